This is an optimization exercise on Yosys and OpenROAD, whose aim is small area, not a production implementation.
Only simulation tests tie the RTL to the original design; equivalence was not proved.
The runs stand in the order in which they began. Some may have run side by side, so a run need not build on the results above it, and the first need not be the original design.
Not every run is shown, and edits may drop behaviour that the tests do not exercise. The flow treats the clock pin as an ideal source, which a real chip does not have.

--- config.mk ---
export PLATFORM = sky130hd
export DESIGN_NAME = dvbcFec
export DESIGN_NICKNAME = dvbcFec
export VERILOG_FILES = /design/flow/design.v
export SDC_FILE = /design/flow/constraint.sdc
export NUM_CORES = 4
export LEC_CHECK = 0
export CAP_MARGIN = 20
export CELL_PAD_IN_SITES_DETAIL_PLACEMENT = 1
export CELL_PAD_IN_SITES_GLOBAL_PLACEMENT = 1
export CORE_MARGIN = 2
export CORE_UTILIZATION = 30
export PLACE_DENSITY = 0.35
export SLEW_MARGIN = 20
export SYNTH_MEMORY_MAX_BITS = 16384
--- run.sh ---
#!/bin/bash
# synth_recipe.tcl (not shown) runs the flow's synth.tcl, then flattens the netlist and writes it again
# the make line also repeats each setting of config.mk as NAME=value (left out here)
make -C /OpenROAD-flow-scripts/flow DESIGN_CONFIG=/design/flow/config.mk WORK_HOME=/design/flow/orfs CLKGATE_MAP_FILE= SYNTH_SCRIPT=/design/flow/synth_recipe.tcl finish
--- design.v ---
`timescale 1ns/1ns
module sync1InvertPRBS(
	input iClk,
	input iClrn,
	input iValid,
	input[7:0] iData,
	input iPSync,
	input iCheck,
	output logic[7:0] oData
	);
	localparam INITIALBITS = 15'b000000010101001;
	logic[2:0] packCnt;	 
	logic[15:1] prbs;	 
	logic[7:0] serial;
	assign serial = prbs[15:8] ^ prbs[14:7];
	always_comb begin
		if (iPSync)
			oData = (packCnt == 3'b0) ? ~iData : iData;
		else
			oData = serial ^ iData;
	end
	always_ff @(posedge iClk or negedge iClrn) begin
		if (!iClrn)
			packCnt <= 3'b0;
		else if (iValid & ~iCheck & iPSync)
			packCnt <= packCnt + 3'b1;
	end
	always_ff @(posedge iClk) begin
		if (iValid & ~iCheck) begin
			if (iPSync & (packCnt == 3'b0))
				prbs <= INITIALBITS;
			else
				prbs <= {prbs[7:1], serial};
		end
	end
endmodule
`timescale 1ns/1ns
module rsenc(
	input iClk,
	input iValid,
	input iCheck,
	input[7:0] iData,
	output[7:0] oParity
	);
	localparam logic[127:0] G = {8'd59, 8'd13, 8'd104, 8'd189, 8'd68, 8'd209, 8'd30, 8'd8,
		8'd163, 8'd65, 8'd41, 8'd229, 8'd98, 8'd50, 8'd36, 8'd59};
	function automatic logic[7:0] gfmul(input logic[7:0] a, input logic[7:0] k);
		logic[7:0] p, s;
		p = 8'd0;
		s = a;
		for (int i = 0; i < 8; i++) begin
			if (k[i]) p = p ^ s;
			s = {s[6:0], 1'b0} ^ (s[7] ? 8'h1d : 8'h00);
		end
		gfmul = p;
	endfunction
	logic[127:0] rem;	 
	logic[7:0] fb;
	assign fb = iCheck ? 8'd0 : (iData ^ rem[127:120]);
	assign oParity = rem[127:120];
	always_ff @(posedge iClk) begin
		if (iValid) begin
			rem[7:0] <= gfmul(fb, G[7:0]);
			for (int k = 1; k < 16; k++)
				rem[8*k +: 8] <= rem[8*k-8 +: 8] ^ gfmul(fb, G[8*k +: 8]);
		end
	end
endmodule
`timescale 1ns/1ns
module cycleCounter(
	input iClk,
	input iClrn,
	input iEn,
	input iPSync,
	output logic[3:0] oCnt
	);
	always_ff @(posedge iClk or negedge iClrn) begin
		if (!iClrn)
			oCnt <= 4'd0;
		else if (iEn) begin
			if (iPSync)
				oCnt <= 4'd1;
			else if (oCnt == 4'd11)
				oCnt <= 4'd0;
			else
				oCnt <= oCnt + 4'd1;
		end
	end
endmodule
`timescale 1ns/1ns
module interleavor(
	input iClk,
	input iClrn,
	input[7:0] iData,
	input iValid,
	input iPSync,
	output logic[7:0] oData,
	output logic oValid,
	output logic oPSync
	);
	localparam LENGTH = 17;
	localparam INTER_B = 12;
	logic[7:0] d1, d2, d3;
	logic p1, p2, p3;
	logic v1, v2, v3;
	logic[3:0] branch;
	logic[7:0] tail[0:INTER_B-1];
	always_ff @(posedge iClk or negedge iClrn) begin
		if (!iClrn) begin
			v1 <= 1'b0;
			v2 <= 1'b0;
			v3 <= 1'b0;
			oValid <= 1'b0;
		end
		else begin
			v1 <= iValid;
			v2 <= v1;
			v3 <= v2;
			oValid <= v3;
		end
	end
	always_ff @(posedge iClk) begin
		d1 <= iData;
		d2 <= d1;
		d3 <= d2;
		p1 <= iPSync;
		p2 <= p1;
		p3 <= p2;
		oPSync <= p3;
	end
	cycleCounter branch_cnt(.iClk(iClk), .iClrn(iClrn), .iEn(v3), .iPSync(p3), .oCnt(branch));
	assign tail[0] = d3;
	genvar b;
	generate
		for (b = 1; b < INTER_B; b = b + 1) begin : gen_branch
			logic[8*LENGTH*b-1:0] sr;
			always_ff @(posedge iClk)
				if (v3 && branch == b)
					sr <= {sr[8*LENGTH*b-9:0], d3};
			assign tail[b] = sr[8*LENGTH*b-1 -: 8];
		end
	endgenerate
	always_ff @(posedge iClk)
		oData <= (branch < INTER_B) ? tail[branch] : 8'd0;
endmodule
`timescale 1ns/1ns
module dvbcFec(
	iClk, iClrn,
	iValid,
	iData,
	iPSync,
	iCheck,
	oData,
	oPSync,
	oValid);
	input iClk;
	input iClrn;
	input iValid;
	input[7:0] iData;
	input iPSync;
	input iCheck;
	output[7:0] oData;
	output oPSync;
	output oValid;
	logic[7:0] rndData;	 
	logic[7:0] parity;	 
	logic[7:0] coded;
	sync1InvertPRBS prbs_inst(
		.iClk(iClk), .iClrn(iClrn), .iCheck(iCheck),
		.iValid(iValid), .iData(iData), .iPSync(iPSync),
		.oData(rndData));
	rsenc rs_inst(
		.iClk(iClk), .iCheck(iCheck),
		.iData(rndData), .iValid(iValid),
		.oParity(parity));
	assign coded = iCheck ? parity : rndData;
	interleavor interleaver_inst(
		.iClk(iClk), .iClrn(iClrn),
		.iData(coded), .iValid(iValid), .iPSync(iPSync),
		.oData(oData), .oValid(oValid), .oPSync(oPSync));
endmodule
--- constraint.sdc ---
create_clock -name core_clock -period 10.0 [get_ports {iClk}]
set_input_delay 2.0000 -clock core_clock [delete_from_list [all_inputs] [get_ports {iClk}]]
set_output_delay 2.0000 -clock core_clock [all_outputs]
set_load 0.01 [all_outputs]
==> impl_results.md, run 1 <==
- # DRC: 0
- Hold-fix buffer count after cts: 0
- Die Y: between 900 and 1000 um
- Top_reg_cell synth: edfxtp_1
- Cts bufs inserted: around 1,100
- Fin nets: 10,915
- Commonest cells in the netlist: edfxtp_1, xnor2_1, xor2_1
- Fillers: between 80,000 and 90,000
- Multi-input logic area: 4270 um^2
- Layout area overhead: 17.9%
- Setup bufs post-CTS: 0
- CP Cell Sequence: inv_1 > ha_1 > nand2_1 > nor2_4 > buf_4 > buf_12 > buf_16 > buf_12
- Syn nets: 9,741
- Tightest Pin Transition: 1230 ps
- FF+latch area: 275,000 um^2
- Most common cell on crit path: buf_12
- Ys Warns: 5
- CP startpoint kind: register
- Clock-pin slew on the worst setup and hold paths: 60 ps
- Final setup violating endpoints: 0
- Mean post-synth cell area: about 29 um^2
- Post-Route Setup TNS: 0 ps
- Seq/Total Area, Yosys: 98.4%
- Maximum clock frequency: 201 MHz
- Die area: 938,000 um^2
- Initial antenna violation count: 35
- Final cell count without fillers: 24,000
- Crit path max-delay family: buffers and inverters
- Worst EP arrival: 5620 ps
- Max Slew Vio Count: 0
- Worst slew margin: 17.8%
- DR WL/cell: about 17 um
- #FFs+latches synth: 9,166
- Clock sinks: 9,166
- Vias in the first global route: approximately 100k
- CTS Buffer Depth: 5
- Post-DP HPWL: 178,000 um
- Minimum clock period after layout: 4970 ps
- CTS tree: yes
- Worst path slowest cell: ha_1
- Slowest cell delay on critical path: 770 ps
- Detailed-route via count: about 95,000
- CTS root buf: clkbuf_16
- Routed WL: 409,000 um
- Final Wtd Congestion: ~0.7
- Ys async rst share: 0.120%
- Crit Path Max Fanout: 189
- Cell area after synthesis: 279,000 um^2
- Layout cells sized above 1: 13.1%
- Final hold violations: 0
- Status: finished clean
- RSZ-0062 raised after global routing: false
- Initial DRC Count: 7,857
- Core Area: between 900,000 and 1,000,000 um^2
- Area share of the largest cell type after synthesis: between 90% and 100%
- H-tree lvl count: 7
- Vias per std cell: 3.94
- Placed Cells: 22,110
- Final ANT Viol Nets: 0
- IO Port Bufs: 22
- Worst skew pair latency: 1050 ps
- All-Layer GR Usage: 8.71%
- WP data required: 10,650 ps
- Place WS: between 4000 and 5000 ps
- Crit Path Class: reg2reg
- Worst path buffer plus inverter count: 5
- Setup Skew: 45.2 ps
- Drt first pass iters: 6
- Critical Path End Type: register
- GRT overflow: 0
- Starting density of the core: ~30%
- Final Cycle Share: 49.7%
- Hold WC Path Type: reg2reg
- First-pass GRT wire length: 649,000 um
- CTS resizes: 0
- Most frequent cell after synthesis: edfxtp_1
- Top cells by area, synth: edfxtp_1, xnor2_1, xor2_1
- Cells after synthesis: 9,722
- Largest net degree at the start of global routing: 201
- Worst setup margin: 5030 ps
- Max cap viols: 0
- Die width: 969 um
- Post-synthesis cell type count: 56
- Post-synth EDFFs: 9,119
- Top-Level Pins: 23
- Most area-hungry cell type in the Yosys netlist: edfxtp_1
- Placement Rows: 354
-- metrics by stage --
stage	utilization, %	hold WS (ps)	cell area [um^2]
final	35.4	334	329000
after global routing	35.4	353	329000
after CTS	35.4	335	329000
after detailed placement	31.9	313	296000
after global placement	31.9	315	296000
after floorplan	-	310	279000
-- cell type report --
class | instances | area share (%)
Sequential cell | 9166 | 83.5
Clock buffer | 1379 | 8.70
Tap cell | 12282 | 4.67
Multi-Input combinational cell | 515 | 1.30
Clock inverter | 495 | 1.27
Timing Repair Buffer | 140 | 0.512
Inverter | 11 | 0.0133
Antenna cell | 12 | 0.00913
-- per-layer routing --
layer	GRT usage, %	vias up	routed length (um)
li1	-	42078	-
met1	13.1	49925	197000
met5	0	-	0
met4	3.17	0	12800
met3	2.41	1015	23300
met2	12.0	1637	175000
-- final timing paths --
kind / from / to / slack [ps] / cells after the start
worst min-delay path: interleaver_inst.d2[7]$_DFF_P_ / interleaver_inst.d3[7]$_DFF_P_ / 330 / 0
max in group asynchronous: iClrn / prbs_inst.packCnt[2]$_DFFE_PN0P_ / 8510 / 1
worst min register to register: interleaver_inst.d2[7]$_DFF_P_ / interleaver_inst.d3[7]$_DFF_P_ / 330 / 0
worst max register to register: interleaver_inst.branch_cnt.oCnt[0]$_DFFE_PN0P_ / interleaver_inst.gen_branch[10].sr[478]$_DFFE_PP_ / 5030 / 8
min in group asynchronous: iClrn / interleaver_inst.branch_cnt.oCnt[1]$_DFFE_PN0P_ / 1000 / 1
worst max-delay path: interleaver_inst.branch_cnt.oCnt[0]$_DFFE_PN0P_ / interleaver_inst.gen_branch[10].sr[478]$_DFFE_PP_ / 5030 / 8
-- worst register-to-register path, stage by stage (launching register included) --
cell and delay, ps:
dfrtp_1 420, inv_1 120, ha_1 770, nand2_1 400, nor2_4 410, buf_4 420
buf_12 410, buf_16 530, buf_12 870
-- layout by cell type (no fill, tap or decap), drive strengths merged, types with 3 or more instances in the layout --
master and n:
a21oi 20, a221oi 4, a222oi 7, a22o 10
a22oi 17, and2 8, buf 121, bufinv 58
clkbuf 1379, clkdlybuf4s50 19, clkinv 392, clkinvlp 6
dfrtp 11, dfxtp 36, diode 12, edfxtp 9119
ha 6, inv 50, mux2 8, mux2i 11
nand2 30, nand2b 5, nor2 67, nor2b 7
nor3b 3, o21ai 14, o22ai 4, xnor2 177
xnor3 3, xor2 92
-- sequential cells by signal, summed over array words and instances, names as in the netlist, 3 cells and up --
signal                            count
interleaver_inst.gen_branch.sr     8976
rs_inst.rem                         128
prbs_inst.prbs                       15
interleaver_inst.d1                   8
interleaver_inst.d2                   8
interleaver_inst.d3                   8
interleaver_inst.oData                8
interleaver_inst.branch_cnt.oCnt      4
prbs_inst.packCnt                     3
-- cell families (layout without fill, tap and decap cells) --
| group | after synthesis | in the layout | share of synthesized area (%) |
|---|---|---|---|
| flip-flops | 9166 | 9166 | 98.4 |
| XOR/XNOR | 274 | 274 | 0.944 |
| AND/OR/NAND/NOR | 127 | 127 | 0.217 |
| AO/OA/AOI/OAI | 89 | 89 | 0.229 |
| buffers and inverters | 41 | 2025 | 0.0610 |
| multiplexers | 19 | 19 | 0.0771 |
| adder cells (fa/ha/maj) | 6 | 6 | 0.0269 |
| other | 0 | 12 | 0 |
Power of run 1 is not shown: the default activity estimate is doubtful for this run.
==> run 2, diff against run 1 <==
--- a/config.mk
+++ b/config.mk
@@ -8,7 +8,7 @@
 export CAP_MARGIN = 20
-export CELL_PAD_IN_SITES_DETAIL_PLACEMENT = 1
-export CELL_PAD_IN_SITES_GLOBAL_PLACEMENT = 1
+export CELL_PAD_IN_SITES_DETAIL_PLACEMENT = 0
+export CELL_PAD_IN_SITES_GLOBAL_PLACEMENT = 0
 export CORE_MARGIN = 2
-export CORE_UTILIZATION = 30
-export PLACE_DENSITY = 0.35
+export CORE_UTILIZATION = 60
+export PLACE_DENSITY = 0.7
 export SLEW_MARGIN = 20
==> run 2 against run 1 <==
Compared with the run above: utilization rose by 32 points; register-to-register slack improved by 410 ps; global-route usage rose by 5.3 points; critical path depth rose by 1; synthesized area did not move.
==> impl_results.md, run 2 <==
- Status: finished clean
- Simple-Gate Fraction of Synth Area: 0.217% (unchanged)
- First-pass GRT wire length: 519,000 um (-20%)
- Tightest Pin Transition: 1190 ps (-46.8 ps)
- RSZ-0062 raised after global routing: false
- Max Slew Vio Count: 0 (unchanged)
- Vias per std cell: 5.16 (+31%)
- Commonest non-fill, non-tap cell in the layout: edfxtp_1
- Final ANT Viol Nets: 0 (unchanged)
- Initial DRC Count: 9,459 (+20%)
- Most area-hungry cell type in the Yosys netlist: edfxtp_1
- Drt first pass iters: 6 (unchanged)
- Final Cycle Share: 46.7% (-3.0 points)
- CTS root buf: clkbuf_16
- Hold WC Path Type: reg2reg
- Core Area: 464,000 um^2 (-50%)
- Seq/Total Area, Yosys: 98.4% (unchanged)
- Critical Path End Type: register
- #FFs+latches synth: 9,166 (unchanged)
- Ys Warns: 5 (unchanged)
- Leading cell types in the layout, fill and taps excluded: edfxtp_1, clkbuf_16, clkinv_1, clkbuf_1, xnor2_1
- Cells after synthesis: 9,722 (unchanged)
- Placement Rows: 250 (-29%)
- Post-synth EDFFs: 9,119 (unchanged)
- Layout cells sized above 1: 11.1% (-2.0 points)
- Clock-pin slew on the worst setup and hold paths: 60 ps (about the same)
- Post-synthesis cell type count: 56 (unchanged)
- Minimum clock period after layout: 4670 ps (-304 ps)
- Syn nets: 9,741 (unchanged)
- IO Port Bufs: 22 (unchanged)
- Clock sinks: 9,166 (unchanged)
- Top cells by area, synth: edfxtp_1, xnor2_1, xor2_1
- Worst skew pair latency: 1090 ps (+40 ps)
- FF+latch area: 275,000 um^2 (unchanged)
- Starting density of the core: 60.2% (+30 points)
- Routed WL: 338,000 um (-17%)
- Hold-fix buffer count after cts: 0 (unchanged)
- # DRC: 0 (unchanged)
- Multi-input logic area: 4270 um^2 (unchanged)
- Largest net degree at the start of global routing: 243 (+21%)
- Setup bufs post-CTS: 0 (unchanged)
- Main combinational cell family by area after synthesis: XOR/XNOR gates
- Mean post-synth cell area: 28.7 um^2 (unchanged)
- Top-Level Pins: 23 (unchanged)
- Largest register by flop count: interleaver_inst.gen_branch.sr
- Cell area after synthesis: 279,000 um^2 (unchanged)
- Detailed-route via count: 90,283 (-4.6%)
- Max FFs per register: 8,976 (unchanged)
- Worst slew margin: 20.9% (+3.1 points)
- Die width: 686 um (-29%)
- Final Wtd Congestion: 0.763 (+9.4%)
- GRT overflow: 0 (unchanged)
- DR WL/cell: 19.3 um (+13%)
- Post-synthesis xor/xnor area fraction: 0.944% (unchanged)
- All-Layer GR Usage: 14.0% (+5.3 points)
- Synth Area in Compound Gates: 0.229% (unchanged)
- Die area: 471,000 um^2 (-50%)
- Cts bufs inserted: 822 (-23%)
- Most frequent cell after synthesis: edfxtp_1
- Fin nets: 10,650 (-2.4%)
- Synth Area in Adders: 0.0269% (unchanged)
- Largest regs: interleaver_inst.gen_branch.sr: 8976 flops, rs_inst.rem: 128 flops, prbs_inst.prbs: 15 flops
- Ys async rst share: 0.120% (unchanged)
- CP startpoint kind: input pin
- Layout area overhead: 12.5%
- Multiplexer share of the synthesized area: 0.0771% (unchanged)
- Final hold violations: 0 (unchanged)
- Commonest cells in the netlist: edfxtp_1, xnor2_1, xor2_1
- Post-Route Setup TNS: 0 ps (unchanged)
- Crit Path Class: in2reg
- Die Y: 686 um (-29%)
- Top_reg_cell synth: edfxtp_1
- Fillers: 27,079 (-69%)
- Worst EP arrival: 5420 ps (-200 ps)
- Final setup violating endpoints: 0 (unchanged)
- Initial antenna violation count: 20 (-43%)
- H-tree lvl count: 6 (-1)
- Maximum clock frequency: 214 MHz (+6.5%)
- WP data required: 10,750 ps (+100 ps)
- Max cap viols: 0 (unchanged)
- Crit Path Max Fanout: 15 (-92%)
- CTS resizes: 0 (unchanged)
- Setup Skew: 70.1 ps (+25.0 ps)
- CTS Buffer Depth: 4 (-1)
- Area share of the largest cell type after synthesis: 98.1% (unchanged)
- CTS tree: yes
- Post-DP HPWL: 145,000 um (-18%)
- Vias in the first global route: 89,145 (-12%)
run 2: cell counts after synthesis:
No cell type changed its count.
run 2: cells by family after synthesis:
| group | after synthesis |
|---|---|
| multiplexers | 19 |
| XOR/XNOR | 274 |
| adder cells (fa/ha/maj) | 6 |
| AO/OA/AOI/OAI | 89 |
| buffers and inverters | 41 |
| AND/OR/NAND/NOR | 127 |
| flip-flops | 9166 |
run 2: layout make-up:
type / instances / area share (%)
Antenna cell: 12 / 0.00956
Sequential cell: 9166 / 87.5
Timing Repair Buffer: 115 / 0.470
Tap cell: 6174 / 2.46
Inverter: 11 / 0.0139
Clock inverter: 479 / 1.27
Multi-Input combinational cell: 515 / 1.36
Clock buffer: 1039 / 6.93
run 2: critical path, cell delays in order:
cell and delay [ps]:
clkdlybuf4s50_1 570, nand3b_1 380, o21ai_1 290, xnor2_4 490
xor2_1 230, nor2_8 480, xor3_2 590, xor2_2 190
xor2_1 170
run 2: path summary, 6_finish.rpt:
path | slack [ps] | to | depth (start not counted) | from
hold reg to reg | 330 | interleaver_inst.d3[5]$_DFF_P_ | 0 | interleaver_inst.d2[5]$_DFF_P_
setup / recovery | 5330 | rs_inst.rem[102]$_DFFE_PP_ | 9 | iPSync
max in group asynchronous | 8210 | interleaver_inst.v1$_DFF_PN0_ | 2 | iClrn
min in group asynchronous | 1370 | interleaver_inst.branch_cnt.oCnt[0]$_DFFE_PN0P_ | 2 | iClrn
setup reg to reg | 5440 | interleaver_inst.gen_branch[5].sr[211]$_DFFE_PP_ | 7 | interleaver_inst.branch_cnt.oCnt[1]$_DFFE_PN0P_
hold / removal | 330 | interleaver_inst.d3[5]$_DFF_P_ | 0 | interleaver_inst.d2[5]$_DFF_P_
run 2: metal layers:
layer | global-route usage [%] | vias to the layer above | wire, um
met5 | 0 | - | 0
met2 | 19.7 | 1741 | 149000
met1 | 22.9 | 46558 | 166000
li1 | - | 41317 | -
met3 | 2.50 | 667 | 15600
met4 | 4.42 | 0 | 8660
run 2: through the flow:
step / util, % / hold slack, ps / area (um^2) / worst slack [ps] / cells
floorplan: - / 310 / 279000 / -13760 / 9722
global placement: 62.2 / 317 / 288000 / 4330 / 15978
detailed placement: 62.2 / 312 / 288000 / 4230 / 15979
CTS: 67.8 / 321 / 314000 / 5380 / 17497
global route: 67.8 / 332 / 314000 / 5130 / 17502
finish: 67.8 / 326 / 314000 / 5330 / 17511
Power of run 2 is not shown: the default activity estimate is doubtful for this run.
==> run 3, diff against run 2 <==
--- a/config.mk
+++ b/config.mk
@@ -12,2 +12,4 @@
 export CORE_UTILIZATION = 60
+export CTS_CLUSTER_DIAMETER = 80
+export CTS_CLUSTER_SIZE = 30
 export PLACE_DENSITY = 0.7
==> run 3 against run 2 <==
Compared with the run above: critical path depth unchanged; clock skew is 34 ps lower; global-route usage fell by 1.1 points; cell count down 5.9%; via count is 4.3% lower; first-iteration DRC count fell by 3.0%; hold slack better by 13 ps; critical endpoint unchanged; synthesized area did not move; wire length shrank 7.2%; final area fell by 5.0%; die area did not move; utilization is 3.4 points lower.
==> impl_results.md, run 3 <==
- Status: finished clean
- Drt first pass iters: 8 (+2)
- Hold WC Path Type: reg2reg
- Post-Route Setup TNS: 0 ps (unchanged)
- Vias per std cell: 5.24 (+1.7%)
- CTS resizes: 0 (unchanged)
- Post-synthesis cell type count: 56 (unchanged)
- CTS Buffer Depth: 4 (unchanged)
- CTS tree: yes
- Min-delay src: interleaver_inst.d2[1]$_DFF_P_
- Worst slew margin: 19.1% (-1.7 points)
- WP data required: 10,690 ps (-60 ps)
- Commonest non-fill, non-tap cell in the layout: edfxtp_1
- Largest regs: interleaver_inst.gen_branch.sr: 8976 flops, rs_inst.rem: 128 flops, prbs_inst.prbs: 15 flops
- Routed WL: 314,000 um (-7.2%)
- Layout area overhead: 6.93%
- GRT overflow: 0 (unchanged)
- Cell area after synthesis: 279,000 um^2 (unchanged)
- RSZ-0062 raised after global routing: false
- Cells after synthesis: 9,722 (unchanged)
- Fillers: 28,690 (+5.9%)
- Setup Skew: 36.5 ps (-33.6 ps)
- Tightest Pin Transition: 1210 ps (+25.9 ps)
- Initial antenna violation count: 15 (-25%)
- Final setup violating endpoints: 0 (unchanged)
- # DRC: 0 (unchanged)
- Ys Warns: 5 (unchanged)
- Critical path launch point: iPSync
- Setup bufs post-CTS: 0 (unchanged)
- Largest net degree at the start of global routing: 243 (unchanged)
- Leading cell types in the layout, fill and taps excluded: edfxtp_1, clkbuf_16, xnor2_1, xor2_1, clkbuf_1
- Layout cells sized above 1: 5.52% (-5.6 points)
- Worst path slowest cell: xor3_2
- Cells on worst reg2reg path: 7 (unchanged)
- Worst EP arrival: 5430 ps (about the same)
- Mean post-synth cell area: 28.7 um^2 (unchanged)
- Ys async rst share: 0.120% (unchanged)
- Area share of the largest cell type after synthesis: 98.1% (unchanged)
- Initial DRC Count: 9,179 (-3.0%)
- Largest register by flop count: interleaver_inst.gen_branch.sr
- Minimum clock period after layout: 4740 ps (+70.6 ps)
- Clock sinks: 9,166 (unchanged)
- Maximum clock frequency: 211 MHz (-1.5%)
- Die area: 471,000 um^2 (unchanged)
- Die width: 686 um (unchanged)
- Vias in the first global route: 82,668 (-7.3%)
- Finished Cell Area: 299,000 um^2 (-5.0%)
- Syn nets: 9,741 (unchanged)
- Hold-fix buffer count after cts: 0 (unchanged)
- Most common cell on crit path: xor2_1
- Final Wtd Congestion: 0.763 (unchanged)
- Max Slew Vio Count: 0 (unchanged)
- Crit Path Class: in2reg
- Area after DPL: 288,000 um^2 (unchanged)
- Post-synth EDFFs: 9,119 (unchanged)
- CTS root buf: clkbuf_16
- Final ANT Viol Nets: 0 (unchanged)
- All-Layer GR Usage: 12.9% (-1.1 points)
- Flop2flop setup slack: 5430 ps (about the same)
- Final hold violations: 0 (unchanged)
- Cts bufs inserted: 357 (-57%)
- Starting density of the core: 60.2% (unchanged)
- DR WL/cell: 19.1 um (-1.4%)
- H-tree lvl count: 5 (-1)
- Seq/Total Area, Yosys: 98.4% (unchanged)
- Placement Rows: 250 (unchanged)
- Top_reg_cell synth: edfxtp_1
- Die Y: 686 um (unchanged)
- Max FFs per register: 8,976 (unchanged)
- Most area-hungry cell type in the Yosys netlist: edfxtp_1
- First-pass GRT wire length: 482,000 um (-7.2%)
- Top-Level Pins: 23 (unchanged)
- Slowest cell delay on critical path: 580 ps (about the same)
- Post-DP HPWL: 145,000 um (unchanged)
- Critical Path End Type: register
- RR Endpoint: interleaver_inst.gen_branch[5].sr[444]$_DFFE_PP_
- Commonest cells in the netlist: edfxtp_1, xnor2_1, xor2_1
- Crit Path Max Fanout: 15 (unchanged)
- Worst Hold Path Cells: 0 (unchanged)
- #FFs+latches synth: 9,166 (unchanged)
- Hold EP: interleaver_inst.d3[1]$_DFF_P_
- Worst skew pair latency: 960 ps (-130 ps)
- CP Cell Sequence: clkdlybuf4s50_1 > nand3b_1 > o21ai_1 > xnor2_4 > xor2_1 > nor2_8 > xor3_2 > xor2_2 > xor2_1
- Clock-pin slew on the worst setup and hold paths: 110 ps (+50 ps)
- Worst path buffer plus inverter count: 1 (unchanged)
- Max cap viols: 0 (unchanged)
- CP startpoint kind: input pin
- Crit path max-delay family: XOR/XNOR gates
- Fin nets: 10,185 (-4.4%)
- FF-to-FF Start: interleaver_inst.branch_cnt.oCnt[1]$_DFFE_PN0P_
- IO Port Bufs: 22 (unchanged)
- Most frequent cell after synthesis: edfxtp_1
- Detailed-route via count: 86,390 (-4.3%)
- Final Cycle Share: 47.4% (+0.71 points)
- Core Area: 464,000 um^2 (unchanged)
- Top cells by area, synth: edfxtp_1, xnor2_1, xor2_1
[run 3: cell counts after synthesis]
Identical to the previous run, type by type.
[run 3: worst max path at each step]
stage	cells past startpoint	to	slack, ps
after global routing	10	rs_inst.rem[12]$_DFFE_PP_	5110
after global placement	9	rs_inst.rem[99]$_DFFE_PP_	4330
after floorplan	5	interleaver_inst.gen_branch[11].sr[0]$_DFFE_PP_	-13760
final	9	rs_inst.rem[102]$_DFFE_PP_	5260
after CTS	9	rs_inst.rem[102]$_DFFE_PP_	5310
after detailed placement	9	rs_inst.rem[108]$_DFFE_PP_	4230
[run 3: kinds of logic after synthesis]
| group | Yosys count | share of synthesized area (%) |
|---|---|---|
| xor+xnor | 274 | 0.944 |
| buf+inv | 41 | 0.0610 |
| mux | 19 | 0.0771 |
| fa+ha+maj | 6 | 0.0269 |
| flops | 9166 | 98.4 |
| compound gates | 89 | 0.229 |
| simple gates | 127 | 0.217 |
[run 3: per-stage QoR]
stage	hold slack, ps	cells	setup WS [ps]	utilization [%]
2_1_floorplan	310	9722	-13760	-
3_3_place_gp	317	15978	4330	62.2
3_5_place_dp	312	15979	4230	62.2
4_1_cts	339	16472	5310	64.4
5_1_grt	346	16475	5110	64.4
6_report	339	16483	5260	64.4
[run 3: final cells by class]
class / instances / area, um^2 / area share (%)
diodes: 9 / 22.5 / 0.00754
clock buffers: 430 / 9380 / 3.14
clock inverters: 63 / 757 / 0.254
inverters: 11 / 43.8 / 0.0147
repair buffers: 115 / 1480 / 0.495
well taps: 6174 / 7720 / 2.59
multi-input cells: 515 / 4270 / 1.43
flip-flops and latches: 9166 / 275000 / 92.1
[run 3: routing by layer]
metal  vias up  GRT usage (%)  wire length (um)  share of wire [%]
met5         -              0                 0                  0
met4         0           3.28              7640                2.4
met3       444           1.61             12000                3.8
met2      1196           18.3            136000                 43
met1     45037           21.9            158000                 50
li1      39713              -                 -                  -
[run 3: worst register-to-register path: cells and delay by family (launching register included)]
kind	cells	cell delay, ps
buffers and inverters	4	2380
flip-flops	1	430
adder cells (fa/ha/maj)	1	610
AND/OR/NAND/NOR	2	550
Power of run 3 is not shown: the default activity estimate is doubtful for this run.
==> run 4, diff against run 3 <==
==> flow/run.sh (new file) <==
#!/bin/bash
# Standard layout (standard.sh, unchanged synthesis) with one change:
# clock tree synthesis uses larger sink clusters and no dummy loads, which
# gives far fewer clock buffers for this flip-flop-dominated design.
set -euo pipefail
cd "$(dirname "$0")/.."
export CTS_ARGS="-sink_clustering_enable -repair_clock_nets -dont_use_dummy_load -sink_clustering_size 30 -sink_clustering_max_diameter 80"
bash standard.sh synth > synth.log 2>&1
bash standard.sh floorplan > floorplan.log 2>&1
bash standard.sh place > place.log 2>&1
bash standard.sh cts > cts.log 2>&1
bash standard.sh route > route.log 2>&1
bash standard.sh finish > finish.log 2>&1
==> standard.sh (new file) <==
#!/bin/bash
# synth_recipe.tcl (not shown) runs the flow's synth.tcl, then flattens the netlist and writes it again
# the make line also repeats each setting of config.mk as NAME=value (left out here)
make -C /OpenROAD-flow-scripts/flow DESIGN_CONFIG=/design/flow/config.mk WORK_HOME=/design/flow/orfs CLKGATE_MAP_FILE= SYNTH_SCRIPT=/design/flow/synth_recipe.tcl "${@:-finish}"
--- a/config.mk
+++ b/config.mk
@@ -12,4 +12,2 @@
 export CORE_UTILIZATION = 60
-export CTS_CLUSTER_DIAMETER = 80
-export CTS_CLUSTER_SIZE = 30
 export PLACE_DENSITY = 0.7
removed: run.sh
==> run 4 against run 3 <==
Compared with the run above: sequential share of layout area increased by 0.37 points; global-route usage about the same; wire length decreased by 0.10%; critical endpoint unchanged.
==> impl_results.md, run 4 <==
- Commonest non-fill, non-tap cell in the layout: edfxtp_1
- Top_reg_cell synth: edfxtp_1
- CP startpoint kind: input pin
- Die area: 471,000 um^2 (unchanged)
- Maximum clock frequency: 209 MHz (-1.1%)
- Final Wtd Congestion: 0.763 (unchanged)
- Cells on worst reg2reg path: 7 (unchanged)
- Met2 routed WL: 136,000 um (-0.24%)
- #FFs+latches synth: 9,166 (unchanged)
- Initial DRC Count: 9,096 (-0.90%)
- Most frequent cell after synthesis: edfxtp_1
- Final core utilization: 64.1% (-0.26 points)
- Max FFs per register: 8,976 (unchanged)
- Post-synth EDFFs: 9,119 (unchanged)
- Clock-pin slew on the worst setup and hold paths: 100 ps (about the same)
- WP data required: 10,620 ps (-70 ps)
- Area share of the largest cell type after synthesis: 98.1% (unchanged)
- Setup bufs post-CTS: 0 (unchanged)
- Mean post-synth cell area: 28.7 um^2 (unchanged)
- Worst EP arrival: 5410 ps (-20 ps)
- Die Y: 686 um (unchanged)
- Status: finished clean
- Tightest Pin Transition: 1210 ps (-0.969 ps)
- FF-to-FF Start: interleaver_inst.branch_cnt.oCnt[1]$_DFFE_PN0P_
- Met3 wire length: 11,600 um (-3.3%)
- Post-DP HPWL: 145,000 um (unchanged)
- Post-Route Setup TNS: 0 ps (unchanged)
- Most area-hungry cell type in the Yosys netlist: edfxtp_1
- Fin nets: 10,185 (unchanged)
- All-Layer GR Usage: 12.9% (-0.036 points)
- Hold-fix buffer count after cts: 0 (unchanged)
- Top cells by area, synth: edfxtp_1, xnor2_1, xor2_1
- CTS Buffer Depth: 4 (unchanged)
- Leading cell types in the layout, fill and taps excluded: edfxtp_1, clkbuf_16, xnor2_1, xor2_1, nor2_1
- Syn nets: 9,741 (unchanged)
- Ys async rst share: 0.120% (unchanged)
- GRT overflow: 0 (unchanged)
- First-pass GRT wire length: 480,000 um (-0.28%)
- Setup Skew: 89.6 ps (+53.1 ps)
- Max Slew Vio Count: 0 (unchanged)
- Final ANT Viol Nets: 0 (unchanged)
- Worst skew pair latency: 940 ps (-20 ps)
- Minimum clock period after layout: 4790 ps (+51.2 ps)
- Cells after synthesis: 9,722 (unchanged)
- Largest net degree at the start of global routing: 243 (unchanged)
- RR Endpoint: interleaver_inst.gen_branch[5].sr[677]$_DFFE_PP_
- Commonest cells in the netlist: edfxtp_1, xnor2_1, xor2_1
- IO Port Bufs: 22 (unchanged)
- Layout area overhead: 6.49%
- Flop2flop setup slack: 5470 ps (+40 ps)
- End point of the critical path: rs_inst.rem[102]$_DFFE_PP_
- Largest regs: interleaver_inst.gen_branch.sr: 8976 flops, rs_inst.rem: 128 flops, prbs_inst.prbs: 15 flops
- RSZ-0062 raised after global routing: false
- Crit Path Max Fanout: 15 (unchanged)
- # DRC: 0 (unchanged)
- Die width: 686 um (unchanged)
- Critical path launch point: iPSync
- Crit Path Class: in2reg
- Drt first pass iters: 6 (-2)
- Final Cycle Share: 47.9% (+0.51 points)
- Final setup violating endpoints: 0 (unchanged)
- Wire length on met1: 159,000 um (+0.22%)
- Placement Rows: 250 (unchanged)
- CTS resizes: 0 (unchanged)
- Cell area after synthesis: 279,000 um^2 (unchanged)
- Max cap viols: 0 (unchanged)
- H-tree lvl count: 5 (unchanged)
- Hold WC Path Type: reg2reg
- Vias per std cell: 5.26 (+0.40%)
- Largest register by flop count: interleaver_inst.gen_branch.sr
- Worst slew margin: 19.2% (+0.065 points)
- CTS root buf: clkbuf_16
- Clock sinks: 9,166 (unchanged)
- Initial antenna violation count: 15 (unchanged)
- Detailed-route via count: 86,001 (-0.45%)
- Seq/Total Area, Yosys: 98.4% (unchanged)
- Core Area: 464,000 um^2 (unchanged)
- Ys Warns: 5 (unchanged)
- Final hold violations: 0 (unchanged)
- DR WL/cell: 19.2 um (+0.75%)
- Starting density of the core: 60.2% (unchanged)
- CTS tree: yes
- Top-Level Pins: 23 (unchanged)
- Post-synthesis cell type count: 56 (unchanged)
- Routed WL: 314,000 um (-0.10%)
- Vias in the first global route: 82,393 (-0.33%)
- Critical Path End Type: register
- Layout cells sized above 1: 5.00% (-0.53 points)
- Cts bufs inserted: 357 (unchanged)
- Top sig layer: met4
## run 4: cell types whose count changed in the layout (fill, tap and decap cells not counted), sizes merged
cell	change
bufinv	-2
clkbuf	-73
clkinv	-28
clkinvlp	-3
diode	-3
inv	-30
## run 4: routing by layer
metal  vias up  GRT usage, %
met5         -             0
met4         0          3.25
met3       440          1.61
met2      1126          18.2
met1     44874          21.9
li1      39561             -
## run 4: layout make-up
cell class	instances	area, um^2
Tap cell	6174	7720
Fill cell	28772	166000
Multi-Input combinational cell	515	4270
Timing Repair Buffer	115	1480
Sequential cell	9166	275000
Clock buffer	357	8930
Inverter	11	43.8
Antenna cell	6	15.0
## run 4: worst min path at each step
stage / end / slack [ps] / from / cells past startpoint
2_1_floorplan: interleaver_inst.d2[0]$_DFF_P_ / 310 / interleaver_inst.d1[0]$_DFF_P_ / 0
3_3_place_gp: interleaver_inst.d3[5]$_DFF_P_ / 320 / interleaver_inst.d2[5]$_DFF_P_ / 0
3_5_place_dp: interleaver_inst.d3[6]$_DFF_P_ / 310 / interleaver_inst.d2[6]$_DFF_P_ / 0
4_1_cts: interleaver_inst.d2[1]$_DFF_P_ / 310 / interleaver_inst.d1[1]$_DFF_P_ / 0
5_1_grt: interleaver_inst.d2[1]$_DFF_P_ / 290 / interleaver_inst.d1[1]$_DFF_P_ / 0
6_report: interleaver_inst.d2[1]$_DFF_P_ / 300 / interleaver_inst.d1[1]$_DFF_P_ / 0
## run 4: cells by family (layout without fill, tap and decap cells)
family	Yosys count	in the layout	share of synthesized area, %
buffers and inverters	41	483	0.0610
AND/OR/NAND/NOR	127	127	0.217
XOR/XNOR	274	274	0.944
other	0	6	0
AO/OA/AOI/OAI	89	89	0.229
adder cells (fa/ha/maj)	6	6	0.0269
multiplexers	19	19	0.0771
flip-flops	9166	9166	98.4
## run 4: per-stage QoR
step | setup slack [ps] | std cells | cell area [um^2] | hold WS, ps
floorplan | -13760 | 9722 | 279000 | 310
global placement | 4330 | 15978 | 288000 | 317
detailed placement | 4230 | 15979 | 288000 | 312
CTS | 5240 | 16336 | 297000 | 306
global route | 5040 | 16339 | 297000 | 294
finish | 5210 | 16344 | 297000 | 301
## run 4: critical path, stage by stage
cell             delay [ps]
clkdlybuf4s50_1         570
nand3b_1                380
o21ai_1                 290
xnor2_4                 480
xor2_1                  230
nor2_8                  470
xor3_2                  580
xor2_2                  190
xor2_1                  170
Power of run 4 is not shown: the default activity estimate is doubtful for this run.
==> run 5, diff against run 4 <==
--- a/design.v
+++ b/design.v
@@ -102,2 +102,3 @@
 	localparam INTER_B = 12;
+	logic[7:0] oNext;
 	logic[7:0] d1, d2, d3;
@@ -105,3 +106,5 @@
 	logic v1, v2, v3;
-	logic[3:0] branch;
+	logic[3:0] branch2;		 
+	logic[INTER_B-1:0] shift;	 
+	logic[INTER_B-1:1] hold;	 
 	logic[7:0] tail[0:INTER_B-1];
@@ -130,3 +133,9 @@
 	end
-	cycleCounter branch_cnt(.iClk(iClk), .iClrn(iClrn), .iEn(v3), .iPSync(p3), .oCnt(branch));
+	cycleCounter branch_cnt(.iClk(iClk), .iClrn(iClrn), .iEn(v2), .iPSync(p2), .oCnt(branch2));
+	always_ff @(posedge iClk) begin
+		for (int i = 0; i < INTER_B; i++)
+			shift[i] <= v2 && branch2 == i;
+		for (int i = 1; i < INTER_B; i++)
+			hold[i] <= !(v2 && branch2 == i);
+	end
 	assign tail[0] = d3;
@@ -137,4 +146,4 @@
 			always_ff @(posedge iClk)
-				if (v3 && branch == b)
-					sr <= {sr[8*LENGTH*b-9:0], d3};
+				sr <= ({sr[8*LENGTH*b-9:0], d3} & {8*LENGTH*b{shift[b]}})
+					| (sr & {8*LENGTH*b{hold[b]}});
 			assign tail[b] = sr[8*LENGTH*b-1 -: 8];
@@ -142,4 +151,9 @@
 	endgenerate
+	always_comb begin
+		oNext = 8'd0;
+		for (int i = 0; i < INTER_B; i++)
+			oNext = oNext | (tail[i] & {8{shift[i]}});
+	end
 	always_ff @(posedge iClk)
-		oData <= (branch < INTER_B) ? tail[branch] : 8'd0;
+		oData <= oNext;
 endmodule
==> run.sh (new file) <==
#!/bin/bash
# synth_recipe.tcl (not shown) runs the flow's synth.tcl, then flattens the netlist and writes it again
# the make line also repeats each setting of config.mk as NAME=value (left out here)
make -C /OpenROAD-flow-scripts/flow DESIGN_CONFIG=/design/flow/config.mk WORK_HOME=/design/flow/orfs CLKGATE_MAP_FILE= SYNTH_SCRIPT=/design/flow/synth_recipe.tcl finish
--- a/config.mk
+++ b/config.mk
@@ -12,2 +12,4 @@
 export CORE_UTILIZATION = 60
+export CTS_CLUSTER_DIAMETER = 80
+export CTS_CLUSTER_SIZE = 30
 export PLACE_DENSITY = 0.7
removed: flow/run.sh
removed: standard.sh
==> run 5 against run 4 <==
Compared with the run above: still clean; sequential share of layout area shrank 28 points; hold slack gained 38 ps; utilization shrank 1.4 points; synthesized area shrank 1.2%; critical path depth grew 1; synthesized cell count grew 110%; critical path type unchanged.
==> impl_results.md, run 5 <==
- Initial DRC Count: 11,300 (+24%)
- Tightest Pin Transition: 1200 ps (-14.5 ps)
- Hold EP: interleaver_inst.d3[2]$_DFF_P_
- Layout cells sized above 1: 3.37% (-1.6 points)
- Drt first pass iters: 5 (-1)
- Cts bufs inserted: 357 (unchanged)
- Top cells by area, synth: dfxtp_1, a22o_1, clkbuf_1
- CTS root buf: clkbuf_16
- Routed WL: 421,000 um (+34%)
- Syn nets: 20,716 (+110%)
- DR WL/cell: 16.5 um (-14%)
- Area share of the largest cell type after synthesis: 65.6% (-33 points)
- Worst skew pair latency: 970 ps (+30 ps)
- Largest net degree at the start of global routing: 277 (+14%)
- Worst slew margin: 20.2% (+0.97 points)
- Largest register by flop count: interleaver_inst.gen_branch.sr
- Crit Path Class: in2reg
- Post-DP HPWL: 223,000 um (+53%)
- Layout area overhead: 4.38%
- Maximum clock frequency: 211 MHz (+0.94%)
- Minimum clock period after layout: 4740 ps (-44.5 ps)
- Core Area: 459,000 um^2 (-1.0%)
- Leading cell types in the layout, fill and taps excluded: dfxtp_1, a22o_1, clkbuf_16, edfxtp_1, xnor2_1
- All-Layer GR Usage: 17.3% (+4.4 points)
- Ys async rst share: 0.120% (-0.00030 points)
- CP startpoint kind: input pin
- FF-to-FF Start: prbs_inst.packCnt[0]$_DFFE_PN0P_
- Setup Skew: 35.3 ps (-54.4 ps)
- Ys Warns: 5 (unchanged)
- #FFs+latches synth: 9,189 (+0.25%)
- Flop2flop setup slack: 6210 ps (+740 ps)
- Status: finished clean
- CTS tree: yes
- RSZ-0062 raised after global routing: false
- Final hold violations: 0 (unchanged)
- Worst EP arrival: 5460 ps (+50 ps)
- Initial antenna violation count: 17 (+2)
- Vias in the first global route: 145,560 (+77%)
- Fin nets: 19,217 (+89%)
- Post-synthesis cell type count: 40 (-29%)
- Setup bufs post-CTS: 0 (unchanged)
- CTS Buffer Depth: 4 (unchanged)
- Mean post-synth cell area: 13.3 um^2 (-54%)
- CTS resizes: 0 (unchanged)
- Die Y: 682 um (-0.59%)
- RR Endpoint: rs_inst.rem[75]$_DFFE_PP_
- Clock-pin slew on the worst setup and hold paths: 110 ps (about the same)
- Vias per std cell: 6.00 (+14%)
- GRT overflow: 0 (unchanged)
- Final ANT Viol Nets: 0 (unchanged)
- Max FFs per register: 8,976 (unchanged)
- Hold WC Path Type: reg2reg
- Critical Path End Type: register
- Starting density of the core: 60.1% (-0.11 points)
- Cells on worst reg2reg path: 9 (+2)
- Max cap viols: 0 (unchanged)
- Seq/Total Area, Yosys: 67.2% (-31 points)
- Placement Rows: 249 (-0.40%)
- Top-Level Pins: 23 (unchanged)
- Worst Hold Path Cells: 0 (unchanged)
- Final Cycle Share: 47.4% (-0.45 points)
- Min-delay src: interleaver_inst.d2[2]$_DFF_P_
- WP data required: 10,720 ps (+100 ps)
- Commonest cells in the netlist: dfxtp_1, a22o_1, clkbuf_1
- Final setup violating endpoints: 0 (unchanged)
- Most area-hungry cell type in the Yosys netlist: dfxtp_1
- Max Slew Vio Count: 0 (unchanged)
- H-tree lvl count: 5 (unchanged)
- Detailed-route via count: 152,714 (+78%)
- Cell area after synthesis: 276,000 um^2 (-1.2%)
- Largest regs: interleaver_inst.gen_branch.sr: 8976 flops, rs_inst.rem: 128 flops, prbs_inst.prbs: 15 flops
- Crit Path Max Fanout: 12 (-3)
- Final Wtd Congestion: 0.744 (-2.4%)
- # DRC: 0 (unchanged)
- Cells after synthesis: 20,697 (+110%)
- Die width: 682 um (-0.59%)
- Hold-fix buffer count after cts: 0 (unchanged)
- Top_reg_cell synth: dfxtp_1
- IO Port Bufs: 22 (unchanged)
- Clock sinks: 9,189 (+0.25%)
- Die area: 465,000 um^2 (-1.2%)
- Post-synth EDFFs: 143 (-98%)
- First-pass GRT wire length: 711,000 um (+48%)
- Post-Route Setup TNS: 0 ps (unchanged)
- Most frequent cell after synthesis: dfxtp_1
- Commonest non-fill, non-tap cell in the layout: dfxtp_1
[run 5: cell count changes after synthesis, sizes merged, moves of 19 or more]
cell	before	now
a221oi	4	24
a22o	10	9000
buf	10	172
clkbuf	20	1862
dfxtp	36	9035
edfxtp	9119	143
nand2	30	9
nand3	2	21
xnor2	177	149
xor2	92	119
[run 5: worst max path at each step]
stage	slack [ps]	cells after the start	end	start
after floorplan	5730	9	rs_inst.rem[107]$_DFFE_PP_	iPSync
after global placement	4220	10	rs_inst.rem[107]$_DFFE_PP_	iPSync
after detailed placement	4210	10	rs_inst.rem[107]$_DFFE_PP_	iPSync
after CTS	5310	10	rs_inst.rem[107]$_DFFE_PP_	iPSync
after global routing	5110	10	rs_inst.rem[107]$_DFFE_PP_	iPSync
final	5260	10	rs_inst.rem[107]$_DFFE_PP_	iPSync
[run 5: cell families after synthesis]
logic type / share of synthesized area (%)
AOI/OAI and AO/OA: 28.7
xor gates and xnor gates: 0.979
adders and majority gates: 0.0272
buffers and inverters: 2.80
DFF: 67.2
muxes: 0.0631
and+or+nand+nor: 0.212
[run 5: worst max-delay path, stage by stage]
cell             delay, ps
clkdlybuf4s50_1        640
nand3b_1               380
o21ai_1                360
xnor2_2                110
buf_4                  250
xnor2_2                560
nand2_1                200
a21oi_4                340
xnor3_1                460
xor2_1                 150
[run 5: final cells by class]
| class | count | area [um^2] |
|---|---|---|
| fillers | 35132 | 171000 |
| inverters | 19 | 76.3 |
| flip-flops and latches | 9189 | 186000 |
| well taps | 6149 | 7690 |
| clock inverters | 58 | 743 |
| repair buffers | 176 | 1920 |
| clock buffers | 389 | 9280 |
| diodes | 2 | 5.00 |
| multi-input cells | 9455 | 82700 |
[run 5: per-layer routing]
layer  part of all wire [%]  vias up  global-route usage, %
met5                 0.0052        -                      0
met4                    2.3        4                   4.04
met3                    2.7      466                   1.93
met2                     43     1007                   28.0
met1                     52    75036                   24.9
li1                       -    76201                      -
[run 5: metrics by stage]
stage / util, % / worst slack, ps / instance area (um^2) / hold WS [ps] / std cells
after floorplan: - / 5730 / 276000 / 310 / 20697
after global placement: 60.5 / 4220 / 278000 / 310 / 24985
after detailed placement: 60.5 / 4210 / 278000 / 312 / 24985
after CTS: 62.7 / 5310 / 288000 / 340 / 25432
after global routing: 62.7 / 5110 / 288000 / 347 / 25436
final: 62.7 / 5260 / 288000 / 339 / 25437
Power of run 5 is not shown: the default activity estimate is doubtful for this run.
==> run 6, diff against run 5 <==
==> flow/run.sh (new file) <==
#!/bin/bash
# Standard layout (standard.sh, unchanged synthesis) with one change:
# clock tree synthesis uses larger sink clusters and no dummy loads, which
# gives far fewer clock buffers for this flip-flop-dominated design.
set -euo pipefail
cd "$(dirname "$0")/.."
export CTS_ARGS="-sink_clustering_enable -repair_clock_nets -dont_use_dummy_load -sink_clustering_size 30 -sink_clustering_max_diameter 80"
bash standard.sh synth > synth.log 2>&1
bash standard.sh floorplan > floorplan.log 2>&1
bash standard.sh place > place.log 2>&1
bash standard.sh cts > cts.log 2>&1
bash standard.sh route > route.log 2>&1
bash standard.sh finish > finish.log 2>&1
==> standard.sh (new file) <==
#!/bin/bash
# synth_recipe.tcl (not shown) runs the flow's synth.tcl, then flattens the netlist and writes it again
# the make line also repeats each setting of config.mk as NAME=value (left out here)
make -C /OpenROAD-flow-scripts/flow DESIGN_CONFIG=/design/flow/config.mk WORK_HOME=/design/flow/orfs CLKGATE_MAP_FILE= SYNTH_SCRIPT=/design/flow/synth_recipe.tcl "${@:-finish}"
--- a/config.mk
+++ b/config.mk
@@ -12,4 +12,2 @@
 export CORE_UTILIZATION = 60
-export CTS_CLUSTER_DIAMETER = 80
-export CTS_CLUSTER_SIZE = 30
 export PLACE_DENSITY = 0.7
removed: run.sh
==> run 6 against run 5 <==
Compared with the run above: die area is the same; sequential share of layout area increased by 0.24 points; final area is 0.38% lower; critical path type unchanged; still clean; sequential cell count unchanged; wire length shrank 0.15%; first-iteration DRC count barely moved.
==> impl_results.md, run 6 <==
- Status: finished clean
- Largest regs: interleaver_inst.gen_branch.sr: 8976 flops, rs_inst.rem: 128 flops, prbs_inst.prbs: 15 flops
- Post-synthesis cell type count: 40 (unchanged)
- Die width: 682 um (unchanged)
- Post-synth EDFFs: 143 (unchanged)
- Fin nets: 19,217 (unchanged)
- Worst path slowest cell: clkdlybuf4s50_1
- Ys async rst share: 0.120% (unchanged)
- Layout cells sized above 1: 3.02% (-0.35 points)
- Most frequent cell after synthesis: dfxtp_1
- Area share of the largest cell type after synthesis: 65.6% (unchanged)
- Detailed-route via count: 152,452 (-0.17%)
- Vias in the first global route: 145,442 (-0.081%)
- Clock-pin slew on the worst setup and hold paths: 100 ps (about the same)
- Commonest non-fill, non-tap cell in the layout: dfxtp_1
- IO Port Bufs: 22 (unchanged)
- CP Cell Sequence: clkdlybuf4s50_1 > nand3b_1 > o21ai_1 > xnor2_2 > buf_4 > xnor2_2 > nand2_1 > a21oi_4 > xnor3_1 > xor2_1
- Maximum clock frequency: 209 MHz (-0.95%)
- Seq/Total Area, Yosys: 67.2% (unchanged)
- Cts bufs inserted: 357 (unchanged)
- Fillers: 35,221 (+0.25%)
- Setup Skew: 79.1 ps (+43.9 ps)
- Syn nets: 20,716 (unchanged)
- Cells after synthesis: 20,697 (unchanged)
- DR WL/cell: 16.6 um (+0.21%)
- Die Y: 682 um (unchanged)
- Vias per std cell: 6.01 (+0.18%)
- Final Wtd Congestion: 0.744 (unchanged)
- Min-delay src: interleaver_inst.d1[3]$_DFF_P_
- Initial antenna violation count: 18 (+1)
- RR Endpoint: rs_inst.rem[75]$_DFFE_PP_
- Largest net degree at the start of global routing: 277 (unchanged)
- Most area-hungry cell type in the Yosys netlist: dfxtp_1
- Starting density of the core: 60.1% (unchanged)
- Placement Rows: 249 (unchanged)
- CTS Buffer Depth: 4 (unchanged)
- Max cap viols: 0 (unchanged)
- Hold-fix buffer count after cts: 0 (unchanged)
- WP data required: 10,670 ps (-50 ps)
- Hold WC Path Type: reg2reg
- Final hold violations: 0 (unchanged)
- Max Slew Vio Count: 0 (unchanged)
- Leading cell types in the layout, fill and taps excluded: dfxtp_1, a22o_1, clkbuf_16, edfxtp_1, xnor2_1
- Ys Warns: 5 (unchanged)
- Final ANT Viol Nets: 0 (unchanged)
- Flop2flop setup slack: 6210 ps (about the same)
- Worst EP arrival: 5460 ps (about the same)
- Minimum clock period after layout: 4790 ps (+45.6 ps)
- Tightest Pin Transition: 1270 ps (+69.1 ps)
- Layout area overhead: 3.99%
- RSZ-0062 raised after global routing: false
- Mean post-synth cell area: 13.3 um^2 (unchanged)
- CP startpoint kind: input pin
- Worst slew margin: 15.6% (-4.6 points)
- Top cells by area, synth: dfxtp_1, a22o_1, clkbuf_1
- Most common cell on crit path: xnor2_2
- Final setup violating endpoints: 0 (unchanged)
- Hold EP: interleaver_inst.d2[3]$_DFF_P_
- Area after DPL: 278,000 um^2 (unchanged)
- Initial DRC Count: 11,305 (+0.044%)
- Slowest cell delay on critical path: 650 ps (about the same)
- Post-Route Setup TNS: 0 ps (unchanged)
- Post-DP HPWL: 223,000 um (unchanged)
- Routed WL: 420,000 um (-0.15%)
- Drt first pass iters: 5 (unchanged)
- Cells on worst reg2reg path: 9 (unchanged)
- Top-Level Pins: 23 (unchanged)
- Commonest cells in the netlist: dfxtp_1, a22o_1, clkbuf_1
- GRT overflow: 0 (unchanged)
- Largest register by flop count: interleaver_inst.gen_branch.sr
- All-Layer GR Usage: 17.3% (-0.018 points)
- Top_reg_cell synth: dfxtp_1
- Worst Hold Path Cells: 0 (unchanged)
- #FFs+latches synth: 9,189 (unchanged)
- Die area: 465,000 um^2 (unchanged)
- Worst skew pair latency: 960 ps (about the same)
- # DRC: 0 (unchanged)
- FF-to-FF Start: prbs_inst.packCnt[0]$_DFFE_PN0P_
- Clock sinks: 9,189 (unchanged)
- First-pass GRT wire length: 710,000 um (about the same)
- CTS root buf: clkbuf_16
- CTS tree: yes
- Crit Path Class: in2reg
- Finished Cell Area: 287,000 um^2 (-0.38%)
- Final Cycle Share: 47.9% (+0.46 points)
- Critical Path End Type: register
- Max FFs per register: 8,976 (unchanged)
- Cell area after synthesis: 276,000 um^2 (unchanged)
- Setup bufs post-CTS: 0 (unchanged)
- Crit Path Max Fanout: 12 (unchanged)
- CTS resizes: 0 (unchanged)
- Core Area: 459,000 um^2 (unchanged)
- H-tree lvl count: 5 (unchanged)
## run 6: cell counts after synthesis
Identical to the previous run, type by type.
## run 6: critical path: cells and delay by family
family	cells	cell delay, ps
buffers and inverters	2	890
AO/OA/AOI/OAI	2	700
AND/OR/NAND/NOR	2	580
XOR/XNOR	4	1270
## run 6: logic make-up (layout without fill, tap and decap cells)
| group | Yosys count | count (layout) | share of synthesized area, % |
|---|---|---|---|
| AO/OA/AOI/OAI | 9039 | 9039 | 28.7 |
| XOR/XNOR | 274 | 274 | 0.979 |
| adder cells (fa/ha/maj) | 6 | 6 | 0.0272 |
| buffers and inverters | 2053 | 552 | 2.80 |
| flip-flops | 9189 | 9189 | 67.2 |
| multiplexers | 14 | 14 | 0.0631 |
| other | 0 | 2 | 0 |
| AND/OR/NAND/NOR | 122 | 122 | 0.212 |
## run 6: stage by stage
step | utilization (%) | setup slack (ps) | hold WS, ps | instances
after CTS | 62.5 | 5260 | 324 | 25342
after global routing | 62.5 | 5050 | 328 | 25346
after global placement | 60.5 | 4220 | 310 | 24985
after detailed placement | 60.5 | 4210 | 312 | 24985
after floorplan | - | 5730 | 310 | 20697
final | 62.5 | 5210 | 327 | 25347
## run 6: layer usage
| layer | GRT usage, % | routed length, um | vias to the layer above |
|---|---|---|---|
| met4 | 4.01 | 9760 | 4 |
| met1 | 24.9 | 219000 | 74855 |
| li1 | - | - | 76085 |
| met5 | 0 | 22 | - |
| met2 | 28.0 | 180000 | 1039 |
| met3 | 1.87 | 11600 | 469 |
## run 6: final cells by class
class / instances / area [um^2] / area share, %
timing repair buffer: 176 / 1920 / 0.670
inverter: 19 / 76.3 / 0.0266
tap: 6149 / 7690 / 2.68
antenna: 2 / 5.00 / 0.00174
clock buffer: 357 / 8930 / 3.11
multi-input combinational: 9455 / 82700 / 28.8
sequential: 9189 / 186000 / 64.7
## run 6: worst max path at each step
stage	slack [ps]	depth (start not counted)	start	end
3_5_place_dp	4210	10	iPSync	rs_inst.rem[107]$_DFFE_PP_
5_1_grt	5050	10	iPSync	rs_inst.rem[107]$_DFFE_PP_
2_1_floorplan	5730	9	iPSync	rs_inst.rem[107]$_DFFE_PP_
6_report	5210	10	iPSync	rs_inst.rem[107]$_DFFE_PP_
4_1_cts	5260	10	iPSync	rs_inst.rem[107]$_DFFE_PP_
3_3_place_gp	4220	10	iPSync	rs_inst.rem[107]$_DFFE_PP_
Power of run 6 is not shown: the default activity estimate is doubtful for this run.
==> run 7, diff against run 6 <==
--- a/flow/run.sh
+++ b/flow/run.sh
@@ -6,3 +6,3 @@
 cd "$(dirname "$0")/.."
-export CTS_ARGS="-sink_clustering_enable -repair_clock_nets -dont_use_dummy_load -sink_clustering_size 30 -sink_clustering_max_diameter 80"
+export CTS_ARGS="-sink_clustering_enable -repair_clock_nets -dont_use_dummy_load -sink_clustering_size 33 -sink_clustering_max_diameter 75"
 bash standard.sh synth > synth.log 2>&1
--- a/config.mk
+++ b/config.mk
@@ -11,4 +11,4 @@
 export CORE_MARGIN = 2
-export CORE_UTILIZATION = 60
-export PLACE_DENSITY = 0.7
+export CORE_UTILIZATION = 70
+export PLACE_DENSITY = 0.78
 export SLEW_MARGIN = 20
==> run 7 against run 6 <==
Compared with the run above: worst setup slack better by 59 ps; cell count down 3.7%; still clean; final area down 0.66%; first-iteration DRC count up 3.9%; wire length up 0.42%; count of clock-buffer cells in the layout down 31; sequential share of layout area up 0.43 points; utilization up 10 points; fmax up 1.2%; largest cell class unchanged; critical endpoint unchanged; via count up 0.23%; hold slack better by 2.5 ps; highest routed layer is now met4; global-route usage up 3.1 points.
==> impl_results.md, run 7 <==
- Final hold violations: 0 (unchanged)
- Max FFs per register: 8,976 (unchanged)
- Die Y: 632 um (-7.4%)
- Core Area: 392,000 um^2 (-15%)
- Largest register by flop count: interleaver_inst.gen_branch.sr
- DR WL/cell: 17.3 um (+4.3%)
- RSZ-0062 raised after global routing: false
- Cell area after synthesis: 276,000 um^2 (unchanged)
- Layout cells sized above 1: 2.87% (-0.15 points)
- Met1 usage: 30.8% (+5.9 points)
- Fillers: 26,710 (-24%)
- Vias per std cell: 6.26 (+4.1%)
- Worst setup margin: 5270 ps (+58.8 ps)
- Max cap viols: 0 (unchanged)
- Leading cell types in the layout, fill and taps excluded: dfxtp_1, a22o_1, clkbuf_16, edfxtp_1, xnor2_1
- Status: finished clean
- H-tree lvl count: 5 (unchanged)
- Die width: 632 um (-7.4%)
- Detailed-route via count: 152,803 (+0.23%)
- Initial antenna violation count: 9 (-9)
- Layout area overhead: 3.30%
- #FFs+latches synth: 9,189 (unchanged)
- Starting density of the core: 70.3% (+10 points)
- Largest net degree at the start of global routing: 275 (-0.72%)
- Top_reg_cell synth: dfxtp_1
- Placement Rows: 230 (-7.6%)
- Ys async rst share: 0.120% (unchanged)
- Top-Level Pins: 23 (unchanged)
- Worst skew pair latency: 940 ps (-20 ps)
- Finished Cell Area: 285,000 um^2 (-0.66%)
- CP startpoint kind: input pin
- Post-synth EDFFs: 143 (unchanged)
- Worst slew margin: 16.5% (+0.92 points)
- Final setup violating endpoints: 0 (unchanged)
- CTS root buf: clkbuf_16
- Final Wtd Congestion: 0.756 (+1.6%)
- Maximum clock frequency: 211 MHz (+1.2%)
- WP data required: 10,710 ps (+40 ps)
- Commonest non-fill, non-tap cell in the layout: dfxtp_1
- Grt met2 use: 32.0% (+4.0 points)
- Clock-pin slew on the worst setup and hold paths: 110 ps (about the same)
- Hold Slack: 330 ps (+2.53 ps)
- Critical Path End Type: register
- CTS Buffer Depth: 4 (unchanged)
- Area after DPL: 277,000 um^2 (-0.44%)
- Hold WC Path Type: reg2reg
- Post-Route Setup TNS: 0 ps (unchanged)
- Place WS: 4300 ps (+88.3 ps)
- Clock sinks: 9,189 (unchanged)
- Largest regs: interleaver_inst.gen_branch.sr: 8976 flops, rs_inst.rem: 128 flops, prbs_inst.prbs: 15 flops
- Worst EP arrival: 5440 ps (-20 ps)
- Tightest Pin Transition: 1250 ps (-13.8 ps)
- Seq/Total Area, Yosys: 67.2% (unchanged)
- Die area: 399,000 um^2 (-14%)
- Hold-fix buffer count after cts: 0 (unchanged)
- Ys Warns: 5 (unchanged)
- Routed WL: 422,000 um (+0.42%)
- Final ANT Viol Nets: 0 (unchanged)
- Fin nets: 19,184 (-0.17%)
- Max Slew Vio Count: 0 (unchanged)
- Top cells by area, synth: dfxtp_1, a22o_1, clkbuf_1
- Met3 GRT Util: 1.86% (-0.011 points)
- Post-synthesis cell type count: 40 (unchanged)
- Cells after synthesis: 20,697 (unchanged)
- Syn nets: 20,716 (unchanged)
- Minimum clock period after layout: 4730 ps (-58.8 ps)
- Vias in the first global route: 143,612 (-1.3%)
- GRT overflow: 0 (unchanged)
- Crit Path Max Fanout: 12 (unchanged)
- Post-DP HPWL: 227,000 um (+1.8%)
- First-pass GRT wire length: 716,000 um (+0.74%)
- Most Used Layer, Global Route: met2
- Most area-hungry cell type in the Yosys netlist: dfxtp_1
- Drt first pass iters: 6 (+1)
- Setup Skew: 50.5 ps (-28.6 ps)
- CTS resizes: 0 (unchanged)
- Most frequent cell after synthesis: dfxtp_1
- Mean post-synth cell area: 13.3 um^2 (unchanged)
- Setup bufs post-CTS: 0 (unchanged)
- All-Layer GR Usage: 20.3% (+3.1 points)
- Area share of the largest cell type after synthesis: 65.6% (unchanged)
- # DRC: 0 (unchanged)
- CTS tree: yes
- Commonest cells in the netlist: dfxtp_1, a22o_1, clkbuf_1
- Cts bufs inserted: 326 (-8.7%)
- IO Port Bufs: 22 (unchanged)
- Final Cycle Share: 47.3% (-0.59 points)
- Crit Path Class: in2reg
- Initial DRC Count: 11,748 (+3.9%)
## run 7: cell counts after synthesis
No cell type changed its count.
## run 7: kinds of logic after synthesis
group / Yosys count / synth area share (%)
buffers and inverters: 2053 / 2.80
AO/OA/AOI/OAI: 9039 / 28.7
AND/OR/NAND/NOR: 122 / 0.212
multiplexers: 14 / 0.0631
XOR/XNOR: 274 / 0.979
flip-flops: 9189 / 67.2
adder cells (fa/ha/maj): 6 / 0.0272
## run 7: final cells by class
type,instances,area [um^2],share of cell area (%)
timing repair buffer,174,1920,0.675
antenna,17,42.5,0.0149
inverter,19,76.3,0.0268
multi-input combinational,9455,82700,29.0
tap,5220,6530,2.29
clock buffer,326,8160,2.86
sequential,9189,186000,65.1
## run 7: critical path, cell delays in order
cell	delay (ps)
clkdlybuf4s50_1	670
nand3b_1	340
o21ai_1	310
xnor2_2	130
buf_4	250
xnor2_2	570
nand2_1	220
a21oi_4	320
xnor3_1	460
xor2_1	150
## run 7: through the flow
stage               std cells  utilization (%)
floorplan               20697                -
global placement        24052             70.5
detailed placement      24052             70.5
CTS                     24378             72.6
global route            24397             72.6
finish                  24400             72.6
## run 7: final timing paths
path,start,to,slack [ps],depth (start not counted)
worst max-delay path,iPSync,rs_inst.rem[107]$_DFFE_PP_,5270,10
worst min-delay path,interleaver_inst.d2[5]$_DFF_P_,interleaver_inst.d3[5]$_DFF_P_,330,0
worst max register to register,prbs_inst.packCnt[0]$_DFFE_PN0P_,rs_inst.rem[59]$_DFFE_PP_,6370,10
worst min register to register,interleaver_inst.d2[5]$_DFF_P_,interleaver_inst.d3[5]$_DFF_P_,330,0
max in group asynchronous,iClrn,prbs_inst.packCnt[2]$_DFFE_PN0P_,7830,1
min in group asynchronous,iClrn,interleaver_inst.branch_cnt.oCnt[2]$_DFFE_PN0P_,1570,1
## run 7: routing by layer
layer  routed length [um]  up-vias
met2               183000     1215
met3                11300      427
li1                     -    76045
met4                 7990        0
met1               219000    75116
met5                    0        -
Power of run 7 is not shown: the default activity estimate is doubtful for this run.
==> run 8, diff against run 7 <==
--- a/design.v
+++ b/design.v
@@ -44,16 +44,219 @@
 	);
-	localparam logic[127:0] G = {8'd59, 8'd13, 8'd104, 8'd189, 8'd68, 8'd209, 8'd30, 8'd8,
-		8'd163, 8'd65, 8'd41, 8'd229, 8'd98, 8'd50, 8'd36, 8'd59};
-	function automatic logic[7:0] gfmul(input logic[7:0] a, input logic[7:0] k);
-		logic[7:0] p, s;
-		p = 8'd0;
-		s = a;
-		for (int i = 0; i < 8; i++) begin
-			if (k[i]) p = p ^ s;
-			s = {s[6:0], 1'b0} ^ (s[7] ? 8'h1d : 8'h00);
-		end
-		gfmul = p;
-	endfunction
 	logic[127:0] rem;	 
 	logic[7:0] fb;
+	logic[127:0] prod;	 
+	logic t8;
+	logic t9;
+	logic t10;
+	logic t11;
+	logic t12;
+	logic t13;
+	logic t14;
+	logic t15;
+	logic t16;
+	logic t17;
+	logic t18;
+	logic t19;
+	logic t20;
+	logic t21;
+	logic t22;
+	logic t23;
+	logic t24;
+	logic t25;
+	logic t26;
+	logic t27;
+	logic t28;
+	logic t29;
+	logic t30;
+	logic t31;
+	logic t32;
+	logic t33;
+	logic t34;
+	logic t35;
+	logic t36;
+	logic t37;
+	logic t38;
+	logic t39;
+	logic t40;
+	logic t41;
+	logic t42;
+	logic t43;
+	logic t44;
+	logic t45;
+	logic t46;
+	logic t47;
+	logic t48;
+	logic t49;
+	logic t50;
+	assign t8 = fb[6] ^ fb[7];
+	assign t9 = fb[1] ^ fb[5];
+	assign t10 = fb[0] ^ fb[4];
+	assign t11 = fb[2] ^ fb[3];
+	assign t12 = t8 ^ t11;
+	assign t13 = fb[2] ^ t8;
+	assign t14 = fb[3] ^ t8;
+	assign t15 = fb[6] ^ t9;
+	assign t16 = fb[5] ^ t10;
+	assign t17 = t9 ^ t10;
+	assign t18 = fb[0] ^ fb[5];
+	assign t19 = fb[1] ^ t10;
+	assign t20 = fb[3] ^ fb[7];
+	assign t21 = fb[4] ^ fb[5];
+	assign t22 = fb[4] ^ t9;
+	assign t23 = fb[7] ^ t11;
+	assign t24 = fb[2] ^ fb[7];
+	assign t25 = fb[1] ^ fb[4];
+	assign t26 = fb[0] ^ t9;
+	assign t27 = fb[2] ^ fb[6];
+	assign t28 = fb[2] ^ t15;
+	assign t29 = fb[6] ^ t11;
+	assign t30 = fb[2] ^ t22;
+	assign t31 = fb[3] ^ fb[4];
+	assign t32 = fb[4] ^ t14;
+	assign t33 = fb[6] ^ t18;
+	assign t34 = t12 ^ t25;
+	assign t35 = fb[0] ^ t23;
+	assign t36 = fb[0] ^ t24;
+	assign t37 = fb[0] ^ t28;
+	assign t38 = fb[1] ^ t8;
+	assign t39 = fb[1] ^ t12;
+	assign t40 = fb[1] ^ t13;
+	assign t41 = fb[3] ^ fb[6];
+	assign t42 = fb[3] ^ t16;
+	assign t43 = fb[3] ^ t19;
+	assign t44 = fb[4] ^ t23;
+	assign t45 = fb[5] ^ t29;
+	assign t46 = fb[7] ^ t21;
+	assign t47 = t8 ^ t9;
+	assign t48 = t10 ^ t15;
+	assign t49 = t10 ^ t24;
+	assign t50 = t11 ^ t15;
+	assign prod[0] = t42;
+	assign prod[1] = t48;
+	assign prod[2] = t34;
+	assign prod[3] = t36;
+	assign prod[4] = t17;
+	assign prod[5] = t37;
+	assign prod[6] = t39;
+	assign prod[7] = t44;
+	assign prod[8] = t14;
+	assign prod[9] = fb[4] ^ fb[7];
+	assign prod[10] = t14 ^ t18;
+	assign prod[11] = fb[3] ^ t25;
+	assign prod[12] = t12 ^ t21;
+	assign prod[13] = t14 ^ t16;
+	assign prod[14] = t8 ^ t22;
+	assign prod[15] = fb[5] ^ t13;
+	assign prod[16] = t31;
+	assign prod[17] = t16;
+	assign prod[18] = t15 ^ t31;
+	assign prod[19] = fb[5] ^ t12;
+	assign prod[20] = fb[0] ^ t8;
+	assign prod[21] = fb[0] ^ fb[1] ^ fb[7];
+	assign prod[22] = fb[1] ^ fb[2];
+	assign prod[23] = t11;
+	assign prod[24] = t12;
+	assign prod[25] = t10 ^ t20;
+	assign prod[26] = t12 ^ t22;
+	assign prod[27] = t21;
+	assign prod[28] = fb[5] ^ t23;
+	assign prod[29] = t10 ^ t41;
+	assign prod[30] = fb[7] ^ t17;
+	assign prod[31] = t28;
+	assign prod[32] = t12 ^ t26;
+	assign prod[33] = t34;
+	assign prod[34] = fb[6] ^ t19;
+	assign prod[35] = t41;
+	assign prod[36] = fb[4] ^ t50;
+	assign prod[37] = t12 ^ t16;
+	assign prod[38] = t14 ^ t17;
+	assign prod[39] = t13 ^ t17;
+	assign prod[40] = t18 ^ t20;
+	assign prod[41] = fb[6] ^ t25;
+	assign prod[42] = t11;
+	assign prod[43] = fb[7] ^ t16;
+	assign prod[44] = fb[1] ^ t14;
+	assign prod[45] = t49;
+	assign prod[46] = fb[3] ^ t9;
+	assign prod[47] = fb[4] ^ t27;
+	assign prod[48] = fb[0] ^ t13;
+	assign prod[49] = fb[1] ^ t20;
+	assign prod[50] = fb[4] ^ t8;
+	assign prod[51] = fb[5] ^ t27;
+	assign prod[52] = t11;
+	assign prod[53] = t31;
+	assign prod[54] = t16;
+	assign prod[55] = t15;
+	assign prod[56] = t14 ^ t26;
+	assign prod[57] = t13 ^ t19;
+	assign prod[58] = t27;
+	assign prod[59] = t15;
+	assign prod[60] = t9 ^ t11;
+	assign prod[61] = t10 ^ t29;
+	assign prod[62] = t20 ^ t22;
+	assign prod[63] = t16 ^ t27;
+	assign prod[64] = fb[5];
+	assign prod[65] = fb[6];
+	assign prod[66] = fb[5] ^ fb[7];
+	assign prod[67] = t33;
+	assign prod[68] = t47;
+	assign prod[69] = t13;
+	assign prod[70] = t20;
+	assign prod[71] = fb[4];
+	assign prod[72] = t8 ^ t21;
+	assign prod[73] = t8 ^ t18;
+	assign prod[74] = t17;
+	assign prod[75] = t19 ^ t24;
+	assign prod[76] = t12 ^ t19;
+	assign prod[77] = t22 ^ t23;
+	assign prod[78] = t21 ^ t29;
+	assign prod[79] = t14 ^ t21;
+	assign prod[80] = fb[2] ^ t17;
+	assign prod[81] = t50;
+	assign prod[82] = t9 ^ t14;
+	assign prod[83] = t47;
+	assign prod[84] = t8 ^ t17;
+	assign prod[85] = t9 ^ t13;
+	assign prod[86] = fb[0] ^ t12;
+	assign prod[87] = t19 ^ t20;
+	assign prod[88] = t24;
+	assign prod[89] = fb[3];
+	assign prod[90] = t49;
+	assign prod[91] = t9 ^ t23;
+	assign prod[92] = t32;
+	assign prod[93] = t46;
+	assign prod[94] = t33;
+	assign prod[95] = t38;
+	assign prod[96] = t43;
+	assign prod[97] = t30;
+	assign prod[98] = t10 ^ t28;
+	assign prod[99] = t13 ^ t16;
+	assign prod[100] = t8 ^ t16;
+	assign prod[101] = t8 ^ t26;
+	assign prod[102] = t40;
+	assign prod[103] = t35;
+	assign prod[104] = t45;
+	assign prod[105] = t32;
+	assign prod[106] = fb[4] ^ t12;
+	assign prod[107] = t10 ^ t13;
+	assign prod[108] = t40;
+	assign prod[109] = t35;
+	assign prod[110] = t43;
+	assign prod[111] = t30;
+	assign prod[112] = t33;
+	assign prod[113] = t38;
+	assign prod[114] = t13 ^ t18;
+	assign prod[115] = t20 ^ t26;
+	assign prod[116] = t30;
+	assign prod[117] = t45;
+	assign prod[118] = t32;
+	assign prod[119] = t46;
+	assign prod[120] = t42;
+	assign prod[121] = t48;
+	assign prod[122] = t34;
+	assign prod[123] = t36;
+	assign prod[124] = t17;
+	assign prod[125] = t37;
+	assign prod[126] = t39;
+	assign prod[127] = t44;
 	assign fb = iCheck ? 8'd0 : (iData ^ rem[127:120]);
@@ -62,5 +265,3 @@
 		if (iValid) begin
-			rem[7:0] <= gfmul(fb, G[7:0]);
-			for (int k = 1; k < 16; k++)
-				rem[8*k +: 8] <= rem[8*k-8 +: 8] ^ gfmul(fb, G[8*k +: 8]);
+			rem <= {rem[119:0], 8'd0} ^ prod;
 		end
==> run 8 against run 7 <==
Compared with the run above: still clean on timing, DRC and antenna; non-clock buffer count shrank 3; final area is essentially flat; hold slack lost 12 ps; sequential cell count is the same.
==> impl_results.md, run 8 <==
- Seq/Total Area, Yosys: 67.3% (+0.074 points)
- Vias in the first global route: 144,699 (+0.76%)
- Leading cell types in the layout, fill and taps excluded: dfxtp_1, a22o_1, clkbuf_16, xnor2_1, edfxtp_1
- First-pass GRT wire length: 709,000 um (-0.89%)
- Hold EP: interleaver_inst.d3[0]$_DFF_P_
- All-Layer GR Usage: 20.2% (-0.16 points)
- # DRC: 0 (unchanged)
- Worst slew margin: 25.3% (+8.8 points)
- CTS resizes: 0 (unchanged)
- Clock-pin slew on the worst setup and hold paths: 90 ps (-20 ps)
- Starting density of the core: 70.2% (-0.078 points)
- Critical Path End Type: register
- WP data required: 10,640 ps (-70 ps)
- Min-delay src: interleaver_inst.d2[0]$_DFF_P_
- Ys Warns: 5 (unchanged)
- H-tree lvl count: 5 (unchanged)
- Worst EP arrival: 5510 ps (+70 ps)
- Flop2flop setup slack: 6430 ps (+60 ps)
- Cells after synthesis: 20,654 (-0.21%)
- Setup Skew: 71.4 ps (+20.9 ps)
- Worst skew pair latency: 970 ps (+30 ps)
- Largest regs: interleaver_inst.gen_branch.sr: 8976 flops, rs_inst.rem: 128 flops, prbs_inst.prbs: 15 flops
- CP startpoint kind: input pin
- Max Slew Vio Count: 0 (unchanged)
- Commonest cells in the netlist: dfxtp_1, a22o_1, clkbuf_1
- IO Port Bufs: 22 (unchanged)
- Routed WL: 419,000 um (-0.60%)
- Core Area: 392,000 um^2 (unchanged)
- Cell area after synthesis: 276,000 um^2 (-0.11%)
- Final ANT Viol Nets: 0 (unchanged)
- Fin nets: 19,142 (-0.22%)
- Most area-hungry cell type in the Yosys netlist: dfxtp_1
- RSZ-0062 raised after global routing: false
- Mean post-synth cell area: 13.3 um^2 (about the same)
- Minimum clock period after layout: 4870 ps (+140 ps)
- Post-Route Setup TNS: 0 ps (unchanged)
- Largest register by flop count: interleaver_inst.gen_branch.sr
- Setup bufs post-CTS: 0 (unchanged)
- Cells on worst reg2reg path: 11 (+1)
- GRT overflow: 0 (unchanged)
- Post-synthesis cell type count: 37 (-7.5%)
- Final hold violations: 0 (unchanged)
- Area share of the largest cell type after synthesis: 65.6% (+0.073 points)
- RR Endpoint: rs_inst.rem[33]$_DFFE_PP_
- Hold-fix buffer count after cts: 0 (unchanged)
- Max FFs per register: 8,976 (unchanged)
- CTS tree: yes
- Tightest Pin Transition: 1120 ps (-132 ps)
- Hold WC Path Type: reg2reg
- Detailed-route via count: 152,570 (-0.15%)
- Cts bufs inserted: 327 (+0.31%)
- Initial antenna violation count: 13 (+4)
- Initial DRC Count: 11,087 (-5.6%)
- Ys async rst share: 0.120% (unchanged)
- Top_reg_cell synth: dfxtp_1
- Final Wtd Congestion: 0.749 (-0.93%)
- Crit Path Class: in2reg
- Status: finished clean
- Die width: 631 um (about the same)
- Clock sinks: 9,189 (unchanged)
- Post-DP HPWL: 226,000 um (-0.28%)
- Final core utilization: 72.6% (about the same)
- Top-Level Pins: 23 (unchanged)
- Vias per std cell: 6.27 (about the same)
- Most frequent cell after synthesis: dfxtp_1
- Placement Rows: 230 (unchanged)
- Die area: 399,000 um^2 (-0.11%)
- Syn nets: 20,673 (-0.21%)
- FF-to-FF Start: prbs_inst.packCnt[0]$_DFFE_PN0P_
- CTS Buffer Depth: 4 (unchanged)
- Post-synth EDFFs: 143 (unchanged)
- Worst Hold Path Cells: 0 (unchanged)
- Layout area overhead: 3.32% (about the same)
- DR WL/cell: 17.2 um (-0.38%)
- CTS root buf: clkbuf_16
- Final setup violating endpoints: 0 (unchanged)
- Die Y: 631 um (about the same)
- Maximum clock frequency: 205 MHz (-2.9%)
- Final Cycle Share: 48.7% (+1.4 points)
- #FFs+latches synth: 9,189 (unchanged)
- Drt first pass iters: 5 (-1)
- Top cells by area, synth: dfxtp_1, a22o_1, clkbuf_1
- Hold Slack: 318 ps (-11.9 ps)
- Commonest non-fill, non-tap cell in the layout: dfxtp_1
- Max cap viols: 0 (unchanged)
- Crit Path Max Fanout: 13 (+1)
- Layout cells sized above 1: 2.82% (-0.046 points)
- Largest net degree at the start of global routing: 285 (+3.6%)
[run 8: through the flow]
step           area, um^2  std cells  setup slack (ps)
2_1_floorplan      276000      20654              5890
3_3_place_gp       276000      24006              4160
6_report           285000      24345              5130
5_1_grt            285000      24343              4940
3_5_place_dp       276000      24007              4170
4_1_cts            284000      24334              5150
[run 8: worst max path at each step]
| stage | startpoint | endpoint | slack, ps |
|---|---|---|---|
| 2_1_floorplan | iPSync | rs_inst.rem[125]$_DFFE_PP_ | 5890 |
| 3_3_place_gp | iPSync | rs_inst.rem[36]$_DFFE_PP_ | 4160 |
| 3_5_place_dp | iPSync | rs_inst.rem[36]$_DFFE_PP_ | 4170 |
| 4_1_cts | iPSync | rs_inst.rem[36]$_DFFE_PP_ | 5150 |
| 5_1_grt | iPSync | rs_inst.rem[36]$_DFFE_PP_ | 4940 |
| 6_report | iPSync | rs_inst.rem[36]$_DFFE_PP_ | 5130 |
[run 8: layout make-up]
class	instances	area, um^2
sequential	9189	186000
fill	26815	108000
timing repair buffer	171	1980
antenna	4	10.0
clock buffer	327	8180
multi-input combinational	9412	82400
inverter	22	82.6
tap	5220	6530
[run 8: logic make-up (layout without fill, tap and decap cells)]
kind of cell	Yosys count	after routing	share of synthesized area (%)
mux	17	17	0.0727
other cells	0	4	0
buf+inv	2053	520	2.80
simple gates	89	89	0.166
xor+xnor	266	266	0.921
flops	9189	9189	67.3
compound gates	9034	9034	28.7
fa+ha+maj	6	6	0.0272
[run 8: critical path, stage by stage]
cell and delay (ps):
clkdlybuf4s50_1 1030, mux2i_1 300, xnor2_2 550, xor2_1 150, nor2_2 510, buf_4 320, xnor2_2 230, xor2_1 300
xnor2_1 110
[run 8: layer usage]
layer	up-vias	track usage [%]	wire length, um
li1	75833	-	-
met1	75211	29.6	217000
met2	1054	32.8	184000
met3	464	1.79	10200
met4	8	4.07	7990
met5	-	0	48
Power of run 8 is not shown: the default activity estimate is doubtful for this run.

re-timing with driven ports:
In the flow no input, the clock included, has a driving cell. The finished layouts below were timed again as built, in two steps. Step 1 assumes that a clkbuf_16 drives the clock port and a buf_2 every other input. Step 2 times the ports against the registers' clock, not the clock port: input delays grow and output delays shrink by t, the midpoint of the rising clock arrivals with the driver on. a / b / c = no drivers / after step 1 / after step 2; a / b = the first two.
| run | t, ns | setup slack, ns | hold slack, ns | slew at the worst register clock pin (ns) |
|---|---|---|---|---|
| run 1 | 1.161 | 5.030 / 5.030 / 4.288 | 0.334 / 0.334 / 0.334 | 0.06 / 0.06 |
| run 2 | 1.158 | 5.334 / 5.426 / 4.268 | 0.326 / 0.326 / 0.326 | 0.07 / 0.07 |
| run 3 | 1.054 | 5.263 / 5.351 / 4.297 | 0.339 / 0.339 / 0.339 | 0.11 / 0.11 |
| run 4 | 1.022 | 5.212 / 5.301 / 4.278 | 0.301 / 0.301 / 0.301 | 0.11 / 0.11 |
| run 5 | 1.067 | 5.257 / 5.344 / 4.276 | 0.339 / 0.339 / 0.339 | 0.11 / 0.11 |
| run 6 | 1.040 | 5.211 / 5.298 / 4.257 | 0.327 / 0.327 / 0.327 | 0.11 / 0.11 |
| run 7 | 1.042 | 5.270 / 5.161 / 4.118 | 0.330 / 0.330 / 0.330 | 0.12 / 0.12 |
| run 8 | 1.043 | 5.130 / 5.196 / 4.153 | 0.318 / 0.318 / 0.318 | 0.12 / 0.12 |
After both steps setup and hold are still met in every run listed. The setup slack of run 7, which loses most, moves by -0.109 ns with the drivers and by -1.152 ns with both steps.
